Source: an optimization exercise on an open RTL-to-GDS flow (aim: small area, a short achievable clock period and few clock cycles per item). Production flows keep margins and buffers that such runs may drop.
At most, simulation tests tie the RTL to the original design; equivalence was not proved.
Order is by start time. A run may have started before the one above it ended, and the first run may already hold edits.
Some runs may be left out. An edit can pass the tests and still lose a function that they never use.
Function not checked in run 1: the RTL went through the layout flow alone.
Power and IR drop assume default switching activity.

File: design/flow/design.v
module instr_fields (
  input  logic [31:0] instr,
  output logic [6:0]  op,        
  output logic [2:0]  func,      
  output logic [3:0]  rd,
  output logic [3:0]  rs1,
  output logic [3:0]  rs2,
  output logic [31:0] imm,       
  output logic [31:0] immofs,    
  output logic [31:0] lui        
);
  assign op   = instr[6:0];
  assign rd   = instr[10:7];
  assign func = instr[14:12];
  assign rs1  = instr[18:15];
  assign rs2  = instr[23:20];
  always_comb begin
    imm = {{20{instr[31]}}, instr[31:20]};
  end
  always_comb begin
    immofs = {{20{instr[31]}}, instr[31:25], instr[11:7]};
  end
  always_comb begin
    lui = {instr[31:12], 12'b0};
  end
endmodule
module control (
  input  logic [6:0] opcode,    
  input  logic [2:0] func,       
  output logic       oeram,         
  output logic       weram,         
  output logic       immselsorl,    
  output logic       isload,        
  output logic       lwlbu,         
  output logic       islui,         
  output logic       jumpornot,
  output logic       immorR2      
);
  localparam logic [6:0] OP_RTYPE  = 7'b0110011;  
  localparam logic [6:0] OP_ITYPE  = 7'b0010011;  
  localparam logic [6:0] OP_LOAD   = 7'b0000011;  
  localparam logic [6:0] OP_STORE  = 7'b0100011;  
  localparam logic [6:0] OP_LUI    = 7'b0110111;  
  localparam logic [6:0] OP_JALR   = 7'b1100111;  
  localparam logic [2:0] F3_ADDI = 3'b000;
  localparam logic [2:0] F3_LW   = 3'b010;
  localparam logic [2:0] F3_LBU  = 3'b100;
  localparam logic [2:0] F3_SW   = 3'b010;
  localparam logic [2:0] F3_SB   = 3'b000;
  localparam logic [2:0] F3_JALR = 3'b000;
  logic is_add, is_addi, is_lw, is_lbu, is_sw, is_sb, is_store, is_jalr;
  always_comb begin
    is_add   = (opcode == OP_RTYPE);                       
    is_addi  = (opcode == OP_ITYPE) && (func == F3_ADDI);
    is_lw    = (opcode == OP_LOAD)  && (func == F3_LW);
    is_lbu   = (opcode == OP_LOAD)  && (func == F3_LBU);
    is_sw    = (opcode == OP_STORE) && (func == F3_SW);
    is_sb    = (opcode == OP_STORE) && (func == F3_SB);
    is_store = is_sw || is_sb;
    is_jalr  = (opcode == OP_JALR)  && (func == F3_JALR);
  end
  always_comb begin
    oeram      = 1'b0;
    weram      = 1'b0;
    immselsorl = 1'b0;  
    isload     = 1'b0;
    lwlbu      = 1'b0;
    islui      = 1'b0;
    jumpornot  = 1'b0;
    immorR2    = 1'b0;
    if (is_add) begin
      immorR2 = 1'b1;
    end
    if (is_lw || is_lbu) begin
      oeram  = 1'b1;
      weram  = 1'b0;
      isload = 1'b1;
      lwlbu  = is_lbu;    
    end
    if (is_store) begin
      oeram  = 1'b0;      
      weram  = 1'b1;
      immselsorl = 1'b1;
    end
    if (opcode == OP_LUI) begin
      islui = 1'b1;
      oeram = 1'b0;
      weram = 1'b0;
    end
    if (is_jalr) begin
      jumpornot = 1'b1;
      immselsorl = 1'b0;
      oeram = 1'b0;
      weram = 1'b0;
    end
  end
endmodule
module regfile #(
  parameter int NREGS = 16    
) (
  input  logic        clk,
  input  logic        rst,        
  input  logic        we,       
  input  logic [$clog2(NREGS)-1:0] rs1,
  input  logic [$clog2(NREGS)-1:0] rs2,
  input  logic [$clog2(NREGS)-1:0] rd,
  input  logic [31:0] wdata,
  output logic [31:0] rdata1,
  output logic [31:0] rdata2,
  output logic [31:0] dbg_R10   
);
  logic [31:0] regs [0:NREGS-1];
  always_comb begin
    rdata1 = (rs1 == '0) ? 32'd0 : regs[rs1];
    rdata2 = (rs2 == '0) ? 32'd0 : regs[rs2];
  end
  assign dbg_R10 = regs[10];
  integer i;
  always_ff @(posedge clk) begin
    if (rst) begin
      for (i = 0; i < NREGS; i++) regs[i] <= 32'd0;
    end else begin
      if (we && (rd != '0)) begin
        regs[rd] <= wdata;
      end  
    end
  end
endmodule
module alu (
  input  logic [31:0] R1,         
  input  logic [31:0] R2,         
  input  logic  [31:0]  imm_sel,     
  input  logic        immorR2,
  input logic   [31:0] imm,    
  input  logic [31:0] pc,         
  output logic [31:0] alures,     
  output logic [31:0] pcjump,     
  output logic [31:0] pc4,        
  output logic [31:0] addr,       
  output logic [1:0]  addr10      
);
  assign pc4 = pc + 32'd4;
  logic [31:0] immR2_res;
  assign immR2_res = (immorR2) ? R2: imm_sel;
  assign alures = R1 + immR2_res;
  assign addr   = alures >> 2;    
  assign addr10 = alures[1:0];    
  assign pcjump = (R1 + imm) & 32'hFFFF_FFFE;
endmodule
module writeback (
  input  logic [31:0] alures,      
  input  logic [31:0] ramout,       
  input  logic [1:0]  addr10,       
  input  logic [31:0] lui,          
  input  logic [31:0] pc4,     
  input  logic        lwlbu,     
  input  logic        isload,       
  input  logic        is_lbu,         
  input  logic        islui,         
  input  logic        jumpornot,     
  output logic [31:0] wdata
);
  logic [31:0] load_value;
  always_comb begin
    if (lwlbu) begin
      case (addr10)
        2'd0: load_value = {24'd0, ramout[7:0]};
        2'd1: load_value = {24'd0, ramout[15:8]};
        2'd2: load_value = {24'd0, ramout[23:16]};
        2'd3: load_value = {24'd0, ramout[31:24]};
      endcase
    end else begin
      load_value = ramout;  
    end
  end
  logic [31:0] alu_or_load;
  assign alu_or_load = isload ? load_value : alures;
  logic [31:0] lui_or_prev;
  assign lui_or_prev = islui ? lui : alu_or_load;
  assign wdata = jumpornot ? pc4 : lui_or_prev;
endmodule
module pcrom_port (
  input  logic        clk,
  input  logic        rst,
  input  logic [31:0] pcjump,
  input  logic        jumpornot,
  output logic [31:0] pc,
  output logic [31:0] instr,
  output logic [31:0] imem_addr,
  input  logic [31:0] imem_rdata
);
  always_ff @(posedge clk) begin
    if (rst)              pc <= 32'h8000_0000;
    else if (jumpornot)   pc <= pcjump;
    else                  pc <= pc + 32'd4;
  end
  assign imem_addr = pc;
  always_comb begin
    if (rst) instr = 32'h0000_0013;
    else     instr = imem_rdata;
  end
endmodule
module ram_port (
  input  logic [31:0] addr,      
  input  logic [1:0]  addr10,    
  input  logic        weram,
  input  logic        oeram,
  input  logic [2:0]  func,      
  input  logic [31:0] R2,
  output logic [31:0] ramout,
  output logic        dmem_we,
  output logic [31:0] dmem_addr,
  output logic [3:0]  dmem_wmask,
  output logic [31:0] dmem_wdata,
  input  logic [31:0] dmem_rdata
);
  logic [31:0] byte_addr;
  always_comb begin
    byte_addr = {addr[29:0], 2'b00};
  end
  always_comb begin
    if (oeram) ramout = dmem_rdata;
    else       ramout = 32'd0;
  end
  logic [3:0]  wmask4;
  logic [31:0] wdata_aligned;
  always_comb begin
    wmask4 = 4'b0000;
    wdata_aligned = 32'd0;
    case (func)
      3'b000: begin  
        wmask4 = (4'b0001 << addr10);
        wdata_aligned = ({24'd0, R2[7:0]} << (8 * addr10));
      end
      3'b010: begin  
        wmask4 = 4'b1111;
        wdata_aligned = R2;
      end
      default: begin
        wmask4 = 4'b0000;
        wdata_aligned = 32'd0;
      end
    endcase
  end
  assign dmem_we    = weram;
  assign dmem_addr  = byte_addr;
  assign dmem_wmask = wmask4;
  assign dmem_wdata = wdata_aligned;
endmodule
module miniRV_top (
  input  logic        clk,
  input  logic        rst,
  output logic [31:0] imem_addr,
  input  logic [31:0] imem_rdata,
  output logic        dmem_we,
  output logic [31:0] dmem_addr,
  output logic [3:0]  dmem_wmask,
  output logic [31:0] dmem_wdata,
  input  logic [31:0] dmem_rdata,
  output logic        halt
);
  logic [31:0] pc;
  logic [31:0] instr;
  logic [6:0]  opcode;
  logic [2:0]  func;         
  logic [3:0]  rs1, rs2, rd;
  logic [31:0] imm_i;        
  logic [31:0] imm_s;        
  logic [31:0] imm_u;        
  logic        oeram;
  logic        weram;
  logic        immselsorl;    
  logic        isload;        
  logic        lwlbu;         
  logic        islui;         
  logic        jumpornot;     
  logic        immorR2;
  logic     we;
  logic is_ebreak;
assign is_ebreak = (instr == 32'h0010_0073);
assign halt = is_ebreak;
  logic [31:0] R1, R2;
  assign we = (opcode != 7'h23) && !is_ebreak;  
  logic [31:0] alures;
  logic [31:0] pcjump;
  logic [31:0] pc4;
  logic [31:0] addr;         
  logic [1:0]  addr10;       
  logic [31:0] ramout;
  logic [31:0] wdata;
  logic [31:0] imm_sel;
  assign imm_sel = (immselsorl) ? imm_s : imm_i;
  pcrom_port u_pcrom (
  .clk       (clk),
  .rst       (rst),
  .pcjump    (pcjump),
  .jumpornot (jumpornot),
  .pc        (pc),
  .instr     (instr),
  .imem_addr (imem_addr),
  .imem_rdata(imem_rdata)
);
  instr_fields u_instr_fields (
    .instr  (instr),
    .op (opcode),
    .func   (func),
    .rs1    (rs1),
    .rs2    (rs2),
    .rd     (rd),
    .imm  (imm_i),
    .immofs  (imm_s),
    .lui  (imm_u)
  );
  control u_control (
    .opcode     (opcode),
    .func       (func),
    .oeram      (oeram),
    .weram      (weram),
    .immselsorl (immselsorl),
    .isload     (isload),
    .lwlbu      (lwlbu),
    .islui      (islui),
    .jumpornot  (jumpornot),
    .immorR2    (immorR2)
  );
  regfile u_regfile (
    .clk    (clk),
    .rst    (rst),
    .rs1    (rs1),
    .rs2    (rs2),
    .rd     (rd),    
    .wdata  (wdata),
    .rdata1     (R1),
    .we (we),
    .rdata2     (R2),
    .dbg_R10    ()
  );
  alu u_alu (
    .R1       (R1),
    .R2       (R2),
    .imm_sel   (imm_sel),    
    .pc       (pc),
    .immorR2  (immorR2),
    .imm      (imm_i),
    .pcjump   (pcjump),
    .alures   (alures),
    .addr     (addr),
    .addr10   (addr10),
    .pc4      (pc4)
  );
  ram_port u_ram (
  .addr  (addr),
  .addr10(addr10),
  .weram (weram),
  .oeram (oeram),
  .func  (func),
  .R2    (R2),
  .ramout(ramout),
  .dmem_we   (dmem_we),
  .dmem_addr (dmem_addr),
  .dmem_wmask(dmem_wmask),
  .dmem_wdata(dmem_wdata),
  .dmem_rdata(dmem_rdata)
);
  writeback u_writeback (
    .alures        (alures),
    .ramout        (ramout),
    .lwlbu        (lwlbu),
    .islui         (islui),
    .isload        (isload),
    .jumpornot     (jumpornot),   
    .lui         (imm_u),
    .pc4           (pc4),
    .wdata         (wdata),
    .addr10       (addr10)
  );
endmodule
File: design/flow/config.mk
export PLATFORM = sky130hd
export DESIGN_NAME = miniRV_top
export DESIGN_NICKNAME = miniRV_top
export VERILOG_FILES = /design/flow/design.v
export SDC_FILE = /design/flow/constraint.sdc
export NUM_CORES = 4
export LEC_CHECK = 0
export CAP_MARGIN = 20
export CORE_MARGIN = 2
export CORE_UTILIZATION = 40
export SLEW_MARGIN = 20
File: design/flow/run.sh
#!/bin/bash
# synth_recipe.tcl (not shown) runs the flow's synth.tcl, then flattens the netlist and writes it again
# the make line also repeats each setting of config.mk as NAME=value (left out here)
make -C /OpenROAD-flow-scripts/flow DESIGN_CONFIG=/design/flow/config.mk WORK_HOME=/design/flow/orfs CLKGATE_MAP_FILE= SYNTH_SCRIPT=/design/flow/synth_recipe.tcl finish
File: design/flow/constraint.sdc
create_clock -name core_clock -period 13.0 [get_ports {clk}]
set_input_delay 2.6000 -clock core_clock [delete_from_list [all_inputs] [get_ports {clk}]]
set_output_delay 2.6000 -clock core_clock [all_outputs]
set_load 0.01 [all_outputs]
==> results of run 1 <==
-- power breakdown --
part	internal, W	total (W)	leakage [nW]	switching (W)
Combinational	0.000308	0.000949	7.18	0.000641
Sequential	0.00187	0.00191	5.23	0.0000397
Clock	0.000892	0.00160	0.864	0.000710
-- cell type report --
type / instances / area [µm²] / share of cell area, %
Timing Repair Buffer: 289 / 2624 / 7.156
Sequential cell: 511 / 15030 / 41.00
Clock inverter: 38 / 345.3 / 0.9418
Tap cell: 1050 / 1314 / 3.583
Multi-Input combinational cell: 2505 / 15690 / 42.79
Clock buffer: 66 / 1439 / 3.924
Inverter: 59 / 221.5 / 0.6040
-- synthesized netlist by cell type, types with 55 or more instances --
library cell | n | area [µm²]
a21oi_1 | 349 | 1747
a22oi_1 | 70 | 525.5
a31oi_1 | 70 | 437.9
o21ai_0 | 114 | 570.6
mux2i_1 | 100 | 1001
a221oi_1 | 55 | 481.7
ha_1 | 62 | 775.7
inv_1 | 57 | 214.0
nand2_1 | 218 | 818.3
nor2_1 | 670 | 2515
edfxtp_1 | 480 | 14410
clkbuf_1 | 227 | 852.1
o22ai_1 | 70 | 437.9
-- per-layer routing --
layer  routed length (µm)  part of all wire [%]  vias to the layer above
met4                 8566                   6.0                        4
li1                     -                     -                    12610
met3                17990                    13                      452
met1                53250                    37                    14470
met5                   29                 0.020                        -
met2                62190                    44                     2322
-- worst max path at each step --
stage               cells past startpoint  slack [ns]            end
floorplan                              20        3.55  dmem_addr[29]
global placement                       19        1.87  dmem_addr[29]
detailed placement                     19        1.84  dmem_addr[29]
CTS                                    19        1.81  dmem_addr[29]
global route                           18        1.58  dmem_addr[31]
finish                                 18        1.81  dmem_addr[31]
-- sequential cells by signal, indices dropped and copies added, names as in the netlist --
name,count
u_pcrom.pc,31
u_regfile.regs,480
-- metrics by stage --
stage,setup WS [ns],total power [W],area (µm²),hold WS [ns],std cells
CTS,1.811,0.004430,36670,0.5237,4518
global route,1.575,0.004567,36670,0.5390,4518
detailed placement,1.844,0.002856,34880,0.5144,4414
floorplan,3.548,0.002451,31950,0.5057,3374
finish,1.811,0.004462,36670,0.5110,4518
global placement,1.874,0.002856,34860,0.5005,4413
-- worst register-to-register path: cells and delay by family, from the launching register on --
| family | cells | cell delay [ns] |
|---|---|---|
| compound gates | 11 | 3.69 |
| fa+ha+maj | 1 | 0.39 |
| flops | 1 | 0.41 |
| mux | 1 | 0.16 |
| simple gates | 2 | 0.42 |
-- logic make-up (layout without fill, tap and decap cells) --
family	Yosys count	in the layout	synth area share [%]
xor+xnor	75	75	2.057
other cells	1	3	0.01174
fa+ha+maj	64	64	2.554
buf+inv	358	452	4.470
flops	511	511	47.07
compound gates	1003	1003	20.41
simple gates	1180	1180	16.21
mux	180	180	7.223
==> impl_metrics.py, run 1 <==
metrics = {
    "status": {
        "status": "finished clean",
    },
    "global_route": {
        "grt_util_all_layers_pct": 33.55,
        "busiest_layer": "met2",
        "grt_overflow": 0,
        "use_met1_pct": 44.24,
        "grt_pass1_wl_um": 199800,
        "antenna_found_initial": 4,
        "met3_usage_pct": 7.846,
        "grt_util_met2_pct": 51.18,
        "grt_pass1_vias": 27820,
        "grt_max_degree": 115,
    },
    "synthesis": {
        "synthArstFlopShare_pct": 0,
        "avgSynthCellArea_um2": 9.472,
        "synth-edff-count": 480,
        "ys_ff_latch": 511,
        "yosys_warnings": 6,
        "syn-cell-area_um2": 31940,
        "synth.distinct_cells": 90,
        "synth_cells": 3372,
        "yosys_most_used_dff": "edfxtp_1",
        "synth-seq-area-share_pct": 47.07,
    },
    "cells_and_area": {
        "fin_util_pct": 46.42,
        "drive_above_1_share_pct": 11.19,
        "layout_commonest_cell": "nor2_1",
        "fillCellCount": 7470,
        "area_growth_syn_to_layout_pct": 14.80,
        "layout.nets": 3552,
        "antenna_cells": 0,
        "final_cell_mix": "nor2_1 (667), edfxtp_1 (480), a21oi_1 (349)",
    },
    "worst_setup_path": {
        "rrSetupSlack_ns": 7.65,
        "critPathArrivalTime_ns": 8.59,
        "critPathRequiredTime_ns": 10.40,
        "worstReg2RegEnd": "u_regfile.regs[10][29]",
        "crit_buf_inv": 2,
        "cpMostUsedCell": "a21oi_1",
        "start_kind": "input port",
        "ff2ff_path_depth": 15,
        "critPathMaxFanout": 51,
        "cp_top_family": "compound AO/OA/AOI/OAI gates",
        "timing.rr.start": "u_regfile.regs[13][16]",
        "cp_slowest_cell": "nor2b_4",
        "worstSetupPathType": "input port to output port",
        "cp_cell_sequence": "buf_6, nor2b_4, mux4_2, a21oi_1, nor2_1, a21oi_1, nor2_1, ha_1, nand2_1, nor3_1, o21ai_1, a21boi_1, o211ai_2, a21o_1, a21oi_1, o311a_1, and2_1, clkdlybuf4s50_1",
        "cp-end-kind": "output port",
        "max_stage_delay_ns": 1.02,
        "crit_start": "imem_rdata[15]",
    },
    "cts": {
        "post_cts_buffers": 0,
        "cts_tree": "yes",
        "clockRootBuffer": "clkbuf_16",
        "clock_latency_ns": 0.63,
        "cts_hold_buf": 0,
        "cts_buffers": 56,
        "cts_buffer_depth": 3,
        "clk_pin_slew_ns": 0.06,
        "clock_sinks": 511,
        "htree_levels": 2,
        "post_cts_resized": 0,
    },
    "timing": {
        "max_freq_ghz": 0.08938,
        "drv_slew": 0,
        "setup_violations": 0,
        "tightest_slew_ns": 1.207,
        "post-route-period-util_pct": 86.07,
        "period_minus_slack_ns": 11.19,
        "hold_viol_final": 0,
        "fin_setup_tns_ns": 0,
        "relSlewSlack_pct": 19.16,
        "rsz0062_at_grt": "no",
        "fin_worst_skew_ns": 0.01449,
    },
    "floorplanning": {
        "die_w_um": 286.6,
        "die-area_um2": 82130,
        "die_h_um": 286.6,
        "core_um2": 79000,
        "io_pins": 168,
        "row_count": 103,
        "initial_core_util_pct": 40.43,
    },
    "power_and_ir_drop": {
        "cellLeakagePower_nw": 13.28,
        "ir_drop_uv": 111.3,
        "power_density_nw_per_um2": 121.7,
    },
    "placement": {
        "portBuffers": 164,
        "place_congestion": 1.001,
        "dpl.hpwl_um": 89910,
    },
    "routing": {
        "first_pass_iters": 6,
        "via_per_inst": 6.607,
        "first_iter_violations": 4748,
        "drc_errors": 0,
        "finalWirelength_um": 142000,
        "wl_per_cell_um": 31.44,
        "ant_nets": 0,
        "routed-via-count": 29850,
    },
    "worst_hold_path": {
        "min_path_type": "register to register",
        "worstHoldEndpoint": "u_pcrom.pc[1]",
        "worstHoldPathCells": 2,
        "hp-start": "u_pcrom.pc[1]",
    },
    "run": {
        "maxCapViolCount": 0,
    },
}
==> inputs of run 2 (changes only) <==
==> design/flow/design.v (replaced) <==
module regfile (
  input  logic        clk,
  input  logic        rst,
  input  logic        we,        
  input  logic [3:0]  wa,
  input  logic [31:0] wd,
  output logic [15:1] vld_next,  
  input  logic [15:1] sel1,
  input  logic        bp1,
  input  logic [31:0] bv1,
  input  logic [15:1] sel2,
  input  logic        bp2,
  input  logic [31:0] bv2,
  output logic [31:0] rd1,
  output logic [31:0] rd2
);
  logic [15:1][31:0] regs;
  logic [15:1]       vld;
  logic [15:1]       wsel;
  always_comb begin
    for (int k = 1; k < 16; k++) begin
      wsel[k]     = we && (wa == k);
      vld_next[k] = vld[k] | wsel[k];
    end
  end
  always_ff @(posedge clk) begin
    for (int k = 1; k < 16; k++) begin
      if (rst)           vld[k] <= 1'b0;
      else if (wsel[k])  vld[k] <= 1'b1;
      if (wsel[k])       regs[k] <= wd;
    end
  end
  always_comb begin
    rd1 = {32{bp1}} & bv1;
    rd2 = {32{bp2}} & bv2;
    for (int k = 1; k < 16; k++) begin
      rd1 = rd1 | ({32{sel1[k]}} & regs[k]);
      rd2 = rd2 | ({32{sel2[k]}} & regs[k]);
    end
  end
endmodule
module miniRV_top (
  input  logic        clk,
  input  logic        rst,
  output logic [31:0] imem_addr,
  input  logic [31:0] imem_rdata,
  output logic        dmem_we,
  output logic [31:0] dmem_addr,
  output logic [3:0]  dmem_wmask,
  output logic [31:0] dmem_wdata,
  input  logic [31:0] dmem_rdata,
  output logic        halt
);
  logic [31:2] pc;           
  logic [31:0] ir;           
  logic        x_wr;         
  logic        x_ld;         
  logic        x_st;         
  logic        x_jmp;        
  logic        x_add;        
  logic        x_lui;
  logic [3:0]  x_rd;
  logic [15:1] sel1, sel2;   
  logic        fw1, fw2;     
  logic        m_wr;         
  logic        m_ld;
  logic        m_lbu;
  logic [3:0]  m_rd;
  logic [31:0] m_res;        
  logic        st_q;
  logic [3:0]  wmask_q;
  logic [31:0] wdata_q;
  logic        halt_q;
  assign imem_addr  = {pc, 2'b00};
  assign dmem_we    = st_q;
  assign dmem_addr  = {m_res[31:2], 2'b00};
  assign dmem_wmask = wmask_q;
  assign dmem_wdata = wdata_q;
  assign halt       = halt_q;
  logic [31:0] wb;
  logic [7:0]  ld_byte;
  always_comb begin
    case (m_res[1:0])
      2'd0: ld_byte = dmem_rdata[7:0];
      2'd1: ld_byte = dmem_rdata[15:8];
      2'd2: ld_byte = dmem_rdata[23:16];
      default: ld_byte = dmem_rdata[31:24];
    endcase
    if (!m_ld)      wb = m_res;
    else if (m_lbu) wb = {24'd0, ld_byte};
    else            wb = dmem_rdata;
  end
  logic [15:1] vld_next;
  logic [31:0] v1, v2;
  regfile u_regfile (
    .clk      (clk),
    .rst      (rst),
    .we       (m_wr),
    .wa       (m_rd),
    .wd       (wb),
    .vld_next (vld_next),
    .sel1     (sel1),
    .bp1      (fw1),
    .bv1      (m_res),
    .sel2     (sel2),
    .bp2      (fw2),
    .bv2      (m_res),
    .rd1      (v1),
    .rd2      (v2)
  );
  logic [31:0] fi;
  assign fi = imem_rdata;
  logic f_lui, f_jalr, f_ebreak, f_add, f_store, f_load;
  assign f_lui    = ~fi[6] &  fi[2];
  assign f_jalr   =  fi[6] & ~fi[4];
  assign f_ebreak =  fi[6] &  fi[4];
  assign f_add    = ~fi[6] &  fi[5] & fi[4] & ~fi[2];
  assign f_store  = ~fi[6] &  fi[5] & ~fi[4];
  assign f_load   = ~fi[5] & ~fi[4];
  logic [3:0] f_rs1, f_rs2, f_rd;
  assign f_rd  = fi[10:7];
  assign f_rs1 = fi[18:15];
  assign f_rs2 = fi[23:20];
  logic f_use1, f_use2;
  assign f_use1 = ~f_lui;
  assign f_use2 = f_add | f_store;
  logic stall;
  assign stall = x_wr & x_ld & ((f_use1 & (f_rs1 == x_rd)) | (f_use2 & (f_rs2 == x_rd)));
  logic f_fw1, f_fw2;
  assign f_fw1 = x_wr & ~x_ld & (f_rs1 == x_rd) & f_use1;
  assign f_fw2 = x_wr & ~x_ld & (f_rs2 == x_rd);
  logic [15:1] f_sel1, f_sel2;
  always_comb begin
    for (int k = 1; k < 16; k++) begin
      f_sel1[k] = (f_rs1 == k) && vld_next[k] && !f_fw1 && f_use1;
      f_sel2[k] = (f_rs2 == k) && vld_next[k] && !f_fw2;
    end
  end
  logic [31:0] imm;
  assign imm[31:12] = x_lui ? ir[31:12] : {20{ir[31]}};
  assign imm[11:5]  = x_lui ? 7'd0 : ir[31:25];
  assign imm[4:0]   = x_lui ? 5'd0 : (x_st ? ir[11:7] : ir[24:20]);
  logic [31:0] opb, sum;
  assign opb = x_add ? v2 : imm;
  assign sum = v1 + opb;
  logic f_go;    
  assign f_go = ~stall & ~x_jmp;
  always_ff @(posedge clk) begin
    if (rst) begin
      x_wr   <= 1'b0;
      x_st   <= 1'b0;
      x_jmp  <= 1'b0;
      halt_q <= 1'b0;
      m_wr   <= 1'b0;
      st_q   <= 1'b0;
    end else begin
      x_wr   <= f_go & ~f_store & (f_rd != 4'd0);
      x_st   <= f_go & f_store;
      x_jmp  <= f_go & f_jalr;
      halt_q <= f_go & f_ebreak;
      m_wr   <= x_wr;
      st_q   <= x_st;
    end
  end
  logic        pc_en;
  logic [31:2] pc_d;
  assign pc_en = rst | x_jmp | ~stall;
  assign pc_d  = ({30{rst}} & 30'h2000_0000)
               | ({30{~rst & x_jmp}} & sum[31:2])
               | ({30{~rst & ~x_jmp}} & (pc + 30'd1));
  always_ff @(posedge clk) begin
    if (pc_en) pc <= pc_d;
  end
  always_ff @(posedge clk) begin
    ir    <= fi;
    x_ld  <= f_load;
    x_add <= f_add;
    x_lui <= f_lui;
    x_rd  <= f_rd;
    sel1  <= f_sel1;
    sel2  <= f_sel2;
    fw1   <= f_fw1;
    fw2   <= f_fw2;
    m_ld    <= x_ld;
    m_lbu   <= ir[14];
    m_rd    <= x_rd;
    m_res   <= x_jmp ? {pc, 2'b00} : sum;
    wmask_q <= ir[13] ? 4'b1111 : (4'b0001 << sum[1:0]);
    wdata_q <= ir[13] ? v2 : {4{v2[7:0]}};
  end
endmodule
==> design/flow/flow/run.sh (new file) <==
#!/bin/bash
# Layout flow: the standard ORFS flow (standard.sh, unchanged synthesis) with
#  - timing repair asked to leave a setup margin, so that the layout is optimised for a
#    period well below the design's 13 ns (the SDC itself is not changed),
#  - port buffers of a plain buffer cell (buf_4) instead of the delay-buffer cell that
#    buffer_ports picks by default, and sizing not limited to same-footprint cells,
#    so that the port buffers can be sized like any other cell.
# make's full output goes to standard.log in the work folder; ORFS's per-step logs are
# under orfs/logs/.
set -euo pipefail
export SETUP_SLACK_MARGIN=${FLOW_SETUP_MARGIN:-9.0}
export BUFFER_PORTS_ARGS="-buffer_cell sky130_fd_sc_hd__buf_4"
bash standard.sh MATCH_CELL_FOOTPRINT=0 finish > standard.log 2>&1
==> design/flow/standard.sh (new file) <==
#!/bin/bash
# synth_recipe.tcl (not shown) runs the flow's synth.tcl, then flattens the netlist and writes it again
# the make line also repeats each setting of config.mk as NAME=value (left out here)
make -C /OpenROAD-flow-scripts/flow DESIGN_CONFIG=/design/flow/config.mk WORK_HOME=/design/flow/orfs CLKGATE_MAP_FILE= SYNTH_SCRIPT=/design/flow/synth_recipe.tcl "${@:-finish}"
--- a/design/flow/config.mk
+++ b/design/flow/config.mk
@@ -7,5 +7,5 @@
 export LEC_CHECK = 0
 export CAP_MARGIN = 20
 export CORE_MARGIN = 2
-export CORE_UTILIZATION = 40
+export CORE_UTILIZATION = 60
 export SLEW_MARGIN = 20
removed: design/flow/run.sh
==> run 2 against run 1 <==
First-iteration DRC count rose by 2.1%. Hold slack got worse by 0.12 ns. Die area fell by 39%. Critical endpoint is now pc[30]. Wire length fell by 19%. Global-route usage rose by 11 points. Critical path depth fell by 1. Final area fell by 6.3%. Power rose by 4.4%. Synthesized area fell by 9.9%. Still clean. Sequential share of layout area rose by 13 points. Flip-flop and latch count rose by 154.
==> impl_metrics.py, run 2 <==
metrics = {
    "synthesis": {
        "synth_top_family_by_area": "compound AO/OA/AOI/OAI gates",
        "syn-cell-area_um2": 28770,
        "ys_ff_latch": 665,
        "synth-adder-area-share_pct": 1.461,
        "synth_top_area_share_pct": 53.22,
        "yosys_most_used_dff": "edfxtp_1",
        "synth-edff-count": 510,
        "synth.distinct_cells": 60,
        "synth_cells": 2232,
        "synth_top_cell_by_area": "edfxtp_1",
        "yosys_warnings": 2,
        "synth.most_common_cell": "edfxtp_1",
        "avgSynthCellArea_um2": 12.89,
        "netlist_top_cells_area": "edfxtp_1 (53%), dfxtp_1 (11%), a22o_1 (5.4%)",
        "synth-seq-area-share_pct": 64.01,
        "yosys-top-cells-count": "edfxtp_1 (510), a22o_1 (179), a221oi_1 (176)",
        "synthArstFlopShare_pct": 0,
        "synth-xor-area-share_pct": 1.948,
        "synth_mux_area_share_pct": 1.152,
        "synthSimpleGateAreaFrac_pct": 7.644,
        "synth_compound_area_share_pct": 20.51,
    },
    "cells_and_area": {
        "regMostFlops": "u_regfile.regs",
        "largest_reg_flops": 480,
        "layout_commonest_cell": "edfxtp_1",
        "layout.nets": 2529,
        "largestRegisters": "u_regfile.regs: 480 flops, m_res: 32 flops, wdata_q: 32 flops",
        "antenna_cells": 0,
        "drive_above_1_share_pct": 21.98,
        "fillCellCount": 3180,
        "area_growth_syn_to_layout_pct": 19.44,
        "final_cell_mix": "edfxtp_1 (510), buf_4 (250), a22o_1 (179)",
    },
    "run": {
        "maxCapViolCount": 0,
    },
    "cts": {
        "clock_sinks": 665,
        "cts_tree": "yes",
        "clock_latency_ns": 0.63,
        "clockRootBuffer": "clkbuf_16",
        "htree_levels": 3,
        "cts_buffer_depth": 3,
        "clk_pin_slew_ns": 0.06,
        "cts_buffers": 67,
        "cts_hold_buf": 0,
    },
    "worst_setup_path": {
        "ff2ff_path_depth": 17,
        "critPathRequiredTime_ns": 13.31,
        "critPathMaxFanout": 32,
        "critPathArrivalTime_ns": 4.61,
        "crit_cells": 17,
        "max_stage_delay_ns": 0.39,
        "cp_top_family": "compound AO/OA/AOI/OAI gates",
        "worstSetupPathType": "register to register",
        "worstReg2RegEnd": "pc[30]",
        "crit_buf_inv": 3,
        "cp_cell_sequence": "buf_8, a22o_1, a221oi_2, nand4_1, ha_2, inv_2, fa_2, nor2b_2, o31a_1, nor4b_4, o21ai_2, buf_4, o2111ai_4, a21oi_2, nor3_2, xor2_1, a211oi_1",
        "start_kind": "register",
        "rrSetupSlack_ns": 8.69,
        "timing.rr.start": "sel1[7]",
        "cp-end-kind": "register",
        "cp_slowest_cell": "nand4_1",
    },
    "floorplanning": {
        "row_count": 80,
        "initial_core_util_pct": 60.52,
        "die_w_um": 223.0,
        "die_h_um": 223.0,
        "die-area_um2": 49720,
        "core_um2": 47550,
        "io_pins": 168,
    },
    "routing": {
        "first_pass_iters": 7,
        "finalWirelength_um": 114400,
        "first_iter_violations": 4850,
        "wl_per_cell_um": 36.96,
        "routed-via-count": 23730,
        "via_per_inst": 7.668,
        "ant_nets": 0,
        "drc_errors": 0,
    },
    "power_and_ir_drop": {
        "comb_power_share_pct": 7.1,
        "clockPowerShare_pct": 40.4,
        "seqPwrFrac_pct": 52.5,
        "p_sw_w": 0.001106,
        "cellLeakagePower_nw": 12.07,
        "sw_frac_of_total_pct": 23.74,
        "power_density_nw_per_um2": 135.6,
        "ir_drop_uv": 119.1,
        "intPower_w": 0.003553,
        "p_total_w": 0.004659,
    },
    "global_route": {
        "grt_pass1_vias": 22140,
        "grt_max_degree": 101,
        "grt_util_all_layers_pct": 44.40,
        "grt_overflow": 0,
        "grt_pass1_wl_um": 155000,
        "antenna_found_initial": 1,
    },
    "timing": {
        "post-route-period-util_pct": 33.13,
        "max_freq_ghz": 0.2322,
        "rsz0062_at_grt": "yes",
        "drv_slew": 0,
        "hold_viol_final": 0,
        "fin_setup_tns_ns": 0,
        "fin_worst_skew_ns": 0.03957,
        "setup_violations": 0,
        "relSlewSlack_pct": 26.38,
        "period_minus_slack_ns": 4.307,
        "tightest_slew_ns": 1.099,
    },
    "worst_hold_path": {
        "hp-start": "ir[14]",
        "min_path_type": "register to register",
        "worstHoldEndpoint": "m_lbu",
        "worstHoldPathCells": 0,
    },
    "status": {
        "status": "finished clean",
    },
    "placement": {
        "dpl.hpwl_um": 61780,
        "portBuffers": 160,
        "place_congestion": 0.9460,
    },
}
run 2: cell count changes in the layout (fill, tap and decap cells not counted), sizes merged, moves of 65 or more:
cell,before,now
nor2,690,148
o22ai,70,5
nand2,218,94
a221oi,56,176
a21oi,351,84
buf,132,287
clkdlybuf4s50,157,0
a31oi,71,1
dfxtp,31,155
a22o,10,179
a22oi,70,162
mux2i,100,14
run 2: how the worst max path moves through the flow:
stage | startpoint | slack, ns | endpoint
finish | sel1[7] | 8.69 | pc[30]
global route | sel2[3] | 8.63 | pc[30]
CTS | sel2[13] | 8.93 | pc[26]
detailed placement | rst | 8.15 | pc[23]
global placement | rst | 8.17 | pc[24]
floorplan | imem_rdata[6] | 9.01 | pc[10]
run 2: cell families (layout without fill, tap and decap cells):
kind of cell,Yosys count,count (layout)
AO/OA/AOI/OAI,773,773
flip-flops,665,665
AND/OR/NAND/NOR,457,457
buffers and inverters,216,461
XOR/XNOR,64,64
adder cells (fa/ha/maj),33,33
multiplexers,23,23
other,1,4
run 2: repair_timing:
item	4_1_cts	5_1_grt
pin swaps	25	65
cloned	6	5
setup endpoints to repair	70	67
gates resized for setup	122	116
setup buffers	37	29
run 2: layout make-up:
class	count	area [µm²]	area share (%)
Inverter	41	153.9	0.4478
Sequential cell	665	18490	53.80
Tap cell	615	769.5	2.239
Timing Repair Buffer	301	2780	8.089
Clock inverter	28	192.7	0.5607
Clock buffer	91	1922	5.592
Multi-Input combinational cell	1354	10060	29.27
run 2: metrics by stage:
stage / setup slack (ns) / hold slack, ns / cells / cell area (µm²) / util [%]
finish: 8.693 / 0.3947 / 3095 / 34370 / 72.28
global route: 8.630 / 0.4181 / 3095 / 34370 / 72.28
CTS: 8.927 / 0.3991 / 3059 / 33520 / 70.51
detailed placement: 8.148 / 0.3874 / 2897 / 30550 / 64.24
global placement: 8.171 / 0.3914 / 2894 / 30530 / 64.21
floorplan: 9.013 / 0.3315 / 2235 / 28790 / -
run 2: power groups by stage:
stage | clock [W] | sequential, W | combinational (W)
after global routing | 0.00196 | 0.00244 | 0.000353
after global placement | 0 | 0.00248 | 0.000293
after CTS | 0.00188 | 0.00244 | 0.000310
after floorplan | 0 | 0.00245 | 0.000178
after detailed placement | 0 | 0.00248 | 0.000300
final | 0.00188 | 0.00244 | 0.000333
run 2: per-layer routing:
metal	track usage [%]	up-vias	wire length, µm
met3	20.73	556	21400
met4	24.90	2	7976
met2	63.03	2418	47010
met1	56.23	11370	37980
met5	0	-	18
li1	-	9389	-
Testbench counts for the RTL of run 2, summed over its fixed seeds: cycles 33,477, instructions 31,279.
==> inputs of run 3 (changes only) <==
==> design/flow/flow/run.sh (replaced) <==
#!/bin/bash
# Layout flow: the standard ORFS flow (standard.sh, unchanged synthesis) with
#  - timing repair asked to leave a setup margin, so that the layout is optimised for a
#    period well below the design's 13 ns (the SDC itself is not changed),
#  - port buffers of a plain buffer cell (buf_2) instead of the delay-buffer cell that
#    buffer_ports picks by default, and sizing not limited to same-footprint cells,
#    so that the port buffers can be sized like any other cell.
# make's full output goes to standard.log in the work folder; ORFS's per-step logs are
# under orfs/logs/.
set -euo pipefail
export SETUP_SLACK_MARGIN=${FLOW_SETUP_MARGIN:-9.0}
export BUFFER_PORTS_ARGS="-buffer_cell sky130_fd_sc_hd__buf_2"
bash standard.sh MATCH_CELL_FOOTPRINT=0 finish > standard.log 2>&1
--- a/design/flow/config.mk
+++ b/design/flow/config.mk
@@ -8,4 +8,6 @@
 export CAP_MARGIN = 20
 export CORE_MARGIN = 2
 export CORE_UTILIZATION = 60
+export CTS_CLUSTER_DIAMETER = 60
+export CTS_CLUSTER_SIZE = 30
 export SLEW_MARGIN = 20
==> run 3 against run 2 <==
Still clean. Synthesized cell count unchanged. Synthesized area unchanged. Core utilization shrank 1.6 points. Maximum frequency rose by 3.3%. Final cell count down 0.55%. Non-clock buffer count up 20. Clock skew rose by 0.0079 ns. Wire length rose by 1.1%. Register-to-register slack improved by 0.14 ns. Setup slack improved by 0.14 ns. Via count down 0.16%. Largest cell class unchanged. Highest routed layer is now met4.
==> impl_metrics.py, run 3 <==
metrics = {
    "worst_setup_path": {
        "worstSetupPathType": "register to register",
        "critPathArrivalTime_ns": 4.48,
        "cp-end-kind": "register",
        "critPathRequiredTime_ns": 13.31,
        "start_kind": "register",
        "critPathMaxFanout": 16,
    },
    "synthesis": {
        "yosys_warnings": 2,
        "avgSynthCellArea_um2": 12.89,
        "syn-cell-area_um2": 28770,
        "synth_top_area_share_pct": 53.22,
        "synth_cells": 2232,
        "yosys-top-cells-count": "edfxtp_1 (510), a22o_1 (179), a221oi_1 (176)",
        "synth.distinct_cells": 60,
        "synth_top_cell_by_area": "edfxtp_1",
        "synth.most_common_cell": "edfxtp_1",
        "netlist_top_cells_area": "edfxtp_1 (53%), dfxtp_1 (11%), a22o_1 (5.4%)",
        "yosys_most_used_dff": "edfxtp_1",
        "ys_ff_latch": 665,
        "synthArstFlopShare_pct": 0,
        "synth-seq-area-share_pct": 64.01,
        "synth-edff-count": 510,
    },
    "timing": {
        "relSlewSlack_pct": 30.23,
        "fin_setup_tns_ns": 0,
        "period_minus_slack_ns": 4.168,
        "fin_worst_skew_ns": 0.04745,
        "tightest_slew_ns": 1.046,
        "post-route-period-util_pct": 32.06,
        "max_freq_ghz": 0.2399,
        "hold_viol_final": 0,
        "drv_slew": 0,
        "setup_violations": 0,
        "rsz0062_at_grt": "yes",
    },
    "cells_and_area": {
        "largestRegisters": "u_regfile.regs: 480 flops, m_res: 32 flops, wdata_q: 32 flops",
        "regMostFlops": "u_regfile.regs",
        "final_cell_mix": "edfxtp_1 (510), a22o_1 (179), buf_2 (163)",
        "fin_util_pct": 70.71,
        "layout.nets": 2526,
        "drive_above_1_share_pct": 22.31,
        "largest_reg_flops": 480,
        "area_growth_syn_to_layout_pct": 16.85,
        "layout_commonest_cell": "edfxtp_1",
    },
    "worst_hold_path": {
        "min_path_type": "register to register",
    },
    "routing": {
        "finalWirelength_um": 115600,
        "wl_per_cell_um": 37.57,
        "first_pass_iters": 8,
        "routed-via-count": 23700,
        "drc_errors": 0,
        "via_per_inst": 7.699,
        "ant_nets": 0,
        "first_iter_violations": 4973,
    },
    "floorplanning": {
        "die_h_um": 223.0,
        "die_w_um": 223.0,
        "die-area_um2": 49720,
        "core_um2": 47550,
        "initial_core_util_pct": 60.52,
        "io_pins": 168,
        "row_count": 80,
    },
    "power_and_ir_drop": {
        "comb_power_share_pct": 7.4,
        "intPower_w": 0.003176,
        "sw_frac_of_total_pct": 25.76,
        "seqPwrFrac_pct": 57.0,
        "ir_drop_uv": 125.7,
        "p_sw_w": 0.001102,
        "power_density_nw_per_um2": 127.3,
        "clockPowerShare_pct": 35.6,
        "cellLeakagePower_nw": 11.82,
    },
    "cts": {
        "clock_latency_ns": 0.64,
        "clk_pin_slew_ns": 0.10,
        "clockRootBuffer": "clkbuf_16",
        "clock_sinks": 665,
        "cts_buffers": 44,
        "cts_tree": "yes",
        "cts_buffer_depth": 3,
        "htree_levels": 2,
        "cts_hold_buf": 0,
    },
    "placement": {
        "portBuffers": 160,
        "dpl.hpwl_um": 62060,
        "place_congestion": 0.9275,
    },
    "run": {
        "maxCapViolCount": 0,
    },
    "global_route": {
        "antenna_found_initial": 1,
        "grt_overflow": 0,
        "grt_util_all_layers_pct": 45.28,
        "grt_pass1_vias": 22140,
        "grt_max_degree": 104,
        "grt_pass1_wl_um": 158200,
    },
    "status": {
        "status": "finished clean",
    },
}
-- run 3: timing repair --
action                     in CTS  in global routing
resized for setup             182                 69
cloned                          9                  3
pin swaps                      44                 54
buffers inserted               41                 41
setup endpoints to repair      82                 37
-- run 3: power by group through the flow --
stage	Sequential (W)	Clock [W]	Combinational, W
2_1_floorplan	0.00245	0	0.000178
3_3_place_gp	0.00248	0	0.000276
3_5_place_dp	0.00248	0	0.000286
4_1_cts	0.00243	0.00152	0.000297
5_1_grt	0.00244	0.00159	0.000337
6_report	0.00244	0.00152	0.000316
-- run 3: area by class of cell --
type                            instances  area [µm²]
Clock inverter                         32       392.9
Tap cell                              615       769.5
Clock buffer                           48        1147
Sequential cell                       665       18500
Antenna cell                            2       5.005
Fill cell                            3190       13920
Inverter                               41       153.9
Multi-Input combinational cell       1354       10060
Timing Repair Buffer                  321        2591
-- run 3: routing by layer --
| layer | vias to the layer above | GRT usage (%) | part of all wire [%] |
|---|---|---|---|
| li1 | 9364 | - | - |
| met5 | - | 0 | 0 |
| met4 | 0 | 27.50 | 7.6 |
| met2 | 2503 | 64.14 | 41 |
| met3 | 629 | 19.86 | 19 |
| met1 | 11200 | 57.44 | 33 |
-- run 3: final timing paths --
kind,to,cells after the start,slack (ns),from
max,pc[31],15,8.83,sel1[5]
min,m_lbu,0,0.40,ir[14]
max reg2reg,pc[31],15,8.83,sel1[5]
min reg2reg,m_lbu,0,0.40,ir[14]
-- run 3: critical path, stage by stage, from the launching register on --
cell,delay [ns]
dfxtp_4,0.36
buf_12,0.16
a22o_1,0.25
a221oi_2,0.21
nand4_1,0.53
ha_4,0.53
and4_4,0.24
nand2_4,0.06
a211oi_4,0.32
nor4_4,0.05
buf_4,0.16
a211o_4,0.37
a21oi_4,0.18
o21ai_2,0.09
xnor2_2,0.19
a22oi_1,0.10
-- run 3: logic make-up (layout without fill, tap and decap cells) --
| family | after synthesis | in the layout | synth area share (%) |
|---|---|---|---|
| compound gates | 773 | 773 | 20.51 |
| flops | 665 | 665 | 64.01 |
| simple gates | 457 | 457 | 7.644 |
| buf+inv | 216 | 442 | 3.261 |
| xor+xnor | 64 | 64 | 1.948 |
| fa+ha+maj | 33 | 33 | 1.461 |
| mux | 23 | 23 | 1.152 |
| other cells | 1 | 6 | 0.01303 |
-- run 3: per-stage QoR --
stage	setup slack, ns	hold slack (ns)	total power, W	cells	cell area (µm²)
2_1_floorplan	9.013	0.3315	0.002628	2235	28790
3_3_place_gp	8.021	0.3924	0.002757	2898	30160
3_5_place_dp	8.043	0.3852	0.002766	2902	30180
4_1_cts	9.004	0.3995	0.004244	3032	32920
5_1_grt	8.798	0.3987	0.004365	3076	33620
6_report	8.832	0.4037	0.004279	3078	33620
==> inputs of run 4 (changes only) <==
--- a/design/flow/flow/run.sh
+++ b/design/flow/flow/run.sh
@@ -8,6 +8,6 @@
 # make's full output goes to standard.log in the work folder; ORFS's per-step logs are
 # under orfs/logs/.
 set -euo pipefail
-export SETUP_SLACK_MARGIN=${FLOW_SETUP_MARGIN:-9.0}
+export SETUP_SLACK_MARGIN=${FLOW_SETUP_MARGIN:-9.4}
 export BUFFER_PORTS_ARGS="-buffer_cell sky130_fd_sc_hd__buf_2"
 bash standard.sh MATCH_CELL_FOOTPRINT=0 finish > standard.log 2>&1
--- a/design/flow/config.mk
+++ b/design/flow/config.mk
@@ -5,6 +5,7 @@
 export SDC_FILE = /design/flow/constraint.sdc
 export NUM_CORES = 4
 export LEC_CHECK = 0
+export ABC_AREA = 1
 export CAP_MARGIN = 20
 export CORE_MARGIN = 2
 export CORE_UTILIZATION = 60
==> run 4 against run 3 <==
Maximum frequency rose by 5.5%. Critical path depth fell by 14. Final area rose by 8.9%. Sequential power barely moved. Critical path type is now register to output port. Core utilization rose by 1.1 points. Flip-flop and latch count did not move. Highest routed layer is now met5. Combinational power rose by 34%. Die area rose by 6.8%. Still clean. Synthesized area rose by 7.0%. Setup slack improved by 0.22 ns. First-iteration DRC count rose by 15%.
==> impl_metrics.py, run 4 <==
metrics = {
    "cts": {
        "cts_buffer_depth": 3,
        "clk_pin_slew_ns": 0.10,
        "cts_tree": "yes",
        "clockRootBuffer": "clkbuf_16",
        "cts_hold_buf": 0,
        "clock_sinks": 665,
        "htree_levels": 2,
        "cts_buffers": 45,
        "clock_latency_ns": 0.64,
    },
    "synthesis": {
        "yosys_most_used_dff": "edfxtp_1",
        "netlist_top_cells_area": "edfxtp_1 (50%), nand2_1 (12%), dfxtp_1 (10%)",
        "avgSynthCellArea_um2": 9.628,
        "synth.most_common_cell": "nand2_1",
        "syn-cell-area_um2": 30780,
        "synth_top_cell_by_area": "edfxtp_1",
        "synth.distinct_cells": 52,
        "synth_top_area_share_pct": 49.76,
        "yosys_warnings": 2,
        "synth_cells": 3197,
        "synth-seq-area-share_pct": 59.84,
        "ys_ff_latch": 665,
        "yosys-top-cells-count": "nand2_1 (971), edfxtp_1 (510), inv_1 (280)",
        "synthArstFlopShare_pct": 0,
        "synth-edff-count": 510,
    },
    "worst_setup_path": {
        "critPathRequiredTime_ns": 10.40,
        "cp_top_family": "flip-flops",
        "worstSetupPathType": "register to output port",
        "crit_start": "pc[23]",
        "timing.rr.start": "sel1[1]",
        "start_kind": "register",
        "max_stage_delay_ns": 0.52,
        "crit_buf_inv": 1,
        "critPathMaxFanout": 2,
        "cp_cell_sequence": "buf_2",
        "critPathArrivalTime_ns": 1.35,
        "cp-end-kind": "output port",
        "cp_slowest_cell": "edfxtp_1",
    },
    "cells_and_area": {
        "largestRegisters": "u_regfile.regs: 480 flops, m_res: 32 flops, wdata_q: 32 flops",
        "final_cell_mix": "nand2_1 (959), edfxtp_1 (510), inv_1 (272)",
        "layout.nets": 3546,
        "regMostFlops": "u_regfile.regs",
        "fin_util_pct": 71.78,
        "layout_commonest_cell": "nand2_1",
        "drive_above_1_share_pct": 19.20,
        "largest_reg_flops": 480,
        "area_growth_syn_to_layout_pct": 18.92,
    },
    "global_route": {
        "grt_util_all_layers_pct": 47.63,
        "grt_max_degree": 36,
        "grt_util_met2_pct": 67.06,
        "busiest_layer": "met2",
        "grt_overflow": 0,
        "met3_usage_pct": 15.53,
        "use_met1_pct": 61.85,
        "grt_pass1_wl_um": 178200,
        "grt_pass1_vias": 25840,
        "antenna_found_initial": 5,
    },
    "timing": {
        "max_freq_ghz": 0.2531,
        "fin_ws_ns": 9.049,
        "period_minus_slack_ns": 3.951,
        "relSlewSlack_pct": 15.02,
        "tightest_slew_ns": 1.263,
        "hold_viol_final": 0,
        "drv_slew": 0,
        "post-route-period-util_pct": 30.40,
        "setup_violations": 0,
        "fin_worst_skew_ns": 0.03772,
        "fin_setup_tns_ns": 0,
        "rsz0062_at_grt": "yes",
    },
    "floorplanning": {
        "initial_core_util_pct": 60.36,
        "core_um2": 50990,
        "row_count": 83,
        "io_pins": 168,
        "die_w_um": 230.5,
        "die-area_um2": 53130,
        "die_h_um": 230.5,
    },
    "worst_hold_path": {
        "min_path_type": "register to register",
        "hp-start": "x_ld",
    },
    "placement": {
        "dp_slack_ns": 8.358,
        "place_congestion": 1.009,
        "dpl.hpwl_um": 75470,
        "portBuffers": 160,
    },
    "routing": {
        "first_pass_iters": 9,
        "finalWirelength_um": 129800,
        "drc_errors": 0,
        "ant_nets": 0,
        "wl_per_cell_um": 31.16,
        "via_per_inst": 6.819,
        "first_iter_violations": 5736,
        "routed-via-count": 28410,
    },
    "status": {
        "status": "finished clean",
    },
    "power_and_ir_drop": {
        "ir_drop_uv": 161.7,
        "power_density_nw_per_um2": 120.7,
        "p_total_w": 0.004419,
        "cellLeakagePower_nw": 14.55,
    },
    "run": {
        "maxCapViolCount": 0,
    },
}
-- run 4: cell count changes in the layout (fill, tap and decap cells not counted), moves of 50 or more --
cell,delta
inv_1,+232
nand3_1,+97
a22oi_1,-162
a221oi_1,-58
buf_6,+56
nand2_1,+867
buf_2,-50
o21ai_0,+69
a22o_1,-133
-- run 4: stage by stage --
step,instances,area [µm²],hold slack (ns)
6_report,4166,36600,0.4197
4_1_cts,4117,35450,0.4128
2_1_floorplan,3200,30870,0.3311
5_1_grt,4164,36600,0.4302
3_5_place_dp,3935,32270,0.3993
3_3_place_gp,3935,32270,0.4049
-- run 4: timing repair --
action	in CTS	in global routing
buffers inserted	94	44
pin swaps	23	37
endpoints found under the setup margin	193	160
resized for setup	189	183
gates cloned	4	2
-- run 4: layout make-up --
cell class	instances	area [µm²]
inverter	289	1111
fill	3781	14390
tap	680	850.8
clock buffer	51	1212
multi-input combinational	2086	11320
antenna	2	5.005
clock inverter	33	432.9
sequential	665	18570
timing repair buffer	360	3107
-- run 4: where the power goes --
part | switching (W) | internal (W) | leakage (nW)
Sequential | 0.0000358 | 0.00237 | 6.03
Combinational | 0.000290 | 0.000134 | 7.73
Clock | 0.000854 | 0.000736 | 0.788
Total | 0.00118 | 0.00324 | 14.5
-- run 4: layer usage --
metal  vias up  part of all wire [%]
met1     13070                    33
met4         4                   9.1
met5         -                 0.019
li1      11710                     -
met2      2899                    41
met3       727                    17
-- run 4: path summary, 6_finish.rpt --
kind,endpoint,slack [ns],cells past startpoint
worst min-delay path,m_ld,0.42,0
worst max register to register,pc[27],9.26,18
worst min register to register,m_ld,0.42,0
worst max-delay path,imem_addr[23],9.05,1
-- run 4: logic make-up (layout without fill, tap and decap cells) --
| group | Yosys count | count (layout) | synth area share [%] |
|---|---|---|---|
| AO/OA/AOI/OAI | 519 | 519 | 11.17 |
| XOR/XNOR | 21 | 21 | 0.6220 |
| adder cells (fa/ha/maj) | 33 | 33 | 1.366 |
| buffers and inverters | 450 | 733 | 6.069 |
| flip-flops | 665 | 665 | 59.84 |
| other | 1 | 6 | 0.01218 |
| AND/OR/NAND/NOR | 1508 | 1509 | 20.93 |
==> inputs of run 5 (changes only) <==
==> design/flow/flow/run.sh (replaced) <==
#!/bin/bash
# Layout flow: the standard ORFS flow (standard.sh, unchanged synthesis) with
#  - timing repair asked to leave a setup margin, so that the layout is optimised for a
#    period well below the design's 13 ns (the SDC itself is not changed),
#  - port buffers of a plain buffer cell (buf_2) instead of the delay-buffer cell that
#    buffer_ports picks by default, and sizing not limited to same-footprint cells,
#    so that the port buffers can be sized like any other cell,
#  - clock tree sinks clustered 30 to a buffer within 60 um, with no dummy loads.
# make's full output goes to standard.log in the work folder; ORFS's per-step logs are
# under orfs/logs/.
set -euo pipefail
export SETUP_SLACK_MARGIN=${FLOW_SETUP_MARGIN:-9.0}
export CTS_ARGS="-sink_clustering_enable -repair_clock_nets -dont_use_dummy_load -sink_clustering_size 30 -sink_clustering_max_diameter 60"
export BUFFER_PORTS_ARGS="-buffer_cell sky130_fd_sc_hd__buf_2"
bash standard.sh MATCH_CELL_FOOTPRINT=0 finish > standard.log 2>&1
==> design/flow/config.mk (replaced) <==
export PLATFORM = sky130hd
export DESIGN_NAME = miniRV_top
export DESIGN_NICKNAME = miniRV_top
export VERILOG_FILES = /design/flow/design.v
export SDC_FILE = /design/flow/constraint.sdc
export NUM_CORES = 4
export LEC_CHECK = 0
export CAP_MARGIN = 20
export CORE_MARGIN = 2
export CORE_UTILIZATION = 70
export SLEW_MARGIN = 20
==> run 5 against run 4 <==
Combinational power decreased by 25%. Synthesized cell count decreased by 30%. Die area decreased by 20%. Sequential power increased by 2%. Final area decreased by 9.6%. Synthesized area decreased by 6.5%.
==> impl_metrics.py, run 5 <==
metrics = {
    "status": {
        "status": "finished clean",
    },
    "global_route": {
        "met3_usage_pct": 29.36,
        "grt_pass1_wl_um": 152600,
        "antenna_found_initial": 5,
        "grt_util_all_layers_pct": 51.39,
        "use_met1_pct": 61.56,
        "grt_overflow": 0,
        "grt_max_degree": 95,
        "grt_util_met2_pct": 70.86,
        "grt_pass1_vias": 22460,
        "busiest_layer": "met2",
    },
    "power_and_ir_drop": {
        "seqPwrFrac_pct": 62.1,
        "intPower_w": 0.002993,
        "p_total_w": 0.003939,
        "clockPowerShare_pct": 29.9,
        "sw_frac_of_total_pct": 24.01,
        "cellLeakagePower_nw": 11.60,
        "power_density_nw_per_um2": 119.0,
        "comb_power_share_pct": 8.1,
        "p_sw_w": 0.0009456,
        "ir_drop_uv": 116.5,
    },
    "placement": {
        "place_congestion": 0.9854,
        "dp_slack_ns": 8.093,
        "dpl_cell_area_um2": 30040,
        "portBuffers": 160,
        "dpl.hpwl_um": 59580,
    },
    "synthesis": {
        "synthArstFlopShare_pct": 0,
        "synth_top_cell_by_area": "edfxtp_1",
        "synth_cells": 2232,
        "yosys-top-cells-count": "edfxtp_1 (510), a22o_1 (179), a221oi_1 (176)",
        "syn-cell-area_um2": 28770,
        "yosys_warnings": 2,
        "synth.distinct_cells": 60,
        "ys_ff_latch": 665,
        "synth_top_area_share_pct": 53.22,
        "netlist_top_cells_area": "edfxtp_1 (53%), dfxtp_1 (11%), a22o_1 (5.4%)",
        "synth-seq-area-share_pct": 64.01,
        "synth-edff-count": 510,
        "yosys_most_used_dff": "edfxtp_1",
        "synth.most_common_cell": "edfxtp_1",
        "avgSynthCellArea_um2": 12.89,
    },
    "cts": {
        "clk_pin_slew_ns": 0.10,
        "cts_buffers": 38,
        "clock_latency_ns": 0.61,
        "cts_tree": "yes",
        "htree_levels": 2,
        "cts_hold_buf": 0,
        "cts_buffer_depth": 3,
        "clockRootBuffer": "clkbuf_16",
        "clock_sinks": 665,
    },
    "cells_and_area": {
        "regMostFlops": "u_regfile.regs",
        "largest_reg_flops": 480,
        "fillCellCount": 2146,
        "layout.nets": 2522,
        "largestRegisters": "u_regfile.regs: 480 flops, m_res: 32 flops, wdata_q: 32 flops",
        "area_growth_syn_to_layout_pct": 15.03,
        "layout_commonest_cell": "edfxtp_1",
        "multi_input_area_um2": 10090,
        "regArea_um2": 18520,
        "drive_above_1_share_pct": 21.60,
        "final_cell_mix": "edfxtp_1 (510), a22o_1 (179), a22oi_1 (162), buf_2 (162), a221oi_1 (144)",
        "final_cell_area_um2": 33100,
    },
    "routing": {
        "ant_nets": 0,
        "wl_per_cell_um": 39.51,
        "via_per_inst": 8.305,
        "drc_errors": 0,
        "first_iter_violations": 6061,
        "finalWirelength_um": 116700,
        "routed-via-count": 24530,
        "first_pass_iters": 12,
    },
    "worst_setup_path": {
        "cp-end-kind": "register",
        "critPathArrivalTime_ns": 4.47,
        "cp_slowest_cell": "nand4_1",
        "crit_buf_inv": 2,
        "critPathMaxFanout": 32,
        "critPathRequiredTime_ns": 13.29,
        "max_stage_delay_ns": 0.45,
        "ff2ff_path_depth": 15,
        "cpMostUsedCell": "a21oi_1",
        "start_kind": "register",
        "timing.rr.start": "sel1[10]",
        "rrSetupSlack_ns": 8.81,
        "worstSetupPathType": "register to register",
        "cp_top_family": "compound AO/OA/AOI/OAI gates",
        "cp_cell_sequence": "buf_6, a22o_1, a221oi_1, nand4_1, ha_4, a21oi_1, o22ai_1, a311oi_2, o21ai_4, o2111ai_2, a21oi_1, nor3_1, xor2_1, buf_4, a211oi_2",
        "worstReg2RegEnd": "pc[30]",
    },
    "floorplanning": {
        "core_um2": 40740,
        "io_pins": 168,
        "die_w_um": 206.7,
        "row_count": 74,
        "die_h_um": 206.7,
        "initial_core_util_pct": 70.63,
        "die-area_um2": 42740,
    },
    "timing": {
        "fin_setup_tns_ns": 0,
        "drv_slew": 0,
        "post-route-period-util_pct": 32.22,
        "setup_violations": 0,
        "max_freq_ghz": 0.2387,
        "hold_viol_final": 0,
        "tightest_slew_ns": 1.023,
        "relSlewSlack_pct": 31.32,
        "rsz0062_at_grt": "yes",
        "fin_ws_ns": 8.811,
        "period_minus_slack_ns": 4.189,
        "fin_worst_skew_ns": 0.07013,
    },
    "worst_hold_path": {
        "min_path_type": "register to register",
        "worstHoldEndpoint": "m_lbu",
        "hp-start": "ir[14]",
        "worstHoldPathCells": 0,
    },
    "run": {
        "maxCapViolCount": 0,
    },
}
==> run 5: per-stage QoR <==
stage | utilization [%] | hold slack, ns | cells
floorplan | - | 0.3315 | 2235
global placement | 73.65 | 0.3897 | 2808
detailed placement | 73.73 | 0.3818 | 2815
CTS | 78.35 | 0.3966 | 2889
global route | 81.24 | 0.4070 | 2953
finish | 81.25 | 0.4070 | 2954
==> run 5: power groups by stage <==
stage	Clock (W)	Combinational, W	Sequential [W]
detailed placement	0	0.000273	0.00248
floorplan	0	0.000178	0.00245
CTS	0.00115	0.000283	0.00244
finish	0.00118	0.000317	0.00245
global placement	0	0.000263	0.00248
global route	0.00122	0.000334	0.00244
==> run 5: cell families (layout without fill, tap and decap cells) <==
family	Yosys count	in the layout	share of synthesized area (%)
muxes	23	23	1.152
DFF	665	665	64.01
other	1	5	0.01303
AOI/OAI and AO/OA	773	773	20.51
buffers and inverters	216	402	3.261
adders and majority gates	33	33	1.461
and+or+nand+nor	457	457	7.644
xor gates and xnor gates	64	64	1.948
==> run 5: worst reg2reg max path: stages (launching register included) <==
cell and delay, ns:
dfxtp_1 0.32, buf_6 0.25, a22o_1 0.31, a221oi_1 0.32
nand4_1 0.45, ha_4 0.41, a21oi_1 0.20, o22ai_1 0.14
a311oi_2 0.39, o21ai_4 0.16, o2111ai_2 0.23, a21oi_1 0.09
nor3_1 0.22, xor2_1 0.17, buf_4 0.15, a211oi_2 0.07
==> run 5: worst max path at each step <==
stage	start	end	slack [ns]	cells past startpoint
floorplan	imem_rdata[6]	pc[10]	9.01	5
global placement	rst	pc[27]	8.05	4
detailed placement	rst	pc[29]	8.09	4
CTS	sel1[1]	pc[30]	8.93	14
global route	sel1[2]	pc[30]	8.75	17
finish	sel1[10]	pc[30]	8.81	15
==> run 5: final cells by class <==
class                   count  share of cell area (%)
diodes                      1                0.007560
clock buffers              38                   2.873
inverters                  41                  0.4650
multi-input cells        1354                   30.48
flip-flops and latches    665                   55.94
well taps                 532                   2.011
repair buffers            323                   8.226
==> run 5: layer usage <==
metal	part of all wire, %	wire (µm)
met5	0.095	111
met4	9.1	10560
met3	21	24370
met2	40	46300
met1	30	35360
==> run 5: timing repair <==
item / CTS / global route
resized for setup: 155 / 122
endpoints found under the setup margin: 70 / 45
hold endpoints to repair: 0 / 0
buffers inserted: 28 / 50
pin swaps: 39 / 62
cloned: 8 / 10
==> inputs of run 6 (changes only) <==
--- a/design/flow/flow/run.sh
+++ b/design/flow/flow/run.sh
@@ -9,7 +9,7 @@
 # make's full output goes to standard.log in the work folder; ORFS's per-step logs are
 # under orfs/logs/.
 set -euo pipefail
-export SETUP_SLACK_MARGIN=${FLOW_SETUP_MARGIN:-9.0}
+export SETUP_SLACK_MARGIN=${FLOW_SETUP_MARGIN:-9.3}
 export CTS_ARGS="-sink_clustering_enable -repair_clock_nets -dont_use_dummy_load -sink_clustering_size 30 -sink_clustering_max_diameter 60"
 export BUFFER_PORTS_ARGS="-buffer_cell sky130_fd_sc_hd__buf_2"
 bash standard.sh MATCH_CELL_FOOTPRINT=0 finish > standard.log 2>&1
--- a/design/flow/config.mk
+++ b/design/flow/config.mk
@@ -7,5 +7,5 @@
 export LEC_CHECK = 0
 export CAP_MARGIN = 20
 export CORE_MARGIN = 2
-export CORE_UTILIZATION = 70
+export CORE_UTILIZATION = 60
 export SLEW_MARGIN = 20
==> run 6 against run 5 <==
Still clean. Core utilization down 6.7 points. First-iteration DRC count fell by 15%. Final area is 7.1% higher. Final cell count up 7.7%. Synthesized cell count unchanged. Register-to-register slack gained 0.14 ns. Critical endpoint is now pc[25].
==> impl_metrics.py, run 6 <==
metrics = {
    "cells_and_area": {
        "final_cell_area_um2": 35430,
        "layout_commonest_cell": "edfxtp_1",
        "area_growth_syn_to_layout_pct": 23.15,
        "layout.nets": 2666,
        "regMostFlops": "u_regfile.regs",
        "drive_above_1_share_pct": 30.06,
        "largest_reg_flops": 480,
        "final_cell_mix": "edfxtp_1 (510), buf_4 (217), a22o_1 (179)",
        "fin_util_pct": 74.53,
        "largestRegisters": "u_regfile.regs: 480 flops, m_res: 32 flops, wdata_q: 32 flops",
    },
    "worst_hold_path": {
        "min_path_type": "register to register",
    },
    "floorplanning": {
        "die-area_um2": 49720,
        "die_w_um": 223.0,
        "row_count": 80,
        "die_h_um": 223.0,
        "initial_core_util_pct": 60.52,
        "core_um2": 47550,
        "io_pins": 168,
    },
    "routing": {
        "via_per_inst": 7.711,
        "wl_per_cell_um": 38.65,
        "routed-via-count": 24540,
        "ant_nets": 0,
        "drc_errors": 0,
        "first_pass_iters": 9,
        "first_iter_violations": 5151,
        "finalWirelength_um": 123000,
    },
    "synthesis": {
        "synth-edff-count": 510,
        "synth_top_area_share_pct": 53.22,
        "synth_cells": 2232,
        "synthArstFlopShare_pct": 0,
        "synth-seq-area-share_pct": 64.01,
        "avgSynthCellArea_um2": 12.89,
        "yosys_most_used_dff": "edfxtp_1",
        "synth.distinct_cells": 60,
        "syn-cell-area_um2": 28770,
        "synth.most_common_cell": "edfxtp_1",
        "ys_ff_latch": 665,
        "yosys_warnings": 2,
        "netlist_top_cells_area": "edfxtp_1 (53%), dfxtp_1 (11%), a22o_1 (5.4%)",
        "synth_top_cell_by_area": "edfxtp_1",
        "yosys-top-cells-count": "edfxtp_1 (510), a22o_1 (179), a221oi_1 (176)",
    },
    "cts": {
        "clock_sinks": 665,
        "cts_buffer_depth": 3,
        "clockRootBuffer": "clkbuf_16",
        "htree_levels": 2,
        "cts_hold_buf": 0,
        "cts_tree": "yes",
        "clk_pin_slew_ns": 0.11,
        "clock_latency_ns": 0.62,
        "cts_buffers": 42,
    },
    "timing": {
        "drv_slew": 0,
        "relSlewSlack_pct": 29.88,
        "max_freq_ghz": 0.2470,
        "period_minus_slack_ns": 4.048,
        "hold_viol_final": 0,
        "post-route-period-util_pct": 31.14,
        "tightest_slew_ns": 1.045,
        "rsz0062_at_grt": "yes",
        "setup_violations": 0,
        "fin_setup_tns_ns": 0,
        "fin_worst_skew_ns": 0.07403,
        "fin_ws_ns": 8.952,
    },
    "status": {
        "status": "finished clean",
    },
    "global_route": {
        "grt_overflow": 0,
        "grt_util_all_layers_pct": 48.52,
        "grt_pass1_wl_um": 167200,
        "grt_max_degree": 97,
        "grt_pass1_vias": 23010,
        "antenna_found_initial": 3,
    },
    "worst_setup_path": {
        "critPathArrivalTime_ns": 4.33,
        "max_stage_delay_ns": 0.46,
        "crit_buf_inv": 3,
        "critPathRequiredTime_ns": 13.28,
        "cp_top_family": "compound AO/OA/AOI/OAI gates",
        "cp_cell_sequence": "buf_12, a22o_1, a221oi_2, nand4_1, ha_4, and2_4, nand4_1, buf_6, a211oi_4, nor4_4, buf_4, a211o_4, a21oi_4, nor2_2, xor2_2, a211oi_2",
        "worstSetupPathType": "register to register",
        "cp_slowest_cell": "ha_4",
        "cpMostUsedCell": "nand4_1",
        "start_kind": "register",
        "critPathMaxFanout": 11,
        "cp-end-kind": "register",
    },
    "placement": {
        "portBuffers": 160,
        "dp_slack_ns": 8.145,
        "dpl.hpwl_um": 62180,
        "dpl_cell_area_um2": 30180,
        "place_congestion": 0.9263,
    },
    "power_and_ir_drop": {
        "power_density_nw_per_um2": 114.6,
        "p_total_w": 0.004062,
        "cellLeakagePower_nw": 12.62,
        "ir_drop_uv": 147.0,
    },
    "run": {
        "maxCapViolCount": 0,
    },
}
## run 6: cell counts after synthesis
No cell type changed its count.
## run 6: layer usage
metal	wire length, µm	part of all wire [%]	track usage [%]	vias up
li1	-	-	-	9631
met1	39920	32	58.40	11740
met2	49630	40	67.40	2515
met3	23130	19	25.47	646
met4	10060	8.2	32.63	8
met5	253	0.21	1.955	-
## run 6: repair_timing
item / 4_1_cts / 5_1_grt
buffers inserted: 174 / 41
pin swaps: 60 / 73
gates cloned: 26 / 0
endpoints found under the hold margin: 0 / 0
setup endpoints to repair: 158 / 151
resized for setup: 369 / 92
## run 6: kinds of logic after synthesis
kind of cell / count (synthesis) / synth area share [%]
compound gates: 773 / 20.51
xor+xnor: 64 / 1.948
fa+ha+maj: 33 / 1.461
buf+inv: 216 / 3.261
flops: 665 / 64.01
mux: 23 / 1.152
other cells: 1 / 0.01303
simple gates: 457 / 7.644
## run 6: layout make-up
type	count	area, µm²
clock buffer	42	1051
timing repair buffer	463	4175
antenna	2	5.005
multi-input combinational	1354	10650
sequential	665	18630
inverter	41	153.9
tap	615	769.5
fill	3024	12110
## run 6: power by group
group | switching (W) | internal, W | total, W
sequential | 0.0000429 | 0.00237 | 0.00241
combinational | 0.000263 | 0.000144 | 0.000407
clock | 0.000671 | 0.000573 | 0.00124
total | 0.000977 | 0.00308 | 0.00406
## run 6: path summary, 6_finish.rpt
path / startpoint / to / cells past startpoint / slack [ns]
worst max-delay path: sel1[11] / pc[25] / 16 / 8.95
worst min-delay path: x_ld / m_ld / 0 / 0.42
worst max register to register: sel1[11] / pc[25] / 16 / 8.95
worst min register to register: x_ld / m_ld / 0 / 0.42
## run 6: metrics by stage
| step | std cells | hold WS, ns |
|---|---|---|
| final | 3182 | 0.4169 |
| after global routing | 3180 | 0.4119 |
| after CTS | 3138 | 0.4127 |
| after detailed placement | 2896 | 0.3952 |
| after global placement | 2894 | 0.3932 |
| after floorplan | 2235 | 0.3315 |
==> inputs of run 7 (changes only) <==
--- a/design/flow/flow/run.sh
+++ b/design/flow/flow/run.sh
@@ -9,7 +9,7 @@
 # make's full output goes to standard.log in the work folder; ORFS's per-step logs are
 # under orfs/logs/.
 set -euo pipefail
-export SETUP_SLACK_MARGIN=${FLOW_SETUP_MARGIN:-9.3}
+export SETUP_SLACK_MARGIN=${FLOW_SETUP_MARGIN:-9.0}
 export CTS_ARGS="-sink_clustering_enable -repair_clock_nets -dont_use_dummy_load -sink_clustering_size 30 -sink_clustering_max_diameter 60"
 export BUFFER_PORTS_ARGS="-buffer_cell sky130_fd_sc_hd__buf_2"
 bash standard.sh MATCH_CELL_FOOTPRINT=0 finish > standard.log 2>&1
==> run 7 against run 6 <==
Hold slack got worse by 0.012 ns. Final cell count fell by 4.1%. Via count fell by 4.4%. Combinational power fell by 22%. Clock power rose by 3%. Global-route usage fell by 3.7 points. Final area fell by 5.9%. Maximum frequency fell by 1.1%. Register-to-register slack got worse by 0.04 ns. Clock skew fell by 0.0060 ns. Still clean on timing, DRC and antenna. Flip-flop and latch count did not move.
==> impl_metrics.py, run 7 <==
metrics = {
    "global_route": {
        "grt_util_all_layers_pct": 44.86,
        "grt_pass1_wl_um": 156800,
        "antenna_found_initial": 6,
        "grt_pass1_vias": 22080,
        "grt_overflow": 0,
        "grt_max_degree": 104,
    },
    "timing": {
        "period_minus_slack_ns": 4.091,
        "relSlewSlack_pct": 28.36,
        "fin_worst_skew_ns": 0.06800,
        "tightest_slew_ns": 1.075,
        "drv_slew": 0,
        "fin_ws_ns": 8.909,
        "max_freq_ghz": 0.2444,
        "hold_slack_ns": 0.4052,
        "fin_setup_tns_ns": 0,
        "hold_viol_final": 0,
        "rsz0062_at_grt": "yes",
        "post-route-period-util_pct": 31.47,
        "setup_violations": 0,
    },
    "worst_hold_path": {
        "min_path_type": "register to register",
    },
    "cells_and_area": {
        "layout.nets": 2535,
        "drive_above_1_share_pct": 21.82,
        "final_cell_area_um2": 33340,
        "final_cell_mix": "edfxtp_1 (510), a22o_1 (179), buf_2 (163)",
        "regMostFlops": "u_regfile.regs",
        "largest_reg_flops": 480,
        "layout_commonest_cell": "edfxtp_1",
        "fillCellCount": 3264,
        "area_growth_syn_to_layout_pct": 15.88,
        "largestRegisters": "u_regfile.regs: 480 flops, m_res: 32 flops, wdata_q: 32 flops",
        "stdcell_count": 3051,
    },
    "routing": {
        "wl_per_cell_um": 37.93,
        "first_iter_violations": 4555,
        "first_pass_iters": 9,
        "routed-via-count": 23470,
        "ant_nets": 0,
        "finalWirelength_um": 115700,
        "via_per_inst": 7.692,
        "drc_errors": 0,
    },
    "worst_setup_path": {
        "worstSetupPathType": "register to register",
        "rrSetupSlack_ns": 8.91,
        "worstReg2RegEnd": "pc[24]",
        "critPathRequiredTime_ns": 13.29,
        "crit_start": "sel2[9]",
        "critPathMaxFanout": 32,
        "critPathArrivalTime_ns": 4.39,
        "start_kind": "register",
        "critical_path.endpoint": "pc[24]",
        "ff2ff_path_depth": 16,
        "cp-end-kind": "register",
        "timing.rr.start": "sel2[9]",
    },
    "floorplanning": {
        "core_um2": 47550,
        "die_h_um": 223.0,
        "io_pins": 168,
        "die_w_um": 223.0,
        "initial_core_util_pct": 60.52,
        "die-area_um2": 49720,
        "row_count": 80,
    },
    "status": {
        "status": "finished clean",
    },
    "power_and_ir_drop": {
        "cellLeakagePower_nw": 11.69,
        "power_density_nw_per_um2": 121.0,
        "ir_drop_uv": 106.2,
    },
    "cts": {
        "clock_sinks": 665,
        "htree_levels": 2,
        "clk_pin_slew_ns": 0.10,
        "clock_latency_ns": 0.64,
        "clockRootBuffer": "clkbuf_16",
        "cts_hold_buf": 0,
        "cts_buffer_depth": 3,
        "cts_buffers": 44,
        "cts_tree": "yes",
    },
    "placement": {
        "dp_slack_ns": 8.043,
        "placed_cells": 2902,
        "portBuffers": 160,
        "dpl.hpwl_um": 62060,
        "dpl_cell_area_um2": 30180,
        "place_congestion": 0.9275,
    },
    "synthesis": {
        "ys_ff_latch": 665,
        "avgSynthCellArea_um2": 12.89,
        "syn-cell-area_um2": 28770,
        "synth-seq-area-share_pct": 64.01,
        "synth.distinct_cells": 60,
        "synth_top_area_share_pct": 53.22,
        "synth-edff-count": 510,
        "synth_top_cell_by_area": "edfxtp_1",
        "yosys_most_used_dff": "edfxtp_1",
        "synthArstFlopShare_pct": 0,
        "synth.most_common_cell": "edfxtp_1",
        "yosys_warnings": 2,
        "netlist_top_cells_area": "edfxtp_1 (53%), dfxtp_1 (11%), a22o_1 (5.4%)",
        "synth_cells": 2232,
        "yosys-top-cells-count": "edfxtp_1 (510), a22o_1 (179), a221oi_1 (176)",
    },
    "run": {
        "maxCapViolCount": 0,
    },
}
==> run 7: cell counts after synthesis <==
Identical to the previous run, type by type.
==> run 7: worst min path at each step <==
stage / from / endpoint / slack (ns) / cells past startpoint
CTS: x_ld / m_ld / 0.39 / 0
detailed placement: x_ld / m_ld / 0.39 / 0
global placement: x_ld / m_ld / 0.39 / 0
global route: x_ld / m_ld / 0.39 / 0
finish: x_ld / m_ld / 0.41 / 0
floorplan: ir[14] / m_lbu / 0.33 / 0
==> run 7: cell families (layout without fill, tap and decap cells) <==
family                   after synthesis  count (layout)  synth area share [%]
AO/OA/AOI/OAI                        773             773                 20.51
flip-flops                           665             665                 64.01
AND/OR/NAND/NOR                      457             457                 7.644
buffers and inverters                216             415                 3.261
XOR/XNOR                              64              64                 1.948
adder cells (fa/ha/maj)               33              33                 1.461
multiplexers                          23              23                 1.152
other                                  1               6               0.01303
==> run 7: area by class of cell <==
type	instances	area [µm²]	share of cell area [%]
flip-flops and latches	665	18500	55.49
multi-input cells	1354	10100	30.30
repair buffers	330	2710	8.128
clock buffers	44	1101	3.302
well taps	615	769.5	2.308
inverters	41	153.9	0.4615
diodes	2	5.005	0.01501
==> run 7: through the flow <==
step	power (W)	util [%]
after floorplan	0.002628	-
after global placement	0.002757	63.43
after detailed placement	0.002766	63.48
after CTS	0.003999	68.23
after global routing	0.004122	70.12
final	0.004036	70.13
==> run 7: critical path: stages (launching register included) <==
cell and delay [ns]:
dfxtp_1 0.34, buf_12 0.18, a22o_1 0.23, a221oi_1 0.22
nand3_1 0.18, nor2_4 0.19, o22ai_1 0.11, ha_1 0.38
nor2b_2 0.19, o31a_1 0.32, nor4b_4 0.31, o21ai_4 0.14
o21a_1 0.23, a21oi_4 0.20, o21bai_1 0.10, xnor2_1 0.28
a211oi_2 0.12
==> run 7: layer usage <==
layer  part of all wire, %  vias up  global-route usage (%)
li1                      -     9350                       -
met1                    33    11070                   57.22
met2                    40     2447                   63.11
met3                    19      594                   19.33
met4                   7.9       10                   28.01
met5                  0.10        -                       0
==> run 7: what timing repair did <==
action,in CTS,in global routing
buffers inserted,43,46
gates resized for setup,176,86
gates cloned,8,6
pin swaps,45,48
endpoints found under the setup margin,80,36
==> run 7: power by group <==
| part | switching [W] | internal (W) |
|---|---|---|
| logic | 0.000214 | 0.000104 |
| registers | 0.0000697 | 0.00237 |
| clock network | 0.000682 | 0.000598 |
==> inputs of run 8 (changes only) <==
--- a/design/flow/flow/run.sh
+++ b/design/flow/flow/run.sh
@@ -9,7 +9,7 @@
 # make's full output goes to standard.log in the work folder; ORFS's per-step logs are
 # under orfs/logs/.
 set -euo pipefail
-export SETUP_SLACK_MARGIN=${FLOW_SETUP_MARGIN:-9.0}
+export SETUP_SLACK_MARGIN=${FLOW_SETUP_MARGIN:-8.8}
 export CTS_ARGS="-sink_clustering_enable -repair_clock_nets -dont_use_dummy_load -sink_clustering_size 30 -sink_clustering_max_diameter 60"
 export BUFFER_PORTS_ARGS="-buffer_cell sky130_fd_sc_hd__buf_2"
 bash standard.sh MATCH_CELL_FOOTPRINT=0 finish > standard.log 2>&1
==> run 8 against run 7 <==
Power fell by 0.22%. Sequential share of layout area increased by 1.1 points. Core utilization shrank 1.5 points. Wire length down 2.1%. First-iteration DRC count grew 7.5%. Register-to-register slack worse by 0.17 ns. Via count decreased by 0.85%. Maximum frequency fell by 3.9%. Combinational power fell by 3%. Flip-flop and latch count did not move. Critical endpoint is now pc[31]. Largest cell class unchanged. Highest routed layer unchanged.
==> impl_metrics.py, run 8 <==
metrics = {
    "synthesis": {
        "synth_top_area_share_pct": 53.22,
        "yosys_warnings": 2,
        "synth.distinct_cells": 60,
        "synth.most_common_cell": "edfxtp_1",
        "synthArstFlopShare_pct": 0,
        "avgSynthCellArea_um2": 12.89,
        "yosys-top-cells-count": "edfxtp_1 (510), a22o_1 (179), a221oi_1 (176)",
        "synth_top_cell_by_area": "edfxtp_1",
        "syn-cell-area_um2": 28770,
        "synth_cells": 2232,
        "yosys_most_used_dff": "edfxtp_1",
        "ys_ff_latch": 665,
        "synth-seq-area-share_pct": 64.01,
        "netlist_top_cells_area": "edfxtp_1 (53%), dfxtp_1 (11%), a22o_1 (5.4%)",
        "synth-edff-count": 510,
    },
    "worst_setup_path": {
        "max_stage_delay_ns": 0.47,
        "crit_buf_inv": 2,
        "cp_cell_sequence": "buf_12, a221oi_1, nand3_1, nor2_4, o21ai_0, ha_4, and4_4, nand2_1, a211oi_4, nor4_4, buf_4, a211o_4, a21oi_2, o21ai_1, xnor2_1, a22oi_1",
        "cp_top_family": "compound AO/OA/AOI/OAI gates",
        "critPathRequiredTime_ns": 13.27,
        "critPathArrivalTime_ns": 4.53,
        "cp-end-kind": "register",
        "start_kind": "register",
        "worstSetupPathType": "register to register",
        "cp_slowest_cell": "dfxtp_1",
        "critPathMaxFanout": 28,
    },
    "placement": {
        "portBuffers": 160,
        "placed_cells": 2902,
        "dp_slack_ns": 8.043,
        "place_congestion": 0.9275,
        "dpl.hpwl_um": 62060,
    },
    "cells_and_area": {
        "regMostFlops": "u_regfile.regs",
        "largest_reg_flops": 480,
        "fillCellCount": 3322,
        "largestRegisters": "u_regfile.regs: 480 flops, m_res: 32 flops, wdata_q: 32 flops",
        "layout.nets": 2497,
        "drive_above_1_share_pct": 18.66,
        "final_cell_mix": "edfxtp_1 (510), a22o_1 (179), buf_2 (163)",
        "area_growth_syn_to_layout_pct": 13.42,
        "layout_commonest_cell": "edfxtp_1",
        "stdcell_count": 3012,
    },
    "timing": {
        "relSlewSlack_pct": 28.43,
        "fin_worst_skew_ns": 0.07112,
        "hold_viol_final": 0,
        "max_freq_ghz": 0.2349,
        "fin_ws_ns": 8.742,
        "tightest_slew_ns": 1.066,
        "fin_setup_tns_ns": 0,
        "period_minus_slack_ns": 4.258,
        "rsz0062_at_grt": "no",
        "post-route-period-util_pct": 32.75,
        "drv_slew": 0,
        "setup_violations": 0,
    },
    "global_route": {
        "antenna_found_initial": 5,
        "grt_util_all_layers_pct": 43.31,
        "grt_pass1_vias": 21660,
        "grt_overflow": 0,
        "grt_max_degree": 104,
        "grt_pass1_wl_um": 152000,
    },
    "power_and_ir_drop": {
        "sw_frac_of_total_pct": 23.87,
        "cellLeakagePower_nw": 11.39,
        "p_sw_w": 0.0009614,
        "ir_drop_uv": 106.3,
        "clockPowerShare_pct": 31.8,
        "intPower_w": 0.003066,
        "seqPwrFrac_pct": 60.5,
        "p_total_w": 0.004027,
        "power_density_nw_per_um2": 123.4,
        "comb_power_share_pct": 7.7,
    },
    "cts": {
        "cts_buffers": 44,
        "clockRootBuffer": "clkbuf_16",
        "htree_levels": 2,
        "clock_latency_ns": 0.64,
        "clock_sinks": 665,
        "cts_buffer_depth": 3,
        "cts_tree": "yes",
        "cts_hold_buf": 0,
        "clk_pin_slew_ns": 0.10,
    },
    "routing": {
        "drc_errors": 0,
        "ant_nets": 0,
        "via_per_inst": 7.725,
        "wl_per_cell_um": 37.61,
        "routed-via-count": 23270,
        "first_pass_iters": 6,
        "first_iter_violations": 4896,
        "finalWirelength_um": 113300,
    },
    "floorplanning": {
        "initial_core_util_pct": 60.52,
        "die_h_um": 223.0,
        "io_pins": 168,
        "row_count": 80,
        "die_w_um": 223.0,
        "die-area_um2": 49720,
        "core_um2": 47550,
    },
    "worst_hold_path": {
        "min_path_type": "register to register",
    },
    "status": {
        "status": "finished clean",
    },
    "run": {
        "maxCapViolCount": 0,
    },
}
==> run 8: cell count changes in the layout (fill, tap and decap cells not counted), moves of 4 or more <==
cell	before	now
a221oi_2	22	16
ha_1	22	27
nor2_1	117	122
buf_12	27	19
dfxtp_4	18	14
ha_4	7	3
dfxtp_2	14	4
clkbuf_16	58	53
buf_4	113	86
dfxtp_1	123	137
o21ai_0	45	50
a221oi_1	153	160
==> run 8: power groups by stage <==
| stage | Combinational, W | Sequential, W | Clock [W] |
|---|---|---|---|
| floorplan | 0.000178 | 0.00245 | 0 |
| global placement | 0.000276 | 0.00248 | 0 |
| detailed placement | 0.000286 | 0.00248 | 0 |
| CTS | 0.000290 | 0.00243 | 0.00127 |
| global route | 0.000330 | 0.00244 | 0.00134 |
| finish | 0.000309 | 0.00244 | 0.00128 |
==> run 8: routing by layer <==
layer | GRT usage [%] | routed length [µm] | vias to the layer above
li1 | - | - | 9256
met1 | 56.14 | 38690 | 11230
met2 | 62.96 | 47220 | 2318
met3 | 17.92 | 20510 | 457
met4 | 21.76 | 6682 | 8
met5 | 0 | 161 | -
==> run 8: worst reg2reg max path: cells and delay by family (launching register included) <==
kind,cells,cell delay [ns]
fa+ha+maj,1,0.33
compound gates,7,1.58
flops,1,0.47
simple gates,5,0.80
buf+inv,2,0.44
xor+xnor,1,0.26
==> run 8: kinds of logic after synthesis <==
logic type,after synthesis,synth area share (%)
multiplexers,23,1.152
buffers and inverters,216,3.261
XOR/XNOR,64,1.948
other,1,0.01303
flip-flops,665,64.01
AND/OR/NAND/NOR,457,7.644
adder cells (fa/ha/maj),33,1.461
AO/OA/AOI/OAI,773,20.51
==> run 8: path summary, 6_finish.rpt <==
kind                 start      to  slack (ns)  depth (start not counted)
setup / recovery  sel2[15]  pc[31]        8.74                         16
hold / removal        x_ld    m_ld        0.40                          0
setup reg to reg  sel2[15]  pc[31]        8.74                         16
hold reg to reg       x_ld    m_ld        0.40                          0
==> run 8: what timing repair did <==
action,in CTS,in global routing
gates cloned,0,9
pin swaps,14,45
setup buffers,10,46
endpoints found under the setup margin,67,29
gates resized for setup,64,124
==> run 8: through the flow <==
step | hold slack (ns) | cell area, µm² | utilization (%)
floorplan | 0.3315 | 28790 | -
global placement | 0.3924 | 30160 | 63.43
detailed placement | 0.3852 | 30180 | 63.48
CTS | 0.3934 | 31570 | 66.41
global route | 0.3946 | 32630 | 68.63
finish | 0.4014 | 32640 | 68.64
==> run 8: layout make-up <==
cell class                 instances  area, µm²  share of cell area (%)
sequential                       665      18480                   56.61
multi-input combinational       1354       9882                   30.28
timing repair buffer             292       2251                   6.897
clock buffer                      44       1101                   3.374
tap                              615      769.5                   2.358
inverter                          41      153.9                  0.4716
antenna                            1      2.502                0.007668
==> inputs of run 9 (changes only) <==
--- a/design/flow/design.v
+++ b/design/flow/design.v
@@ -162,14 +162,17 @@
       st_q   <= x_st;
     end
   end
-  logic        pc_en;
-  logic [31:2] pc_d;
-  assign pc_en = rst | x_jmp | ~stall;
-  assign pc_d  = ({30{rst}} & 30'h2000_0000)
-               | ({30{~rst & x_jmp}} & sum[31:2])
-               | ({30{~rst & ~x_jmp}} & (pc + 30'd1));
+  logic [31:2] pc_ones;    
+  always_comb begin
+    pc_ones[2] = 1'b1;
+    for (int i = 3; i < 32; i++) pc_ones[i] = pc_ones[i-1] & pc[i-1];
+  end
+  logic [31:2] pc_seq;
+  assign pc_seq = pc ^ (pc_ones & {30{~stall}});
   always_ff @(posedge clk) begin
-    if (pc_en) pc <= pc_d;
+    if (rst)        pc <= 30'h2000_0000;
+    else if (x_jmp) pc <= sum[31:2];
+    else            pc <= pc_seq;
   end
   always_ff @(posedge clk) begin
     ir    <= fi;
--- a/design/flow/flow/run.sh
+++ b/design/flow/flow/run.sh
@@ -9,7 +9,7 @@
 # make's full output goes to standard.log in the work folder; ORFS's per-step logs are
 # under orfs/logs/.
 set -euo pipefail
-export SETUP_SLACK_MARGIN=${FLOW_SETUP_MARGIN:-8.8}
+export SETUP_SLACK_MARGIN=${FLOW_SETUP_MARGIN:-9.0}
 export CTS_ARGS="-sink_clustering_enable -repair_clock_nets -dont_use_dummy_load -sink_clustering_size 30 -sink_clustering_max_diameter 60"
 export BUFFER_PORTS_ARGS="-buffer_cell sky130_fd_sc_hd__buf_2"
 bash standard.sh MATCH_CELL_FOOTPRINT=0 finish > standard.log 2>&1
==> run 9 against run 8 <==
Synthesized cell count shrank 0.22%. Still clean on timing, DRC and antenna. Highest routed layer unchanged. Largest power group unchanged. Sequential power is essentially flat. Maximum frequency is 4.7% higher.
==> impl_metrics.py, run 9 <==
metrics = {
    "placement": {
        "dpl_cell_area_um2": 30030,
        "dpl.hpwl_um": 62650,
        "place_congestion": 0.9658,
        "portBuffers": 160,
    },
    "cells_and_area": {
        "regArea_um2": 18200,
        "layout_commonest_cell": "edfxtp_1",
        "multi_input_area_um2": 10340,
        "drive_above_1_share_pct": 22.54,
        "layout.nets": 2523,
        "final_cell_area_um2": 33250,
        "antenna_cells": 0,
        "largest_reg_flops": 480,
        "area_growth_syn_to_layout_pct": 16.23,
        "largestRegisters": "u_regfile.regs: 480 flops, m_res: 32 flops, wdata_q: 32 flops",
        "fillCellCount": 3251,
        "regMostFlops": "u_regfile.regs",
        "fin_util_pct": 70.22,
        "final_cell_mix": "edfxtp_1 (480), a22o_1 (178), a22oi_1 (163)",
    },
    "synthesis": {
        "yosys_most_used_dff": "edfxtp_1",
        "synth.distinct_cells": 78,
        "synth_top_cell_by_area": "edfxtp_1",
        "synth_cells": 2227,
        "synth-seq-area-share_pct": 63.34,
        "netlist_top_cells_area": "edfxtp_1 (50%), dfxtp_1 (13%), a22o_1 (5.5%)",
        "synth-edff-count": 480,
        "yosys-top-cells-count": "edfxtp_1 (480), dfxtp_1 (185), a22o_1 (178)",
        "ys_ff_latch": 665,
        "synth_top_area_share_pct": 50.39,
        "synthArstFlopShare_pct": 0,
        "syn-cell-area_um2": 28600,
        "avgSynthCellArea_um2": 12.84,
        "yosys_warnings": 2,
        "synth.most_common_cell": "edfxtp_1",
    },
    "cts": {
        "clock_sinks": 665,
        "clock_latency_ns": 0.62,
        "cts_tree": "yes",
        "cts_hold_buf": 0,
        "clk_pin_slew_ns": 0.10,
        "cts_buffer_depth": 3,
        "clockRootBuffer": "clkbuf_16",
        "cts_buffers": 42,
        "htree_levels": 2,
    },
    "power_and_ir_drop": {
        "cellLeakagePower_nw": 11.56,
        "ir_drop_uv": 104.9,
        "power_density_nw_per_um2": 120.2,
        "p_total_w": 0.003998,
    },
    "floorplanning": {
        "die-area_um2": 49430,
        "io_pins": 168,
        "initial_core_util_pct": 60.41,
        "row_count": 80,
        "die_w_um": 222.3,
        "die_h_um": 222.3,
        "core_um2": 47350,
    },
    "global_route": {
        "antenna_found_initial": 4,
        "grt_max_degree": 82,
        "grt_overflow": 0,
        "grt_pass1_vias": 21560,
        "grt_util_all_layers_pct": 43.90,
        "grt_pass1_wl_um": 153100,
    },
    "timing": {
        "fin_worst_skew_ns": 0.04294,
        "hold_viol_final": 0,
        "fin_setup_tns_ns": 0,
        "max_freq_ghz": 0.2458,
        "tightest_slew_ns": 1.032,
        "period_minus_slack_ns": 4.068,
        "relSlewSlack_pct": 31.23,
        "post-route-period-util_pct": 31.29,
        "hold_slack_ns": 0.3962,
        "rsz0062_at_grt": "yes",
        "drv_slew": 0,
        "setup_violations": 0,
    },
    "worst_setup_path": {
        "timing.rr.start": "sel1[2]",
        "worstReg2RegEnd": "pc[30]",
        "cp-end-kind": "register",
        "critPathArrivalTime_ns": 4.53,
        "worstSetupPathType": "register to register",
        "critPathRequiredTime_ns": 13.46,
        "start_kind": "register",
        "critPathMaxFanout": 7,
        "ff2ff_path_depth": 15,
        "rrSetupSlack_ns": 8.93,
    },
    "routing": {
        "drc_errors": 0,
        "first_pass_iters": 6,
        "ant_nets": 0,
        "first_iter_violations": 5007,
        "via_per_inst": 7.766,
        "wl_per_cell_um": 38.32,
        "finalWirelength_um": 116400,
        "routed-via-count": 23580,
    },
    "worst_hold_path": {
        "worstHoldEndpoint": "m_ld",
        "hp-start": "x_ld",
        "min_path_type": "register to register",
        "worstHoldPathCells": 0,
    },
    "run": {
        "maxCapViolCount": 0,
    },
    "status": {
        "status": "finished clean",
    },
}
run 9: worst max-delay path by stage:
stage	from	to	cells after the start
finish	sel1[2]	pc[30]	15
global route	sel2[12]	pc[30]	16
CTS	sel1[10]	pc[29]	13
detailed placement	sel2[1]	m_res[26]	14
global placement	sel2[12]	m_res[26]	15
floorplan	imem_rdata[21]	pc[30]	9
run 9: layer usage:
metal	vias up	track usage [%]	routed length, µm
met5	-	0	46
met4	6	23.77	7491
met1	11350	57.37	38720
li1	9319	-	-
met2	2378	61.34	48070
met3	528	19.69	22060
run 9: cell type report:
class / count / share of cell area [%]
flip-flops and latches: 665 / 54.73
multi-input cells: 1352 / 31.11
repair buffers: 328 / 8.287
clock buffers: 42 / 3.161
well taps: 615 / 2.315
inverters: 35 / 0.3952
run 9: logic make-up after synthesis:
kind of cell    count (synthesis)  synth area share (%)
xor+xnor                       59                 1.807
buf+inv                       213                 3.268
fa+ha+maj                      33                 1.470
mux                            25                 1.234
compound gates                767                 20.83
simple gates                  464                 8.040
flops                         665                 63.34
other cells                     1               0.01311
run 9: worst max-delay path: stages (launching register included):
cell       delay (ns)
dfxtp_4          0.38
buf_4            0.16
clkbuf_16        0.18
buf_4            0.14
a22o_1           0.20
a221oi_1         0.22
nand4_1          0.37
ha_4             0.36
a211o_1          0.28
a2111oi_2        0.22
a21bo_4          0.30
a311oi_4         0.37
o31ai_4          0.13
a2111o_1         0.40
nand3_2          0.12
a2111oi_4        0.08
run 9: what timing repair did:
item	CTS	global route
gates resized for setup	114	159
buffers inserted	13	72
pin swaps	21	66
gates cloned	3	16
endpoints found under the setup margin	42	34
run 9: where the power goes:
part / switching [W] / internal [W]
registers: 0.0000719 / 0.00235
clock network: 0.000672 / 0.000573
logic: 0.000220 / 0.000107
total: 0.000964 / 0.00303
run 9: per-stage QoR:
step / worst slack (ns) / std cells
2_1_floorplan: 8.802 / 2230
3_3_place_gp: 8.183 / 2888
3_5_place_dp: 8.184 / 2889
4_1_cts: 8.934 / 2947
5_1_grt: 8.847 / 3037
6_report: 8.932 / 3037
Testbench counts for the RTL of run 9, summed over its fixed seeds: cycles 33,477, instructions 31,279.
==> inputs of run 10 (changes only) <==
--- a/design/flow/config.mk
+++ b/design/flow/config.mk
@@ -7,5 +7,5 @@
 export LEC_CHECK = 0
 export CAP_MARGIN = 20
 export CORE_MARGIN = 2
-export CORE_UTILIZATION = 60
+export CORE_UTILIZATION = 55
 export SLEW_MARGIN = 20
==> run 10 against run 9 <==
Still clean on timing, DRC and antenna. Final area about the same. Synthesized area unchanged. Clock power increased by 5%. Via count is 0.41% higher. Clock skew rose by 0.015 ns. Power is 2.2% higher. Critical path type unchanged.
==> impl_metrics.py, run 10 <==
metrics = {
    "synthesis": {
        "synth_top_area_share_pct": 50.39,
        "ys_ff_latch": 665,
        "yosys_most_used_dff": "edfxtp_1",
        "synth_top_cell_by_area": "edfxtp_1",
        "synth.distinct_cells": 78,
        "yosys_warnings": 2,
        "synth.most_common_cell": "edfxtp_1",
        "netlist_top_cells_area": "edfxtp_1 (50%), dfxtp_1 (13%), a22o_1 (5.5%)",
        "synthArstFlopShare_pct": 0,
        "avgSynthCellArea_um2": 12.84,
        "yosys-top-cells-count": "edfxtp_1 (480), dfxtp_1 (185), a22o_1 (178)",
        "synth-edff-count": 480,
        "synth-seq-area-share_pct": 63.34,
        "syn-cell-area_um2": 28600,
        "synth_cells": 2227,
    },
    "floorplanning": {
        "row_count": 83,
        "initial_core_util_pct": 55.64,
        "die_h_um": 232.0,
        "core_um2": 51410,
        "die_w_um": 232.0,
        "io_pins": 168,
        "die-area_um2": 53840,
    },
    "timing": {
        "fin_setup_tns_ns": 0,
        "relSlewSlack_pct": 23.48,
        "period_minus_slack_ns": 4.145,
        "fin_worst_skew_ns": 0.05837,
        "rsz0062_at_grt": "yes",
        "setup_violations": 0,
        "drv_slew": 0,
        "max_freq_ghz": 0.2412,
        "post-route-period-util_pct": 31.89,
        "hold_viol_final": 0,
        "tightest_slew_ns": 1.148,
    },
    "power_and_ir_drop": {
        "cellLeakagePower_nw": 11.47,
        "sw_frac_of_total_pct": 24.26,
        "ir_drop_uv": 153.1,
        "power_density_nw_per_um2": 122.9,
        "intPower_w": 0.003095,
        "p_sw_w": 0.0009914,
        "clockPowerShare_pct": 32.1,
        "p_total_w": 0.004086,
        "comb_power_share_pct": 8.6,
        "seqPwrFrac_pct": 59.3,
    },
    "worst_setup_path": {
        "critPathMaxFanout": 32,
        "max_stage_delay_ns": 0.48,
        "worstSetupPathType": "register to register",
        "cp_top_family": "compound AO/OA/AOI/OAI gates",
        "critPathRequiredTime_ns": 13.46,
        "cp_cell_sequence": "buf_12, a22o_1, a221oi_1, nand4_1, ha_2, a211o_1, a2111oi_1, a21bo_2, a311oi_2, o31ai_2, a2111o_1, nand3_4, a2111oi_4",
        "crit_buf_inv": 1,
        "cp_slowest_cell": "a2111o_1",
        "cp-end-kind": "register",
        "critPathArrivalTime_ns": 4.61,
        "start_kind": "register",
    },
    "placement": {
        "place_congestion": 1.006,
        "portBuffers": 160,
        "dpl.hpwl_um": 66690,
    },
    "global_route": {
        "grt_max_degree": 87,
        "grt_util_all_layers_pct": 44.29,
        "grt_overflow": 0,
        "met3_usage_pct": 15.84,
        "grt_pass1_vias": 22090,
        "grt_util_met2_pct": 63.08,
        "use_met1_pct": 57.46,
        "grt_pass1_wl_um": 165100,
        "antenna_found_initial": 5,
        "busiest_layer": "met2",
    },
    "routing": {
        "routed-via-count": 23680,
        "wl_per_cell_um": 40.23,
        "drc_errors": 0,
        "first_iter_violations": 4453,
        "first_pass_iters": 6,
        "ant_nets": 0,
        "finalWirelength_um": 124000,
        "via_per_inst": 7.681,
    },
    "cells_and_area": {
        "layout.nets": 2501,
        "largestRegisters": "u_regfile.regs: 480 flops, m_res: 32 flops, wdata_q: 32 flops",
        "regMostFlops": "u_regfile.regs",
        "largest_reg_flops": 480,
        "area_growth_syn_to_layout_pct": 16.20,
        "drive_above_1_share_pct": 22.33,
        "final_cell_mix": "edfxtp_1 (480), a22o_1 (178), a22oi_1 (162)",
        "layout_commonest_cell": "edfxtp_1",
    },
    "cts": {
        "htree_levels": 2,
        "cts_buffer_depth": 3,
        "clockRootBuffer": "clkbuf_16",
        "clock_latency_ns": 0.64,
        "cts_tree": "yes",
        "clk_pin_slew_ns": 0.08,
        "cts_hold_buf": 0,
        "cts_buffers": 46,
        "clock_sinks": 665,
    },
    "run": {
        "maxCapViolCount": 0,
    },
    "worst_hold_path": {
        "min_path_type": "register to register",
    },
    "status": {
        "status": "finished clean",
    },
}
[run 10: power by group through the flow]
stage	logic (W)	registers (W)	clock network [W]
3_3_place_gp	0.000305	0.00246	0
6_report	0.000353	0.00242	0.00131
5_1_grt	0.000372	0.00242	0.00138
4_1_cts	0.000324	0.00242	0.00131
3_5_place_dp	0.000312	0.00247	0
2_1_floorplan	0.000187	0.00243	0
[run 10: cell type report]
cell class              instances  area, µm²
well taps                     680      850.8
flip-flops and latches        665      18190
fillers                      3812      18170
inverters                      35      131.4
diodes                          3      7.507
multi-input cells            1352      10420
repair buffers                302       2484
clock buffers                  46       1151
[run 10: logic make-up after synthesis]
| logic type | count (synthesis) | synth area share, % |
|---|---|---|
| xor gates and xnor gates | 59 | 1.807 |
| muxes | 25 | 1.234 |
| adders and majority gates | 33 | 1.470 |
| buffers and inverters | 213 | 3.268 |
| DFF | 665 | 63.34 |
| AOI/OAI and AO/OA | 767 | 20.83 |
| other | 1 | 0.01311 |
| and+or+nand+nor | 464 | 8.040 |
[run 10: per-stage QoR]
step           setup WS (ns)  hold WS [ns]  instances  area [µm²]  utilization (%)
2_1_floorplan          8.802        0.3315       2230       28700                -
3_3_place_gp           8.211        0.3509       2965       30200            58.76
3_5_place_dp           8.189        0.3533       2965       30200            58.76
4_1_cts                8.950        0.3654       3031       32160            62.56
5_1_grt                8.812        0.3777       3080       33230            64.64
6_report               8.855        0.3661       3083       33240            64.65
[run 10: path summary, 6_finish.rpt]
check | from | endpoint | slack (ns) | depth (start not counted)
hold / removal | x_ld | m_ld | 0.37 | 0
setup / recovery | sel1[12] | pc[30] | 8.85 | 13
setup reg to reg | sel1[12] | pc[30] | 8.85 | 13
hold reg to reg | x_ld | m_ld | 0.37 | 0
[run 10: repair_timing]
action                                  CTS  global route
setup buffers                            16            40
endpoints found under the setup margin   74            44
hold endpoints to repair                  0             0
gates resized for setup                 168           137
pin swaps                                33            71
gates cloned                              4             8
[run 10: routing by layer]
| layer | part of all wire (%) | vias up | wire length, µm |
|---|---|---|---|
| li1 | - | 9293 | - |
| met1 | 34 | 11420 | 42290 |
| met2 | 41 | 2377 | 51050 |
| met3 | 17 | 579 | 20960 |
| met4 | 7.8 | 8 | 9664 |
| met5 | 0.058 | - | 72 |
==> inputs of run 11 (changes only) <==
--- a/design/flow/flow/run.sh
+++ b/design/flow/flow/run.sh
@@ -9,7 +9,7 @@
 # make's full output goes to standard.log in the work folder; ORFS's per-step logs are
 # under orfs/logs/.
 set -euo pipefail
-export SETUP_SLACK_MARGIN=${FLOW_SETUP_MARGIN:-9.0}
+export SETUP_SLACK_MARGIN=${FLOW_SETUP_MARGIN:-9.1}
 export CTS_ARGS="-sink_clustering_enable -repair_clock_nets -dont_use_dummy_load -sink_clustering_size 30 -sink_clustering_max_diameter 60"
 export BUFFER_PORTS_ARGS="-buffer_cell sky130_fd_sc_hd__buf_2"
 bash standard.sh MATCH_CELL_FOOTPRINT=0 finish > standard.log 2>&1
--- a/design/flow/config.mk
+++ b/design/flow/config.mk
@@ -7,5 +7,5 @@
 export LEC_CHECK = 0
 export CAP_MARGIN = 20
 export CORE_MARGIN = 2
-export CORE_UTILIZATION = 55
+export CORE_UTILIZATION = 60
 export SLEW_MARGIN = 20
==> run 11 against run 10 <==
Still clean on timing, DRC and antenna. Final area up 0.47%. Non-clock buffer count up 27. Clock power hardly changed. Sequential share of layout area fell by 0.14 points. Critical path depth shrank 3. Largest cell class unchanged.
==> impl_metrics.py, run 11 <==
metrics = {
    "synthesis": {
        "synth-edff-count": 480,
        "avgSynthCellArea_um2": 12.84,
        "synth_top_family_by_area": "compound AO/OA/AOI/OAI gates",
        "synth-adder-area-share_pct": 1.470,
        "synthSimpleGateAreaFrac_pct": 8.040,
        "netlist_top_cells_area": "edfxtp_1 (50%), dfxtp_1 (13%), a22o_1 (5.5%)",
        "yosys_most_used_dff": "edfxtp_1",
        "ys_ff_latch": 665,
        "synth_top_cell_by_area": "edfxtp_1",
        "synth_mux_area_share_pct": 1.234,
        "synth_compound_area_share_pct": 20.83,
        "synth.most_common_cell": "edfxtp_1",
        "synth.distinct_cells": 78,
        "synthArstFlopShare_pct": 0,
        "yosys-top-cells-count": "edfxtp_1 (480), dfxtp_1 (185), a22o_1 (178)",
        "synth_cells": 2227,
        "synth-seq-area-share_pct": 63.34,
        "syn-cell-area_um2": 28600,
        "synth_top_area_share_pct": 50.39,
        "yosys_warnings": 2,
        "synth-xor-area-share_pct": 1.807,
    },
    "timing": {
        "period_minus_slack_ns": 4.078,
        "fin_worst_skew_ns": 0.07404,
        "rsz0062_at_grt": "yes",
        "fin_setup_tns_ns": 0,
        "relSlewSlack_pct": 25.23,
        "hold_slack_ns": 0.4080,
        "max_freq_ghz": 0.2452,
        "hold_viol_final": 0,
        "post-route-period-util_pct": 31.37,
        "setup_violations": 0,
        "tightest_slew_ns": 1.117,
        "drv_slew": 0,
    },
    "cells_and_area": {
        "drive_above_1_share_pct": 24.00,
        "final_cell_mix": "edfxtp_1 (480), a22o_1 (178), a22oi_1 (162)",
        "largestRegisters": "u_regfile.regs: 480 flops, m_res: 32 flops, wdata_q: 32 flops",
        "layout_commonest_cell": "edfxtp_1",
        "regMostFlops": "u_regfile.regs",
        "area_growth_syn_to_layout_pct": 16.74,
        "fin_util_pct": 70.53,
        "largest_reg_flops": 480,
        "layout.nets": 2526,
    },
    "global_route": {
        "grt_max_degree": 81,
        "grt_pass1_vias": 22100,
        "grt_util_all_layers_pct": 45.89,
        "grt_pass1_wl_um": 159500,
        "grt_overflow": 0,
        "antenna_found_initial": 5,
    },
    "routing": {
        "via_per_inst": 7.894,
        "finalWirelength_um": 116500,
        "routed-via-count": 24030,
        "wl_per_cell_um": 38.27,
        "drc_errors": 0,
        "first_pass_iters": 9,
        "first_iter_violations": 4769,
        "ant_nets": 0,
    },
    "worst_setup_path": {
        "critPathRequiredTime_ns": 13.51,
        "critPathMaxFanout": 4,
        "cp_cell_sequence": "buf_12, xnor2_2, nand4_1, o32ai_4, buf_6, a2111oi_4, and3_4, nand3_4, nor3b_4, a2111oi_4",
        "cp_top_family": "compound AO/OA/AOI/OAI gates",
        "start_kind": "input port",
        "critPathArrivalTime_ns": 4.59,
        "max_stage_delay_ns": 0.38,
        "crit_buf_inv": 2,
        "cp-end-kind": "register",
        "worstSetupPathType": "input port to register",
        "cp_slowest_cell": "a2111oi_4",
        "cpMostUsedCell": "a2111oi_4",
    },
    "cts": {
        "cts_tree": "yes",
        "clk_pin_slew_ns": 0.08,
        "cts_buffer_depth": 3,
        "cts_buffers": 44,
        "htree_levels": 2,
        "clockRootBuffer": "clkbuf_16",
        "clock_sinks": 665,
        "clock_latency_ns": 0.64,
    },
    "floorplanning": {
        "die-area_um2": 49430,
        "die_h_um": 222.3,
        "row_count": 80,
        "core_um2": 47350,
        "die_w_um": 222.3,
        "io_pins": 168,
        "initial_core_util_pct": 60.41,
    },
    "run": {
        "maxCapViolCount": 0,
    },
    "placement": {
        "portBuffers": 160,
        "dpl.hpwl_um": 62680,
        "place_congestion": 0.9458,
    },
    "worst_hold_path": {
        "min_path_type": "register to register",
    },
    "power_and_ir_drop": {
        "ir_drop_uv": 108.8,
        "cellLeakagePower_nw": 11.62,
        "power_density_nw_per_um2": 121.1,
    },
    "status": {
        "status": "finished clean",
    },
}
## run 11: cell count changes in the layout (fill, tap and decap cells not counted), sizes merged
cell	before	now
diode	3	4
clkbuf	58	57
buf	290	316
## run 11: worst register-to-register path: stages, from the launching register on
cell and delay, ns:
dfxtp_1 0.34, buf_12 0.18, a22o_1 0.28, a221oi_1 0.35, nand4_1 0.16, buf_4 0.19
a22o_1 0.20, ha_1 0.24, or3_4 0.42, o21bai_2 0.22, a21bo_2 0.25, a311oi_2 0.28
o31ai_2 0.16, a2111o_1 0.42, nand3_4 0.10, a2111oi_4 0.07
## run 11: cell families after synthesis
group,after synthesis
xor+xnor,59
flops,665
fa+ha+maj,33
mux,25
buf+inv,213
compound gates,767
other cells,1
simple gates,464
## run 11: where the power goes
group | switching, W | internal (W) | total (W)
clock | 0.000683 | 0.000598 | 0.00128
sequential | 0.0000697 | 0.00235 | 0.00242
combinational | 0.000226 | 0.000113 | 0.000339
total | 0.000978 | 0.00307 | 0.00404
## run 11: cell type report
type                            instances  area [µm²]
Sequential cell                       665       18230
Fill cell                            3238       13950
Multi-Input combinational cell       1352       10440
Timing Repair Buffer                  329        2718
Clock buffer                           44        1101
Tap cell                              615       769.5
Inverter                               35       131.4
Antenna cell                            4       10.01
## run 11: final timing paths
check | startpoint | endpoint | slack [ns] | cells after the start
setup / recovery | imem_rdata[23] | pc[30] | 8.92 | 10
hold / removal | x_ld | m_ld | 0.41 | 0
setup reg to reg | sel2[10] | pc[30] | 8.97 | 15
hold reg to reg | x_ld | m_ld | 0.41 | 0
## run 11: per-stage QoR
stage                     cell area, µm²  setup WS [ns]  power (W)  cells
after floorplan                    28700          8.802   0.002621   2230
final                              33390          8.922   0.004044   3044
after CTS                          32650          8.989   0.003997   3003
after detailed placement           30040          8.193   0.002761   2890
after global routing               33380          8.867   0.004117   3041
after global placement             30030          8.199   0.002753   2888
## run 11: timing repair
| action | CTS | global route |
|---|---|---|
| gates resized for setup | 240 | 98 |
| setup buffers | 57 | 34 |
| hold buffers | 0 | 0 |
| pin swaps | 47 | 78 |
| endpoints found under the setup margin | 73 | 41 |
| gates cloned | 12 | 2 |
## run 11: layer usage
metal	vias up	part of all wire (%)	track usage (%)
li1	9347	-	-
met1	11570	33	57.85
met2	2546	41	65.46
met3	564	18	20.80
met4	4	7.1	26.72
met5	-	0.11	0
==> inputs of run 12 (changes only) <==
==> design/flow/run.sh (new file) <==
#!/bin/bash
# synth_recipe.tcl (not shown) runs the flow's synth.tcl, then flattens the netlist and writes it again
# the make line also repeats each setting of config.mk as NAME=value (left out here)
make -C /OpenROAD-flow-scripts/flow DESIGN_CONFIG=/design/flow/config.mk WORK_HOME=/design/flow/orfs CLKGATE_MAP_FILE= SYNTH_SCRIPT=/design/flow/synth_recipe.tcl finish
--- a/design/flow/config.mk
+++ b/design/flow/config.mk
@@ -8,4 +8,7 @@
 export CAP_MARGIN = 20
 export CORE_MARGIN = 2
 export CORE_UTILIZATION = 60
+export CTS_CLUSTER_DIAMETER = 60
+export CTS_CLUSTER_SIZE = 30
+export SETUP_SLACK_MARGIN = 5
 export SLEW_MARGIN = 20
removed: design/flow/flow/run.sh
removed: design/flow/standard.sh
==> run 12 against run 11 <==
Sequential power barely moved. Synthesized cell count did not move. Synthesized area did not move. Die area did not move. Non-clock buffer count fell by 110. Clock power rose by 19%. Register-to-register slack got worse by 1.0 ns. Critical path type is now register to register. Via count fell by 4.5%. Combinational power fell by 2%. Clock skew fell by 0.026 ns. Final cell count fell by 2.6%. Largest power group unchanged.
==> impl_metrics.py, run 12 <==
metrics = {
    "routing": {
        "drc_errors": 0,
        "first_pass_iters": 7,
        "finalWirelength_um": 109500,
        "routed-via-count": 22940,
        "first_iter_violations": 4443,
        "wl_per_cell_um": 36.93,
        "ant_nets": 0,
        "via_per_inst": 7.737,
    },
    "placement": {
        "placed_cells": 2885,
        "dpl.hpwl_um": 62140,
        "dpl_cell_area_um2": 30720,
        "dp_slack_ns": 7.555,
        "place_congestion": 0.9662,
        "portBuffers": 160,
    },
    "cts": {
        "cts_buffer_depth": 3,
        "htree_levels": 2,
        "clock_sinks": 665,
        "cts_buffers": 42,
        "clockRootBuffer": "clkbuf_16",
        "clock_latency_ns": 0.64,
        "cts_hold_buf": 0,
        "post_cts_resized": 0,
        "clk_pin_slew_ns": 0.10,
        "post_cts_buffers": 0,
        "cts_tree": "yes",
    },
    "cells_and_area": {
        "fin_util_pct": 68.15,
        "largestRegisters": "u_regfile.regs: 480 flops, m_res: 32 flops, wdata_q: 32 flops",
        "largest_reg_flops": 480,
        "final_cell_mix": "edfxtp_1 (480), dfxtp_1 (183), a22o_1 (178)",
        "drive_above_1_share_pct": 8.135,
        "layout.nets": 2414,
        "area_growth_syn_to_layout_pct": 12.80,
        "layout_commonest_cell": "edfxtp_1",
        "stdcell_count": 2965,
        "regMostFlops": "u_regfile.regs",
        "final_cell_area_um2": 32260,
    },
    "worst_setup_path": {
        "rrSetupSlack_ns": 7.94,
        "worstReg2RegEnd": "m_res[30]",
        "critPathRequiredTime_ns": 13.45,
        "timing.rr.start": "sel2[1]",
        "cp_cell_sequence": "buf_4, a22o_1, a221oi_1, nand3_1, nor2_1, o22ai_1, ha_1, fa_1, a211oi_1, o21bai_1, a21bo_2, a311oi_2, o31ai_2, a2111o_1, nand3_1, o21ai_1",
        "critPathArrivalTime_ns": 5.51,
        "worstSetupPathType": "register to register",
        "crit_buf_inv": 1,
        "cp_top_family": "compound AO/OA/AOI/OAI gates",
        "cp-end-kind": "register",
        "cp_slowest_cell": "nor2_1",
        "critPathMaxFanout": 32,
        "max_stage_delay_ns": 0.59,
        "cpMostUsedCell": "nand3_1",
        "ff2ff_path_depth": 16,
        "start_kind": "register",
        "crit_start": "sel2[1]",
    },
    "timing": {
        "fin_ws_ns": 7.936,
        "rsz0062_at_grt": "no",
        "setup_violations": 0,
        "fin_setup_tns_ns": 0,
        "period_minus_slack_ns": 5.064,
        "max_freq_ghz": 0.1975,
        "relSlewSlack_pct": 30.76,
        "tightest_slew_ns": 1.039,
        "drv_slew": 0,
        "post-route-period-util_pct": 38.96,
        "hold_viol_final": 0,
        "fin_worst_skew_ns": 0.04813,
    },
    "synthesis": {
        "yosys_most_used_dff": "edfxtp_1",
        "synth_top_cell_by_area": "edfxtp_1",
        "yosys-top-cells-count": "edfxtp_1 (480), dfxtp_1 (185), a22o_1 (178)",
        "synth.distinct_cells": 78,
        "synth-edff-count": 480,
        "avgSynthCellArea_um2": 12.84,
        "yosys_warnings": 2,
        "synth_cells": 2227,
        "synth.most_common_cell": "edfxtp_1",
        "syn-cell-area_um2": 28600,
        "netlist_top_cells_area": "edfxtp_1 (50%), dfxtp_1 (13%), a22o_1 (5.5%)",
        "synth-seq-area-share_pct": 63.34,
        "synthArstFlopShare_pct": 0,
        "synth_top_area_share_pct": 50.39,
        "ys_ff_latch": 665,
    },
    "run": {
        "maxCapViolCount": 0,
    },
    "worst_hold_path": {
        "worstHoldPathCells": 0,
        "hp-start": "x_ld",
        "min_path_type": "register to register",
        "worstHoldEndpoint": "m_ld",
    },
    "power_and_ir_drop": {
        "power_density_nw_per_um2": 132.6,
        "cellLeakagePower_nw": 10.74,
        "ir_drop_uv": 129.9,
    },
    "floorplanning": {
        "io_pins": 168,
        "row_count": 80,
        "die_w_um": 222.3,
        "initial_core_util_pct": 60.41,
        "core_um2": 47350,
        "die-area_um2": 49430,
        "die_h_um": 222.3,
    },
    "global_route": {
        "grt_pass1_wl_um": 152100,
        "grt_util_all_layers_pct": 43.40,
        "grt_pass1_vias": 21640,
        "grt_max_degree": 97,
        "grt_overflow": 0,
        "antenna_found_initial": 8,
    },
    "status": {
        "status": "finished clean",
    },
}
## run 12: cell counts after synthesis
Identical to the previous run, type by type.
## run 12: how the worst max path moves through the flow
stage | cells past startpoint | slack [ns] | end
2_1_floorplan | 8 | 8.69 | pc[30]
3_3_place_gp | 10 | 7.58 | pc[19]
3_5_place_dp | 10 | 7.55 | pc[19]
4_1_cts | 10 | 8.17 | pc[19]
5_1_grt | 16 | 7.73 | pc[30]
6_report | 16 | 7.94 | m_res[30]
## run 12: area by class of cell
cell class                      instances  area, µm²
Antenna cell                            2      5.005
Clock buffer                           44       1080
Clock inverter                         33      450.4
Fill cell                            3389      15080
Inverter                               35      131.4
Multi-Input combinational cell       1352       9667
Sequential cell                       665      18120
Tap cell                              615      769.5
Timing Repair Buffer                  219       2039
## run 12: worst reg2reg max path: cells and delay by family, from the launching register on
| kind | cells | cell delay, ns |
|---|---|---|
| AOI/OAI and AO/OA | 10 | 2.59 |
| adders and majority gates | 2 | 0.77 |
| buffers and inverters | 1 | 0.36 |
| DFF | 1 | 0.31 |
| and+or+nand+nor | 3 | 0.89 |
## run 12: kinds of logic (layout without fill, tap and decap cells)
| logic type | after synthesis | after routing | synth area share (%) |
|---|---|---|---|
| buffers and inverters | 213 | 331 | 3.268 |
| DFF | 665 | 665 | 63.34 |
| muxes | 25 | 25 | 1.234 |
| xor gates and xnor gates | 59 | 59 | 1.807 |
| AOI/OAI and AO/OA | 767 | 767 | 20.83 |
| other | 1 | 6 | 0.01311 |
| and+or+nand+nor | 464 | 464 | 8.040 |
| adders and majority gates | 33 | 33 | 1.470 |
## run 12: report_power, final
group,switching (W),internal [W]
registers,0.0000721,0.00235
logic,0.000207,0.000124
clock network,0.000817,0.000702
total,0.00110,0.00318
## run 12: stage by stage
stage / total power, W / hold slack (ns)
3_3_place_gp: 0.002782 / 0.3822
6_report: 0.004278 / 0.3907
5_1_grt: 0.004365 / 0.4007
3_5_place_dp: 0.002790 / 0.3756
4_1_cts: 0.004264 / 0.3874
2_1_floorplan: 0.002619 / 0.3315
## run 12: routing by layer
metal / wire length, µm / track usage, % / up-vias
li1: - / - / 9138
met1: 37250 / 55.60 / 10960
met2: 44930 / 61.66 / 2313
met3: 20770 / 20.95 / 517
met4: 6359 / 21.17 / 10
met5: 181 / 1.857 / -
==> inputs of run 13 (changes only) <==
==> design/flow/flow/run.sh (new file) <==
#!/bin/bash
# Layout flow: the standard ORFS flow (standard.sh, unchanged synthesis) with
#  - timing repair asked to leave a setup margin, so that the layout is optimised for a
#    period well below the design's 13 ns (the SDC itself is not changed),
#  - port buffers of a plain buffer cell (buf_2) instead of the delay-buffer cell that
#    buffer_ports picks by default, and sizing not limited to same-footprint cells,
#    so that the port buffers can be sized like any other cell,
#  - clock tree sinks clustered 30 to a buffer within 60 um, with no dummy loads.
# make's full output goes to standard.log in the work folder; ORFS's per-step logs are
# under orfs/logs/.
set -euo pipefail
export SETUP_SLACK_MARGIN=${FLOW_SETUP_MARGIN:-9.0}
export CTS_ARGS="-sink_clustering_enable -repair_clock_nets -dont_use_dummy_load -sink_clustering_size 30 -sink_clustering_max_diameter 60"
export BUFFER_PORTS_ARGS="-buffer_cell sky130_fd_sc_hd__buf_2"
bash standard.sh MATCH_CELL_FOOTPRINT=0 finish > standard.log 2>&1
==> design/flow/standard.sh (new file) <==
#!/bin/bash
# synth_recipe.tcl (not shown) runs the flow's synth.tcl, then flattens the netlist and writes it again
# the make line also repeats each setting of config.mk as NAME=value (left out here)
make -C /OpenROAD-flow-scripts/flow DESIGN_CONFIG=/design/flow/config.mk WORK_HOME=/design/flow/orfs CLKGATE_MAP_FILE= SYNTH_SCRIPT=/design/flow/synth_recipe.tcl "${@:-finish}"
--- a/design/flow/config.mk
+++ b/design/flow/config.mk
@@ -8,7 +8,5 @@
 export CAP_MARGIN = 20
 export CORE_MARGIN = 2
 export CORE_UTILIZATION = 60
-export CTS_CLUSTER_DIAMETER = 60
-export CTS_CLUSTER_SIZE = 30
-export SETUP_SLACK_MARGIN = 5
+export GPL_TIMING_DRIVEN = 0
 export SLEW_MARGIN = 20
removed: design/flow/run.sh
==> run 13 against run 12 <==
Largest power group unchanged. Sequential share of layout area is 2.6 points lower. Clock power is 19% lower. Setup slack better by 0.83 ns. Global-route usage is 8.1 points higher. Clock skew is 0.0052 ns higher.
==> impl_metrics.py, run 13 <==
metrics = {
    "synthesis": {
        "yosys-top-cells-count": "edfxtp_1 (480), dfxtp_1 (185), a22o_1 (178)",
        "netlist_top_cells_area": "edfxtp_1 (50%), dfxtp_1 (13%), a22o_1 (5.5%)",
        "syn-cell-area_um2": 28600,
        "synth_cells": 2227,
        "yosys_most_used_dff": "edfxtp_1",
        "synth-edff-count": 480,
        "synth.distinct_cells": 78,
        "avgSynthCellArea_um2": 12.84,
        "synthArstFlopShare_pct": 0,
        "synth.most_common_cell": "edfxtp_1",
        "synth_top_area_share_pct": 50.39,
        "synth_top_cell_by_area": "edfxtp_1",
        "yosys_warnings": 2,
        "ys_ff_latch": 665,
        "synth-seq-area-share_pct": 63.34,
    },
    "power_and_ir_drop": {
        "p_total_w": 0.004031,
        "power_density_nw_per_um2": 118.6,
        "ir_drop_uv": 132.9,
        "cellLeakagePower_nw": 11.94,
    },
    "cells_and_area": {
        "largestRegisters": "u_regfile.regs: 480 flops, m_res: 32 flops, wdata_q: 32 flops",
        "fillCellCount": 3226,
        "layout.nets": 2627,
        "fin_util_pct": 71.77,
        "final_cell_area_um2": 33980,
        "area_growth_syn_to_layout_pct": 18.80,
        "regMostFlops": "u_regfile.regs",
        "regArea_um2": 18210,
        "largest_reg_flops": 480,
        "final_cell_mix": "edfxtp_1 (480), a22o_1 (178), buf_2 (171)",
        "drive_above_1_share_pct": 25.30,
        "multi_input_area_um2": 10460,
        "layout_commonest_cell": "edfxtp_1",
    },
    "routing": {
        "finalWirelength_um": 131400,
        "drc_errors": 0,
        "ant_nets": 0,
        "first_pass_iters": 11,
        "via_per_inst": 8.115,
        "routed-via-count": 25540,
        "wl_per_cell_um": 41.77,
        "first_iter_violations": 5821,
    },
    "worst_setup_path": {
        "critPathArrivalTime_ns": 4.67,
        "rrSetupSlack_ns": 8.77,
        "cp-end-kind": "register",
        "ff2ff_path_depth": 12,
        "worstReg2RegEnd": "pc[30]",
        "start_kind": "register",
        "timing.rr.start": "sel1[1]",
        "critPathMaxFanout": 10,
        "critPathRequiredTime_ns": 13.44,
        "worstSetupPathType": "register to register",
    },
    "placement": {
        "dpl_cell_area_um2": 31160,
        "dpl.hpwl_um": 90140,
        "portBuffers": 160,
        "place_congestion": 1.039,
    },
    "cts": {
        "cts_buffers": 41,
        "clock_latency_ns": 0.62,
        "clock_sinks": 665,
        "cts_tree": "yes",
        "clockRootBuffer": "clkbuf_16",
        "htree_levels": 2,
        "cts_buffer_depth": 3,
        "clk_pin_slew_ns": 0.09,
    },
    "timing": {
        "rsz0062_at_grt": "yes",
        "setup_violations": 0,
        "hold_viol_final": 0,
        "relSlewSlack_pct": 14.67,
        "fin_setup_tns_ns": 0,
        "tightest_slew_ns": 1.280,
        "period_minus_slack_ns": 4.230,
        "fin_worst_skew_ns": 0.05332,
        "hold_slack_ns": 0.3738,
        "post-route-period-util_pct": 32.54,
        "drv_slew": 0,
        "max_freq_ghz": 0.2364,
    },
    "global_route": {
        "grt_util_all_layers_pct": 51.51,
        "grt_overflow": 0,
        "antenna_found_initial": 7,
        "grt_pass1_wl_um": 174900,
        "grt_max_degree": 31,
        "grt_pass1_vias": 23390,
    },
    "status": {
        "status": "finished clean",
    },
    "worst_hold_path": {
        "hp-start": "x_ld",
        "worstHoldPathCells": 0,
        "min_path_type": "register to register",
        "worstHoldEndpoint": "m_ld",
    },
    "floorplanning": {
        "die_h_um": 222.3,
        "core_um2": 47350,
        "io_pins": 168,
        "die_w_um": 222.3,
        "die-area_um2": 49430,
        "initial_core_util_pct": 60.41,
        "row_count": 80,
    },
    "run": {
        "maxCapViolCount": 0,
    },
}
-- run 13: cell counts after synthesis --
Identical to the previous run, type by type.
-- run 13: cell type report --
cell class              instances  area share [%]
multi-input cells            1352           30.78
inverters                      35          0.3866
plain buffers                 178           3.988
clock buffers                  41           3.019
flip-flops and latches        665           53.58
diodes                          6         0.04419
well taps                     615           2.265
repair buffers                255           5.932
-- run 13: worst max-delay path, stage by stage, from the launching register on --
cell,delay (ns)
dfxtp_1,0.46
buf_2,0.39
a221oi_1,0.36
nand4_1,0.50
ha_4,0.38
or3_4,0.40
o21bai_4,0.22
a21bo_4,0.26
a311oi_4,0.31
o31ai_4,0.13
a2111o_1,0.47
nand3_4,0.11
a2111oi_4,0.08
-- run 13: worst max-delay path by stage --
| stage | startpoint | to | cells past startpoint |
|---|---|---|---|
| 6_report | sel1[1] | pc[30] | 12 |
| 2_1_floorplan | imem_rdata[21] | pc[30] | 9 |
| 5_1_grt | sel1[3] | m_res[29] | 14 |
| 3_3_place_gp | m_wr | sel2[12] | 4 |
| 3_5_place_dp | sel2[1] | m_res[29] | 15 |
| 4_1_cts | sel1[3] | m_res[29] | 14 |
-- run 13: cell families after synthesis --
| logic type | synth area share, % |
|---|---|
| compound gates | 20.83 |
| buf+inv | 3.268 |
| fa+ha+maj | 1.470 |
| mux | 1.234 |
| xor+xnor | 1.807 |
| simple gates | 8.040 |
| flops | 63.34 |
| other cells | 0.01311 |
-- run 13: per-stage QoR --
stage	instances	worst slack, ns
finish	3147	8.770
global route	3141	8.795
CTS	3121	8.897
detailed placement	3050	7.406
global placement	3005	5.499
floorplan	2230	8.802
-- run 13: what timing repair did --
| item | in CTS | in global routing |
|---|---|---|
| pin swaps | 44 | 63 |
| buffers inserted | 30 | 20 |
| hold buffers | 0 | 0 |
| endpoints found under the hold margin | 0 | 0 |
| gates resized for setup | 597 | 170 |
| setup endpoints to repair | 73 | 44 |
-- run 13: metal layers --
| metal | track usage, % | share of wire (%) | wire length, µm | up-vias |
|---|---|---|---|---|
| met5 | 2.737 | 0.23 | 300 | - |
| met4 | 34.53 | 9.9 | 13000 | 14 |
| met3 | 28.97 | 20 | 25760 | 925 |
| met2 | 71.63 | 39 | 51330 | 3032 |
| met1 | 60.54 | 31 | 41060 | 12020 |
| li1 | - | - | - | 9548 |
-- run 13: power breakdown --
| part | internal (W) | switching, W |
|---|---|---|
| clock network | 0.000560 | 0.000672 |
| registers | 0.00236 | 0.0000735 |
| logic | 0.000126 | 0.000243 |
| total | 0.00304 | 0.000989 |
==> inputs of run 14 (changes only) <==
--- a/design/flow/config.mk
+++ b/design/flow/config.mk
@@ -8,5 +8,5 @@
 export CAP_MARGIN = 20
 export CORE_MARGIN = 2
 export CORE_UTILIZATION = 60
-export GPL_TIMING_DRIVEN = 0
+export PLACE_DENSITY = 0.72
 export SLEW_MARGIN = 20
==> run 14 against run 13 <==
Register-to-register slack better by 0.14 ns. First-iteration DRC count is 16% lower. Power hardly changed. Still clean. Critical path type unchanged. Via count is 7.0% lower. Synthesized cell count stayed put. Setup slack better by 0.14 ns. Core utilization is 1.5 points lower. Clock power is 4% higher. Combinational power is about 10% lower. Flip-flop and latch count stayed put.
==> impl_metrics.py, run 14 <==
metrics = {
    "status": {
        "status": "finished clean",
    },
    "synthesis": {
        "synth-adder-area-share_pct": 1.470,
        "synthArstFlopShare_pct": 0,
        "ys_ff_latch": 665,
        "synth.most_common_cell": "edfxtp_1",
        "synth_compound_area_share_pct": 20.83,
        "netlist_top_cells_area": "edfxtp_1 (50%), dfxtp_1 (13%), a22o_1 (5.5%)",
        "synth_cells": 2227,
        "yosys_most_used_dff": "edfxtp_1",
        "avgSynthCellArea_um2": 12.84,
        "synth-xor-area-share_pct": 1.807,
        "yosys-top-cells-count": "edfxtp_1 (480), dfxtp_1 (185), a22o_1 (178)",
        "synth.distinct_cells": 78,
        "synth_mux_area_share_pct": 1.234,
        "synth_top_family_by_area": "compound AO/OA/AOI/OAI gates",
        "synth-edff-count": 480,
        "synth_top_area_share_pct": 50.39,
        "synth_top_cell_by_area": "edfxtp_1",
        "syn-cell-area_um2": 28600,
        "synth-seq-area-share_pct": 63.34,
        "synthSimpleGateAreaFrac_pct": 8.040,
        "yosys_warnings": 2,
    },
    "routing": {
        "finalWirelength_um": 115600,
        "first_iter_violations": 4878,
        "ant_nets": 0,
        "via_per_inst": 7.853,
        "routed-via-count": 23760,
        "first_pass_iters": 7,
        "drc_errors": 0,
        "wl_per_cell_um": 38.21,
    },
    "timing": {
        "rsz0062_at_grt": "yes",
        "hold_viol_final": 0,
        "tightest_slew_ns": 1.051,
        "fin_worst_skew_ns": 0.08455,
        "fin_setup_tns_ns": 0,
        "period_minus_slack_ns": 4.095,
        "drv_slew": 0,
        "setup_violations": 0,
        "post-route-period-util_pct": 31.50,
        "relSlewSlack_pct": 29.91,
        "max_freq_ghz": 0.2442,
    },
    "cts": {
        "cts_tree": "yes",
        "cts_buffers": 44,
        "clockRootBuffer": "clkbuf_16",
        "cts_buffer_depth": 3,
        "clock_latency_ns": 0.64,
        "clock_sinks": 665,
        "cts_hold_buf": 0,
        "clk_pin_slew_ns": 0.07,
        "htree_levels": 2,
    },
    "floorplanning": {
        "die-area_um2": 49430,
        "die_h_um": 222.3,
        "die_w_um": 222.3,
        "row_count": 80,
        "core_um2": 47350,
        "initial_core_util_pct": 60.41,
        "io_pins": 168,
    },
    "worst_hold_path": {
        "hp-start": "x_ld",
        "min_path_type": "register to register",
        "worstHoldEndpoint": "m_ld",
        "worstHoldPathCells": 0,
    },
    "cells_and_area": {
        "fillCellCount": 3197,
        "final_cell_mix": "edfxtp_1 (480), a22o_1 (178), a22oi_1 (163)",
        "largestRegisters": "u_regfile.regs: 480 flops, m_res: 32 flops, wdata_q: 32 flops",
        "regMostFlops": "u_regfile.regs",
        "multi_input_area_um2": 10400,
        "largest_reg_flops": 480,
        "layout.nets": 2510,
        "layout_commonest_cell": "edfxtp_1",
        "area_growth_syn_to_layout_pct": 16.27,
        "drive_above_1_share_pct": 22.50,
        "final_cell_area_um2": 33260,
        "regArea_um2": 18210,
    },
    "worst_setup_path": {
        "worstReg2RegEnd": "m_res[29]",
        "ff2ff_path_depth": 13,
        "critPathMaxFanout": 32,
        "rrSetupSlack_ns": 8.91,
        "start_kind": "register",
        "cp-end-kind": "register",
        "worstSetupPathType": "register to register",
        "timing.rr.start": "sel1[1]",
        "crit_start": "sel1[1]",
        "critPathArrivalTime_ns": 4.54,
        "critPathRequiredTime_ns": 13.44,
    },
    "placement": {
        "portBuffers": 160,
        "dpl.hpwl_um": 61890,
        "place_congestion": 0.9661,
        "dpl_cell_area_um2": 30020,
    },
    "global_route": {
        "grt_util_all_layers_pct": 45.05,
        "antenna_found_initial": 6,
        "grt_pass1_vias": 22300,
        "grt_overflow": 0,
        "grt_pass1_wl_um": 156900,
        "grt_max_degree": 97,
    },
    "power_and_ir_drop": {
        "power_density_nw_per_um2": 121.3,
        "ir_drop_uv": 90.12,
        "cellLeakagePower_nw": 11.52,
    },
    "run": {
        "maxCapViolCount": 0,
    },
}
run 14: cell types whose count changed in the layout (fill, tap and decap cells not counted), moves of 9 or more:
cell,before,now
buf_12,15,24
buf_16,15,0
buf_2,171,156
buf_4,127,100
buf_6,42,7
clkbuf_1,38,0
clkbuf_16,41,61
clkbuf_4,9,0
dfxtp_1,137,153
dfxtp_2,36,12
run 14: worst max-delay path: stages, from the launching register on:
cell and delay, ns:
dfxtp_1 0.31, buf_6 0.25, a22o_1 0.28, a221oi_1 0.24
nand4_1 0.44, ha_2 0.41, a2111oi_4 0.37, o21ai_2 0.10
a311o_1 0.39, a31oi_4 0.26, a21oi_4 0.10, or3_4 0.39
o32ai_4 0.23, o31ai_1 0.11
run 14: power breakdown:
part / internal, W / leakage, nW / switching, W / total, W
clock network: 0.000599 / 0.542 / 0.000679 / 0.00128
logic: 0.000108 / 5.08 / 0.000223 / 0.000331
registers: 0.00235 / 5.90 / 0.0000712 / 0.00242
total: 0.00306 / 11.5 / 0.000973 / 0.00403
run 14: metal layers:
metal  vias up  share of wire, %  GRT usage [%]
met5         -             0.020              0
met4         4               7.9          31.33
met3       649                19          21.75
met2      2501                41          62.25
met1     11290                33          55.53
li1       9317                 -              -
run 14: through the flow:
| stage | hold slack, ns | utilization [%] | cells | setup WS (ns) | total power (W) |
|---|---|---|---|---|---|
| finish | 0.3710 | 70.24 | 3026 | 8.905 | 0.004033 |
| global route | 0.3809 | 70.23 | 3024 | 8.886 | 0.004106 |
| detailed placement | 0.3520 | 63.40 | 2888 | 8.030 | 0.002758 |
| global placement | 0.3574 | 63.37 | 2885 | 8.155 | 0.002747 |
| CTS | 0.3698 | 68.83 | 3001 | 8.923 | 0.003986 |
| floorplan | 0.3315 | - | 2230 | 8.802 | 0.002621 |
run 14: worst max path at each step:
stage | to | slack, ns
after global routing | pc[30] | 8.89
after global placement | pc[25] | 8.16
after CTS | pc[30] | 8.92
after floorplan | pc[30] | 8.80
final | m_res[29] | 8.91
after detailed placement | pc[30] | 8.03
run 14: cell families after synthesis:
family | after synthesis
AND/OR/NAND/NOR | 464
other | 1
AO/OA/AOI/OAI | 767
adder cells (fa/ha/maj) | 33
multiplexers | 25
XOR/XNOR | 59
buffers and inverters | 213
flip-flops | 665
run 14: repair_timing:
action,4_1_cts,5_1_grt
gates cloned,13,4
pin swaps,33,53
gates resized for setup,197,106
setup endpoints to repair,53,47
buffers inserted,56,19
run 14: area by class of cell:
| type | count | share of cell area (%) |
|---|---|---|
| diodes | 2 | 0.01505 |
| clock buffers | 44 | 3.311 |
| inverters | 35 | 0.3950 |
| multi-input cells | 1352 | 31.28 |
| flip-flops and latches | 665 | 54.75 |
| well taps | 615 | 2.314 |
| repair buffers | 313 | 7.942 |

-- re-timing with driven ports --
In the flow no input, the clock included, has a driving cell. The finished layouts below were timed again as built, in two steps.
Step 1 (the two cells are an assumption about what drives the block):
set clk [get_ports {clk}]
set_driving_cell -lib_cell sky130_fd_sc_hd__clkbuf_16 $clk
set_driving_cell -lib_cell sky130_fd_sc_hd__buf_2 [delete_from_list [all_inputs] $clk]
Step 2 moves the port delays by t, midway between the first and last clock arrival at a register: inputs arrive t later, outputs are due t later. That takes back most of the time a late clock gives input paths.
a / b / c = no drivers / after step 1 / after step 2; a / b = the first two.
run	t (ns)	slack for setup (ns)	worst setup path after step 2	clock arrival spread, ns
run 1	0.692	1.811 / 1.773 / 1.773	input to output	0.014 / 0.015
run 2	0.672	8.693 / 8.693 / 8.550	input to register	0.040 / 0.040
run 3	0.677	8.832 / 8.832 / 8.529	input to register	0.048 / 0.048
run 4	0.688	9.049 / 8.981 / 8.787	input to register	0.039 / 0.039
run 5	0.644	8.811 / 8.811 / 8.549	input to register	0.080 / 0.080
run 6	0.645	8.952 / 8.952 / 8.743	input to register	0.074 / 0.074
run 7	0.667	8.909 / 8.909 / 8.502	input to register	0.071 / 0.071
run 8	0.671	8.742 / 8.742 / 8.228	input to register	0.072 / 0.072
run 9	0.662	8.932 / 8.892 / 8.415	input to register	0.044 / 0.044
run 10	0.669	8.855 / 8.855 / 8.380	input to register	0.062 / 0.062
run 11	0.667	8.922 / 8.932 / 8.265	input to register	0.075 / 0.075
run 12	0.676	7.936 / 7.936 / 7.495	input to register	0.048 / 0.049
run 13	0.659	8.770 / 8.770 / 8.235	input to register	0.056 / 0.055
run 14	0.657	8.905 / 8.905 / 8.319	input to register	0.085 / 0.084
After both steps setup and hold are still met in every run listed. For run 11, which loses most, drivers alone change the setup slack by +0.010 ns; drivers and shift together by -0.657 ns.
